Context: an optimization exercise on an open-source flow, tuned for small area. The choices shown serve that exercise and are no tape-out recipe. Where RTL was checked, it was by simulation tests only, not by an equivalence proof against the original. The runs stand in the order in which they began. Some may have run side by side, so a run need not build on the results above it, and the first need not be the original design. Not every run is shown, and edits may drop behaviour that the tests do not exercise. No functional check of the RTL was part of run 3. Power figures rest on the tool's default switching activity, not on a simulated workload.

### flow/run.sh
#!/bin/bash
# synth_recipe.tcl (not shown) runs the flow's synth.tcl, then flattens the netlist and writes it again
# the make line also repeats each setting of config.mk as NAME=value (left out here)
make -C /OpenROAD-flow-scripts/flow DESIGN_CONFIG=/design/flow/config.mk WORK_HOME=/design/flow/orfs CLKGATE_MAP_FILE= SYNTH_SCRIPT=/design/flow/synth_recipe.tcl finish
### flow/config.mk
export PLATFORM = sky130hd
export DESIGN_NAME = fifo_sync
export DESIGN_NICKNAME = fifo_sync
export VERILOG_FILES = /design/flow/design.v
export SDC_FILE = /design/flow/constraint.sdc
export NUM_CORES = 4
export LEC_CHECK = 0
export CAP_MARGIN = 20
export CORE_MARGIN = 2
export CORE_UTILIZATION = 40
export SLEW_MARGIN = 20
### flow/constraint.sdc
create_clock -name core_clock -period 4.0 [get_ports {clk}]
set_input_delay 0.8000 -clock core_clock [delete_from_list [all_inputs] [get_ports {clk}]]
set_output_delay 0.8000 -clock core_clock [all_outputs]
set_load 0.01 [all_outputs]
### flow/design.v
module fifo_sync(
  clk,
  aresetn,
  data_wr,
  wr_en,
  data_rd,
  rd_en,
  data_count,
  full,
  overflow,
  empty,
  underflow
);
  parameter DATA_W = 8;
  parameter SIZE = 32;
  localparam SIZE_W = $clog2(SIZE) + 1;
  localparam POINTER_W = $clog2(SIZE);
  input clk;
  input aresetn;
  input [DATA_W - 1:0] data_wr;
  input wr_en;
  output reg [DATA_W - 1:0] data_rd;
  input rd_en;
  output reg [SIZE_W - 1:0] data_count;
  output full;
  output reg overflow;
  output empty;
  output reg underflow;
  reg [DATA_W - 1:0] data [0:SIZE - 1];
  reg [POINTER_W - 1:0] head;
  reg [POINTER_W - 1:0] tail;
  assign full = data_count == SIZE;
  assign empty = data_count == 0;
  integer i;
  always@(posedge clk, negedge aresetn) begin
    if(aresetn == 0) begin
      for(i = 0 ; i < SIZE; i = i + 1) begin
        data[i] <= 0;
      end
      data_rd <= 0;
      data_count <= 0;
      overflow <= 0;
      underflow <= 0;
      head <= 0;
      tail <= 0;
    end else begin
      overflow <= 0;
      underflow <= 0;
      if(rd_en == 1) begin
        if(empty == 1) begin
          underflow <= 1;
        end else begin
          data_rd <= data[tail];
          data_count <= data_count - 1;
          tail <= tail + 1;
        end
      end
      if(wr_en == 1) begin
        if(full == 1) begin
          overflow <= 1;
          tail <= tail + 1;
        end else begin
          data_count <= data_count + 1;
        end
        data[head] <= data_wr;
        head <= head + 1;
      end
      if(rd_en == 1 && wr_en == 1 && empty == 0) begin
        data_count <= data_count;
      end
    end
  end
endmodule
==> run summary, run 1 <==
DR WL/cell 25.62 um; final period utilization 0.8307; Area contributors post-synth dfrtp_1 (53%), mux2_2 (22%), mux2i_1 (3.3%); GR Util met1 0.3335; PostCTS Resize Cnt 0; actual slew at the worst max-slew pin between 0.9 and 1 ns; Post-Synthesis Cells 1083; met3 GRT Util 0.04165; Synth top area share 0.5258; DP Cell Count between 1500 and 2000; Post-synth ARST share 1.000; Pleak 6.917 nW; TritonCTS Buffers 31; Seq pwr share 0.391; Ant. Diodes 0; CP delay by family, top buffers and inverters; post-route design area 15310 um^2; Worst Path Max Fanout 7; CTS tree built; minimum clock period 3.323 ns; # fillers 3015; Crit-path slowest cell clkdlybuf4s50_1; Area growth, synth to finish 14.07%; GPL Wtd Cong 0.8947; CTS Buffer Depth 3; 1st-pass router iterations 5; Cell Area, Placed 14250 um^2; Cell variety after synth between 60 and 70; internal power around 8 mW; sw power 4.482 mW; yosys warns 2; antenna viol nets, final 0; via count 9349; worst setup path category reg -> out; Clock Sinks 282; dpl hpwl 26320 um; RSZ-0062 raised after global routing no; Gate power share 0.367; fin util 0.4600; Final Skew 0.01370 ns; Post-synth EDFFs 0; Post-synth top flop dfrtp_1; Hold Path Class in -> async; commonest cells after routing, fill and taps aside dfrtp_1 (279), mux2_2 (266), nand2_1 (65); vias in the first global route 9497; Syn Area/Cell around 12 um^2; total chip power about 12 mW; Final WS setup 0.6774 ns; GRT Overall Usage 0.2318; Worst Path Arrival 2.52 ns; max frequency 301.0 MHz; share of cells above drive strength 1 0.3283; commonest non-fill, non-tap cell in the layout dfrtp_1; CTS root buf clkbuf_16; CP endpoint kind primary output; total gr overflow 0; clock group share of total power 0.241; via/cell ratio just under 6; Worst VDD drop 0.4479 mV; htree depth 1; GR Util met2 0.3453; Remaining DRCs 0; leading area contributor after synthesis dfrtp_1; largest net degree at the start of global routing approximately 110; final count of negative-setup-slack endpoints 0; Die Span Y 187.2 um; FP Rows between 60 and 70; core area about 33000 um^2; sw frac 0.3628; status no timing/DRC/antenna violations; antenna violations before repair 0; data required time at the worst endpoint between 3 and 4 ns; Iter 0 DRT Violations 905; CP bufs+invs 3; slowest stage delay, CP 0.53 ns; Slew HR 0.3998; DIE WIDTH 187.2 um; Setup TNS Final 0 ns; pwr/cell area 807.1 nW/um^2; register area share after synthesis 0.5258; die area ~35000 um^2; pre-CTS setup slack 0.9986 ns; Reg clk slew, reported paths 0.06 ns; Starting Density 0.4032; first-pass GRT wire length 61910 um; crit-path cells inv_1 -> ha_1 -> nor4b_1 -> nand2_1 -> inv_1 -> clkdlybuf4s50_1; grt peak-use layer met2; clock latency (worst-skew pair) 0.57 ns; Routed Wire Length 40440 um; Buffers on Ports 29; Fin Hold WS 0.3041 ns; Fin. Hold Viols 0; Setup Buffers After CTS 0; num ports 30; Synth Cell Area around 13000 um^2; Seq cells post-synth 282; startpoint types register; hold buffers post-CTS 0; Finished Layout Cells 1578; Crit path top cell by count inv_1; max-slew violation count 0; maxcap violations 0; fin nets 1133
==> metal layers <==
metal,vias to the layer above,wire [um]
met3,97,3039
met4,0,1749
met5,-,0
li1,4041,-
met2,401,17510
met1,4810,18130
==> cell families (layout without fill, tap and decap cells) <==
group | Yosys count | after routing | synth area share
and+or+nand+nor | 215 | 215 | 0.08344
xor gates and xnor gates | 7 | 7 | 0.004568
DFF | 282 | 282 | 0.5258
buffers and inverters | 92 | 139 | 0.03030
muxes | 313 | 313 | 0.2585
AOI/OAI and AO/OA | 159 | 159 | 0.08335
adders and majority gates | 15 | 15 | 0.01398
==> worst reg2reg max path, stage by stage (launching register included) <==
cell and delay (ns):
dfrtp_2 0.37, buf_4 0.59, nor2_1 0.31, a21oi_1 0.34, o221ai_1 0.16, a2111o_1 0.37
nor4_1 0.60, o21ai_0 0.20
==> power by group through the flow <==
| stage | Clock, mW | Combinational, mW | Sequential (mW) |
|---|---|---|---|
| finish | 2.98 | 4.54 | 4.84 |
| CTS | 3.03 | 4.49 | 4.81 |
| detailed placement | 0 | 4.48 | 4.85 |
| global placement | 0 | 4.39 | 4.83 |
| floorplan | 0 | 3.11 | 4.58 |
| global route | 3.15 | 4.85 | 4.98 |
==> synthesized netlist by cell type (9+ instances only) <==
| cell | count |
|---|---|
| dfrtp_1 | 282 |
| mux2_2 | 266 |
| nand2_1 | 65 |
| clkbuf_1 | 45 |
| mux2i_1 | 44 |
| o21ai_0 | 39 |
| nand3_1 | 35 |
| nor2_1 | 29 |
| buf_2 | 22 |
| a21oi_1 | 21 |
| a22oi_1 | 17 |
| ha_1 | 15 |
| inv_1 | 14 |
| nand4_1 | 12 |
| nor3_1 | 12 |
| and3_1 | 10 |
| a22o_1 | 9 |
| a32oi_1 | 9 |
==> sequential cells by signal, summed over array words and instances (netlist names) <==
name	cells
data	256
tail	5
data_rd	8
data_count	6
head	5
overflow	1
underflow	1
==> worst paths after layout <==
check / start / end / slack [ns] / cells after the start
max in group asynchronous: aresetn / data[9][0] / 2.80 / 2
hold / removal: aresetn / data[3][1] / 0.30 / 1
min in group core_clock: data_rd[5] / data_rd[5] / 0.48 / 2
hold reg to reg: data_rd[5] / data_rd[5] / 0.48 / 2
setup / recovery: data_count[0] / full / 0.68 / 6
setup reg to reg: tail[4] / data_rd[7] / 0.90 / 7
==> final cells by class <==
cell class | instances | area (um^2) | area share
Sequential cell | 282 | 7061 | 0.4612
Multi-Input combinational cell | 709 | 5957 | 0.3891
Clock buffer | 42 | 877.1 | 0.05729
Timing Repair Buffer | 67 | 613.1 | 0.04005
Tap cell | 448 | 560.5 | 0.03662
Clock inverter | 15 | 183.9 | 0.01201
Inverter | 15 | 56.30 | 0.003678
==> run 2: changes to the inputs <==
==> flow/design.v (replaced) <==
module fifo_sync(
  clk,
  aresetn,
  data_wr,
  wr_en,
  data_rd,
  rd_en,
  data_count,
  full,
  overflow,
  empty,
  underflow
);
  input clk;
  input aresetn;
  input [7:0] data_wr;
  input wr_en;
  output reg [7:0] data_rd;
  input rd_en;
  output reg [5:0] data_count;
  output full;
  output reg overflow;
  output empty;
  output reg underflow;
  reg [7:0] sr [0:31];
  assign full = data_count[5];
  assign empty = data_count == 6'd0;
  wire rd_ok = rd_en & ~empty;
  integer i;
  always @(posedge clk) begin
    if (wr_en) begin
      sr[0] <= data_wr;
      for (i = 1; i < 32; i = i + 1)
        sr[i] <= sr[i - 1];
    end
  end
  reg [7:0] rd_next;
  always @(*) begin
    rd_next = rd_ok ? 8'd0 : data_rd;
    for (i = 0; i < 32; i = i + 1)
      if (rd_en && data_count == i + 1)
        rd_next = rd_next | sr[i];
  end
  always @(posedge clk, negedge aresetn) begin
    if (!aresetn) begin
      data_rd <= 8'd0;
      data_count <= 6'd0;
      overflow <= 1'b0;
      underflow <= 1'b0;
    end else begin
      overflow <= wr_en & full;
      underflow <= rd_en & empty;
      data_rd <= rd_next;
      if (wr_en & ~full & ~rd_ok)
        data_count <= data_count + 6'd1;
      else if (rd_ok & ~wr_en)
        data_count <= data_count - 6'd1;
    end
  end
endmodule
==> run summary, run 2 <==
Largest regs sr (256), data_rd (8), data_count (6); vias in the first global route between 6000 and 7000; GRT Overall Usage 0.1972; Buffers on Ports 29; via count 6662; core area between 20000 and 30000 um^2; first-pass GRT wire length 42210 um; Seq pwr share 0.467; Hold Path Class reg -> reg; CTS Buffer Depth 3; Synth top area share 0.7246; minimum clock period 3.834 ns; Area contributors post-synth edfxtp_1 (72%), nand3_1 (4.4%), dfrtp_1 (3.8%); Worst VDD drop 0.3946 mV; largest net degree at the start of global routing 131; Reg clk slew, reported paths around 0.06 ns; status no timing/DRC/antenna violations; max-slew violation count 0; Die Span Y 166.9 um; pre-CTS setup slack 0.5438 ns; num ports 30; fin nets 719; Final Skew 0.02054 ns; hold buffers post-CTS 0; Worst Path Max Fanout 8; Largest Register sr; total gr overflow 0; actual slew at the worst max-slew pin 1.034 ns; CTS tree built; Area growth, synth to finish 15.25%; clock latency (worst-skew pair) roughly 0.55 ns; most common cell in the netlist edfxtp_1; RSZ-0062 raised after global routing no; FP Rows 59; total chip power between 7 and 8 mW; via/cell ratio 6.297; DIE WIDTH approximately 170 um; Worst Path Arrival 3.03 ns; Post-Synthesis Cells 664; max reg flops 256; yosys warns 2; top cells by count, synth edfxtp_1 (256), nand3_1 (93), nand4_1 (33), a32oi_1 (31), clkbuf_1 (25); antenna viol nets, final 0; maxcap violations 0; pwr/cell area 631.0 nW/um^2; Routed Wire Length ~28000 um; Synth Cell Area approximately 11000 um^2; fin util 0.4692; data required time at the worst endpoint 3.20 ns; die area ~28000 um^2; max frequency between 200 and 300 MHz; Post-synth ARST share 0.05882; CTS root buf clkbuf_16; internal power approximately 5.3 mW; CP endpoint kind primary output; final period utilization 0.9586; commonest cells after routing, fill and taps aside edfxtp_1 (256), nand3_1 (93), nand4_1 (33); Setup TNS Final 0 ns; Post-synth EDFFs 256; sw power 2.381 mW; Starting Density 0.4071; Remaining DRCs 0; Ant. Diodes 0; final count of negative-setup-slack endpoints 0; Post-synth top flop edfxtp_1; 1st-pass router iterations 6; Seq cells post-synth 272; register area share after synthesis 0.7624; Syn Area/Cell 15.98 um^2; commonest non-fill, non-tap cell in the layout edfxtp_1; htree depth 1; TritonCTS Buffers 28; Fin Hold WS 0.4392 ns; Setup Buffers After CTS 0; dpl hpwl 17550 um; Pleak 4.206 nW; share of cells above drive strength 1 0.1093; Slew HR 0.3082; GPL Wtd Cong 0.9809; Iter 0 DRT Violations 895; antenna violations before repair 0; sw frac 0.3086; Gate power share 0.220; startpoint types register; Cell variety after synth 58; Clock Sinks 272; Fin. Hold Viols 0; Final WS setup roughly 0.17 ns; worst setup path category reg -> out; DR WL/cell 26.62 um; leading area contributor after synthesis edfxtp_1; clock group share of total power 0.313
-- run 2: what timing repair did --
item	4_1_cts	5_1_grt
gates resized for setup	0	1
setup endpoints to repair	0	1
endpoints found under the hold margin	0	0
-- run 2: path summary, 6_finish.rpt --
check / startpoint / end / slack, ns / depth (start not counted)
setup / recovery: data_count[0] / empty / 0.17 / 5
min in group asynchronous: aresetn / data_rd[3] / 0.82 / 1
setup reg to reg: data_count[1] / data_rd[3] / 0.91 / 7
max in group asynchronous: aresetn / data_rd[6] / 2.54 / 1
hold reg to reg: sr[21][5] / sr[22][5] / 0.44 / 0
hold / removal: sr[21][5] / sr[22][5] / 0.44 / 0
-- run 2: power groups by stage --
stage | combinational, mW | clock (mW) | sequential (mW)
4_1_cts | 1.67 | 2.45 | 3.60
2_1_floorplan | 0.899 | 0 | 3.57
6_report | 1.70 | 2.41 | 3.60
5_1_grt | 1.79 | 2.57 | 3.63
3_5_place_dp | 1.66 | 0 | 3.66
3_3_place_gp | 1.66 | 0 | 3.65
-- run 2: logic make-up (layout without fill, tap and decap cells) --
group	Yosys count	in the layout	synth area share
DFF	272	272	0.7624
buffers and inverters	50	109	0.02076
AOI/OAI and AO/OA	94	94	0.07088
adders and majority gates	5	5	0.005897
xor gates and xnor gates	4	4	0.003303
muxes	17	17	0.01687
and+or+nand+nor	222	222	0.1199
-- run 2: worst max-delay path: stages (launching register included) --
cell and delay (ns):
dfrtp_1 0.47, inv_1 0.17, ha_2 0.34, or4b_2 0.71, nor2_1 0.23, clkdlybuf4s50_1 0.58
-- run 2: per-stage QoR --
step	area, um^2	std cells
3_5_place_dp	11390	1007
6_report	12230	1058
4_1_cts	12220	1058
3_3_place_gp	11390	1007
2_1_floorplan	10610	664
5_1_grt	12230	1058
-- run 2: final cells by class --
| class | instances | area (um^2) |
|---|---|---|
| clock inverter | 11 | 88.84 |
| fill | 2247 | 13830 |
| timing repair buffer | 54 | 508.0 |
| multi-input combinational | 342 | 2362 |
| inverter | 4 | 15.01 |
| clock buffer | 40 | 745.7 |
| sequential | 272 | 8088 |
| tap | 335 | 419.2 |
-- run 2: layer usage --
layer | GRT usage | routed length [um]
met4 | 0.06409 | 909
met1 | 0.2837 | 11840
met5 | 0 | 0
met2 | 0.3027 | 12870
met3 | 0.03945 | 2553
==> run 3: changes to the inputs <==
--- a/flow/design.v
+++ b/flow/design.v
@@ -35,11 +35,43 @@
     end
   end
-  reg [7:0] rd_next;
-  always @(*) begin
-    rd_next = rd_ok ? 8'd0 : data_rd;
-    for (i = 0; i < 32; i = i + 1)
-      if (rd_en && data_count == i + 1)
-        rd_next = rd_next | sr[i];
-  end
+  wire [3:0] lo_n;
+  wire [7:0] hi_n;
+  wire [32:0] sel;
+  genvar g, j;
+  generate
+    for (j = 0; j < 4; j = j + 1) begin : g_lo
+      fifo_nand3 u_lo(.a(rd_en), .b(data_count[1] == j[1]), .c(data_count[0] == j[0]), .y(lo_n[j]));
+    end
+    for (g = 0; g < 8; g = g + 1) begin : g_hi
+      fifo_nand4 u_hi(.a(~data_count[5]), .b(data_count[4] == g[2]), .c(data_count[3] == g[1]),
+                      .d(data_count[2] == g[0]), .y(hi_n[g]));
+    end
+    for (g = 0; g < 31; g = g + 1) begin : g_sel
+      fifo_nor2 u_sel(.a(hi_n[(g + 1) >> 2]), .b(lo_n[(g + 1) & 3]), .y(sel[g]));
+    end
+  endgenerate
+  assign sel[31] = rd_en & data_count[5];
+  assign sel[32] = ~rd_ok;
+  wire [7:0] rd_next;
+  genvar b, k;
+  generate
+    for (b = 0; b < 8; b = b + 1) begin : g_bit
+      wire [32:0] d;
+      wire [10:0] t;
+      wire [2:0] u;
+      for (k = 0; k < 32; k = k + 1) begin : g_d
+        assign d[k] = sr[k][b];
+      end
+      assign d[32] = data_rd[b];
+      for (k = 0; k < 11; k = k + 1) begin : g_aoi
+        fifo_aoi222 u_aoi(.a1(sel[3 * k]), .a2(d[3 * k]), .b1(sel[3 * k + 1]), .b2(d[3 * k + 1]),
+                          .c1(sel[3 * k + 2]), .c2(d[3 * k + 2]), .y(t[k]));
+      end
+      fifo_nand4 u_n0(.a(t[0]), .b(t[1]), .c(t[2]), .d(t[3]), .y(u[0]));
+      fifo_nand4 u_n1(.a(t[4]), .b(t[5]), .c(t[6]), .d(t[7]), .y(u[1]));
+      fifo_nand3 u_n2(.a(t[8]), .b(t[9]), .c(t[10]), .y(u[2]));
+      fifo_or3 u_or(.a(u[0]), .b(u[1]), .c(u[2]), .y(rd_next[b]));
+    end
+  endgenerate
   always @(posedge clk, negedge aresetn) begin
     if (!aresetn) begin
@@ -59,2 +91,27 @@
   end
 endmodule
+module fifo_aoi222(a1, a2, b1, b2, c1, c2, y);
+  input a1, a2, b1, b2, c1, c2;
+  output y;
+  assign y = ~((a1 & a2) | (b1 & b2) | (c1 & c2));
+endmodule
+module fifo_nand4(a, b, c, d, y);
+  input a, b, c, d;
+  output y;
+  assign y = ~(a & b & c & d);
+endmodule
+module fifo_nand3(a, b, c, y);
+  input a, b, c;
+  output y;
+  assign y = ~(a & b & c);
+endmodule
+module fifo_nor2(a, b, y);
+  input a, b;
+  output y;
+  assign y = ~(a | b);
+endmodule
+module fifo_or3(a, b, c, y);
+  input a, b, c;
+  output y;
+  assign y = a | b | c;
+endmodule
--- a/flow/config.mk
+++ b/flow/config.mk
@@ -10,2 +10,3 @@
 export CORE_UTILIZATION = 40
 export SLEW_MARGIN = 20
+export SYNTH_HIERARCHICAL = 1
==> run summary, run 3 <==
clock latency (worst-skew pair) approximately 0.53 ns; Remaining DRCs 0; register area share after synthesis 0.8301; CTS tree built; max-slew violation count 0; R2R setup slack 0.54 ns; Worst VDD drop 0.4452 mV; max frequency 289.0 MHz; Area growth, synth to finish 15.13%; via count between 5000 and 6000; CTS Buffer Depth 3; maxcap violations 0; Synth Cell Area 9743 um^2; final count of negative-setup-slack endpoints 0; Routed Wire Length 18940 um; Die Span Y 160.1 um; most common cell in the netlist edfxtp_1; Post-synth ARST share 0.05882; Iter 0 DRT Violations 903; Setup TNS Final 0 ns; Starting Density 0.4042; Final Skew 0.01095 ns; Slew HR 0.3260; actual slew at the worst max-slew pin 1.011 ns; Largest regs sr (256), data_rd (8), data_count (6); Setup crit start data_count[1]; total gr overflow 0; PostCTS Resize Cnt 0; Post-Synthesis Cells just under 500; Final WS setup approximately 0.54 ns; core area 24110 um^2; Fin. Hold Viols 0; startpoint types register; fin nets 555; minimum clock period 3.460 ns; Ant. Diodes 0; dpl hpwl 12400 um; yosys warns 8; leading area contributor after synthesis edfxtp_1; Buffers on Ports 29; Hold Path Class reg -> reg; CTS root buf clkbuf_16; Clock Sinks about 270; data required time at the worst endpoint 4.39 ns; status no timing/DRC/antenna violations; GRT Overall Usage 0.1457; commonest non-fill, non-tap cell in the layout edfxtp_1; Post-synth EDFFs 256; Pleak 3.692 nW; Worst Path Arrival 3.85 ns; commonest cells after routing, fill and taps aside edfxtp_1 (256), a222oi_1 (88), nor2_1 (33); share of cells above drive strength 1 0.08408; htree depth 1; RSZ-0062 raised after global routing no; via/cell ratio 5.870; hold buffers post-CTS 0; fin util 0.4653; Largest Register sr; CP endpoint kind register; DR WL/cell approximately 21 um; Crit path top cell by count a211oi_1; DIE WIDTH 160.1 um; slowest stage delay, CP approximately 0.6 ns; hold wc startpoint sr[13][7]; 1st-pass router iterations 6; num ports 30; Setup Buffers After CTS 0; antenna viol nets, final 0; final period utilization 0.8651; worst setup path category reg -> reg; largest net degree at the start of global routing a little over 80; TritonCTS Buffers 27; top cells by count, synth edfxtp_1 (256), a222oi_1 (88), nor2_1 (33), nand4_1 (24), dfrtp_1 (16); max reg flops 256; DP Cell Count around 830; Worst Path Max Fanout 13; FP Rows 57; Syn Area/Cell 20.05 um^2; crit-path cells or4_4 -> o31ai_4 -> nand3_1 -> ha_1 -> a211oi_1 -> o21ai_0 -> a2111oi_0 -> a211oi_1; Synth top area share 0.7890; Seq cells post-synth between 200 and 300; Reg clk slew, reported paths about 0.060 ns; die area 25620 um^2; pre-CTS setup slack 0.5614 ns; antenna violations before repair 1; worst r2r path cells 8; Crit-path slowest cell or4_4; vias in the first global route 5196; Post-synth top flop edfxtp_1; Area contributors post-synth edfxtp_1 (79%), a222oi_1 (9.0%), dfrtp_1 (4.1%); GPL Wtd Cong 0.8022; Cell variety after synth 27; pwr/cell area 592.0 nW/um^2; Hold Crit Depth 0; worst r2r src data_count[1]; first-pass GRT wire length about 30000 um; Finished Layout Cells 883
## run 3: path summary, 6_finish.rpt
check                           endpoint
max                        data_count[5]
max reg2reg                data_count[5]
min reg2reg                    sr[14][7]
max in group asynchronous     data_rd[4]
min in group asynchronous  data_count[1]
min                            sr[14][7]
## run 3: cell type report
cell class | count | area (um^2)
clock buffer | 30 | 686.9
clock inverter | 20 | 131.4
fill | 2072 | 12890
inverter | 6 | 22.52
multi-input combinational | 199 | 1565
sequential | 272 | 8088
tap | 324 | 405.4
timing repair buffer | 32 | 317.8
## run 3: per-module statistics from Yosys (local to each module, per instance)
module	area, um^2	copies in the design
fifo_or3	6.256	8
fifo_aoi222	10.01	88
fifo_nor2	3.754	31
fifo_sync	8486	1
fifo_nand4	6.256	24
fifo_nand3	5.005	12
## run 3: power by group
group / total [mW] / switching (mW) / internal, mW
sequential: 3.57 / 0.198 / 3.37
combinational: 0.746 / 0.419 / 0.327
clock: 2.33 / 1.03 / 1.30
## run 3: cells by family after synthesis
kind of cell	share of synthesized area
AO/OA/AOI/OAI	0.1000
buffers and inverters	0.009246
flip-flops	0.8301
adder cells (fa/ha/maj)	0.007192
AND/OR/NAND/NOR	0.04456
XOR/XNOR	0.003596
multiplexers	0.005265
## run 3: metal layers
layer,track usage,wire (um)
met4,0.03604,373
met2,0.2277,8851
met3,0.02779,1139
met5,0,0
met1,0.2128,8570
## run 3: per-stage QoR
step	area [um^2]	hold slack, ns	power, mW
after CTS	11220	0.4473	6.699
after global placement	10400	0.4278	4.315
after detailed placement	10400	0.4312	4.356
after global routing	11220	0.4500	6.906
after floorplan	9743	0.4252	3.989
final	11220	0.4467	6.640
## run 3: critical path, delay by kind of cell (launching register included)
family                   cells  cell delay, ns
AND/OR/NAND/NOR              2            0.94
adder cells (fa/ha/maj)      1            0.39
flip-flops                   1            0.48
AO/OA/AOI/OAI                5            1.51
==> run 4: changes to the inputs <==
--- a/flow/design.v
+++ b/flow/design.v
@@ -25,13 +25,36 @@
   reg [7:0] sr [0:31];
   assign full = data_count[5];
-  assign empty = data_count == 6'd0;
+  wire [5:0] cnt_ones;
+  wire [6:0] cnt_zero;
+  assign cnt_ones[0] = 1'b1;
+  assign cnt_zero[0] = 1'b1;
+  genvar c;
+  generate
+    for (c = 1; c < 6; c = c + 1) begin : g_chain
+      assign cnt_ones[c] = cnt_ones[c - 1] & data_count[c - 1];
+      assign cnt_zero[c] = cnt_zero[c - 1] & ~data_count[c - 1];
+    end
+  endgenerate
+  assign cnt_zero[6] = cnt_zero[5] & ~data_count[5];
+  assign empty = cnt_zero[6];
   wire rd_ok = rd_en & ~empty;
+  wire cnt_up = wr_en & ~full & ~rd_ok;
+  wire cnt_dn = rd_ok & ~wr_en;
+  wire [5:0] cnt_toggle = ({6{cnt_up}} & cnt_ones) | ({6{cnt_dn}} & cnt_zero[5:0]);
+  wire wr_hold = ~wr_en;
+  wire [7:0] sr_d [0:31];
+  genvar e, f;
+  generate
+    for (e = 0; e < 32; e = e + 1) begin : g_ent
+      for (f = 0; f < 8; f = f + 1) begin : g_fb
+        fifo_ao22 u_d(.a1(wr_en), .a2(e == 0 ? data_wr[f] : sr[e == 0 ? 0 : e - 1][f]),
+                      .b1(wr_hold), .b2(sr[e][f]), .y(sr_d[e][f]));
+      end
+    end
+  endgenerate
   integer i;
   always @(posedge clk) begin
-    if (wr_en) begin
-      sr[0] <= data_wr;
-      for (i = 1; i < 32; i = i + 1)
-        sr[i] <= sr[i - 1];
-    end
+    for (i = 0; i < 32; i = i + 1)
+      sr[i] <= sr_d[i];
   end
   wire [3:0] lo_n;
@@ -84,8 +107,5 @@
       underflow <= rd_en & empty;
       data_rd <= rd_next;
-      if (wr_en & ~full & ~rd_ok)
-        data_count <= data_count + 6'd1;
-      else if (rd_ok & ~wr_en)
-        data_count <= data_count - 6'd1;
+      data_count <= data_count ^ cnt_toggle;
     end
   end
@@ -116,2 +136,7 @@
   assign y = a | b | c;
 endmodule
+module fifo_ao22(a1, a2, b1, b2, y);
+  input a1, a2, b1, b2;
+  output y;
+  assign y = (a1 & a2) | (b1 & b2);
+endmodule
==> flow/flow/run.sh (new file) <==
#!/bin/bash
# Standard ORFS layout (standard.sh, synthesis unchanged) with two changes:
#  - ports are buffered with buf_1 instead of the default buffer cell;
#  - CTS uses clkbuf_8 with sink clusters of 16 and no dummy loads.
set -euo pipefail
bash standard.sh \
  "BUFFER_PORTS_ARGS=-buffer_cell sky130_fd_sc_hd__buf_1" \
  "CTS_ARGS=-sink_clustering_enable -repair_clock_nets -dont_use_dummy_load -buf_list sky130_fd_sc_hd__clkbuf_8 -sink_clustering_size 16 -sink_clustering_max_diameter 60" \
  finish > standard_make.log 2>&1
==> flow/standard.sh (new file) <==
#!/bin/bash
# synth_recipe.tcl (not shown) runs the flow's synth.tcl, then flattens the netlist and writes it again
# the make line also repeats each setting of config.mk as NAME=value (left out here)
make -C /OpenROAD-flow-scripts/flow DESIGN_CONFIG=/design/flow/config.mk WORK_HOME=/design/flow/orfs CLKGATE_MAP_FILE= SYNTH_SCRIPT=/design/flow/synth_recipe.tcl "${@:-finish}"
removed: flow/run.sh
==> run summary, run 4 <==
final count of negative-setup-slack endpoints 0; crit-path cells inv_1 -> nand3_1 -> nor2_1 -> a222oi_1 -> nand4_1 -> or3_1; GRT Overall Usage 0.1819; total chip power 5.415 mW; post-route design area 10180 um^2; TritonCTS Buffers 20; DR WL/cell 21.05 um; core area 23260 um^2; CTS tree built; Post-synth EDFFs 0; via count between 7000 and 8000; Post-synth ARST share 0.05882; Seq cells post-synth 272; pre-CTS setup slack 0.9357 ns; Post-Synthesis Cells 744; status no timing/DRC/antenna violations; share of cells above drive strength 1 0.04701; Clock Sinks 272; Hold Path Class in -> async; Post-synth top flop dfxtp_1; Die Span Y 157.3 um; via/cell ratio 6.431; Cell Area, Placed 9907 um^2; total gr overflow 0; largest net degree at the start of global routing around 200; max-slew violation count 0; DIE WIDTH 157.3 um; Synth top area share 0.5450; pwr/cell area roughly 530 nW/um^2; Pleak 3.828 nW; Largest Register sr; die area 24750 um^2; Largest regs sr (256), data_rd (8), data_count (6); antenna viol nets, final 0; worst setup path category reg -> reg; clock latency (worst-skew pair) 0.53 ns; FP Rows 56; Remaining DRCs 0; htree depth 1; actual slew at the worst max-slew pin between 0.9 and 1 ns; Setup TNS Final 0 ns; Area growth, synth to finish 8.303%; Cell variety after synth 31; Slew HR 0.3478; commonest cells after routing, fill and taps aside a22o_1 (256), dfxtp_1 (256), a222oi_1 (88); Routed Wire Length 23280 um; GPL Wtd Cong about 0.83; Ant. Diodes 0; Starting Density 0.4042; Reg clk slew, reported paths approximately 0.10 ns; Iter 0 DRT Violations 1218; leading area contributor after synthesis dfxtp_1; PostCTS Resize Cnt 0; antenna violations before repair 0; Area contributors post-synth dfxtp_1 (55%), a22o_1 (24%), a222oi_1 (9.4%); # fillers 2242; fin nets about 800; slowest stage delay, CP 0.61 ns; 1st-pass router iterations 6; num ports 30; minimum clock period 2.708 ns; Worst Path Arrival 3.11 ns; dpl hpwl approximately 15000 um; Worst VDD drop around 0.28 mV; Fin. Hold Viols 0; first-pass GRT wire length 36510 um; Buffers on Ports 29; Final Skew 0.02557 ns; Crit-path slowest cell dfrtp_1; Worst Path Max Fanout 10; max reg flops 256; final period utilization 0.6771; max frequency about 370 MHz; Final WS setup 1.292 ns; register area share after synthesis 0.5876; Synth Cell Area between 9000 and 10000 um^2; Setup Buffers After CTS 0; hold buffers post-CTS 0; startpoint types register; Syn Area/Cell 12.64 um^2; vias in the first global route 6645; data required time at the worst endpoint 4.40 ns; maxcap violations 0; CTS root buf clkbuf_8; CP endpoint kind register; top cells by count, synth a22o_1 (256), dfxtp_1 (256), a222oi_1 (88), nor2_1 (33), nand4_1 (25); yosys warns 9; CTS Buffer Depth 3; RSZ-0062 raised after global routing no
==> run 4: cell types whose count changed in the layout (fill, tap and decap cells not counted), moves of 27 or more <==
cell / before / now
edfxtp_1: 256 / 0
dfxtp_1: 0 / 256
clkbuf_16: 27 / 0
a22o_1: 0 / 256
buf_1: 0 / 27
clkdlybuf4s50_1: 28 / 0
==> run 4: through the flow <==
stage / instances / hold slack, ns / utilization
3_3_place_gp: 1086 / 0.4614 / 0.4259
3_5_place_dp: 1086 / 0.4569 / 0.4259
6_report: 1106 / 0.1965 / 0.4378
5_1_grt: 1106 / 0.2195 / 0.4378
4_1_cts: 1106 / 0.4142 / 0.4377
2_1_floorplan: 744 / 0.4394 / -
==> run 4: metal layers <==
layer  part of all wire  vias up  GRT usage
li1                   -     3301          -
met1               0.48     3549     0.2656
met2               0.45      232     0.2849
met3              0.056       31    0.02671
met4              0.017        0    0.03983
met5                  0        -          0
==> run 4: worst max-delay path, delay by kind of cell, from the launching register on <==
family                 cells  cell delay (ns)
AND/OR/NAND/NOR            4             1.31
AO/OA/AOI/OAI              1             0.52
flip-flops                 1             0.61
buffers and inverters      1             0.14
==> run 4: kinds of logic after synthesis <==
logic type | after synthesis | synth area share
DFF | 272 | 0.5876
AOI/OAI and AO/OA | 357 | 0.3418
xor gates and xnor gates | 4 | 0.003725
buffers and inverters | 19 | 0.01238
and+or+nand+nor | 92 | 0.05443
==> run 4: worst paths after layout <==
path / end / slack, ns / depth (start not counted) / startpoint
worst max-delay path: data_rd[6] / 1.29 / 6 / data_count[1]
worst min-delay path: overflow / 0.20 / 1 / aresetn
worst max register to register: data_rd[6] / 1.29 / 6 / data_count[1]
worst min register to register: sr[31][6] / 0.49 / 1 / sr[31][6]
max in group asynchronous: data_rd[1] / 3.47 / 1 / aresetn
min in group core_clock: sr[0][0] / 0.48 / 2 / data_wr[0]
==> run 4: area by class of cell <==
class / count / area, um^2 / area share
clock buffer: 20 / 275.3 / 0.02703
inverter: 8 / 33.78 / 0.003317
multi-input combinational: 453 / 3761 / 0.3693
sequential: 272 / 5525 / 0.5426
tap: 319 / 399.1 / 0.03919
timing repair buffer: 34 / 188.9 / 0.01855
==> run 4: report_power, final <==
part           internal, mW  switching [mW]
registers              3.13           0.404
logic                 0.348           0.279
clock network         0.452           0.801
==> run 4: Yosys stat by module, one instance, submodules excluded <==
module	times used	cell area (um^2)
fifo_ao22	256	8.758
fifo_aoi222	88	10.01
fifo_nand3	12	5.005
fifo_nand4	24	6.256
fifo_nor2	31	3.754
fifo_or3	8	6.256
fifo_sync	1	5903
==> run 5: changes to the inputs <==
==> flow/design.v (replaced) <==
module fifo_sync(
  clk,
  aresetn,
  data_wr,
  wr_en,
  data_rd,
  rd_en,
  data_count,
  full,
  overflow,
  empty,
  underflow
);
  input clk;
  input aresetn;
  input [7:0] data_wr;
  input wr_en;
  output reg [7:0] data_rd;
  input rd_en;
  output reg [5:0] data_count;
  output full;
  output reg overflow;
  output empty;
  output reg underflow;
  genvar e, f, g, j, k;
  reg [7:0] sr [0:31];
  wire [7:0] sr_d [0:31];
  wire wr_hold;
  fifo_inv u_wr_hold(.a(wr_en), .y(wr_hold));
  generate
    for (e = 0; e < 32; e = e + 1) begin : g_ent
      for (f = 0; f < 8; f = f + 1) begin : g_fb
        fifo_ao22 u_d(.a1(wr_en), .a2(e == 0 ? data_wr[f] : sr[e == 0 ? 0 : e - 1][f]),
                      .b1(wr_hold), .b2(sr[e][f]), .y(sr_d[e][f]));
      end
    end
  endgenerate
  integer i;
  always @(posedge clk) begin
    for (i = 0; i < 32; i = i + 1)
      sr[i] <= sr_d[i];
  end
  wire [5:0] c = data_count;
  wire [5:0] cn;
  generate
    for (j = 0; j < 6; j = j + 1) begin : g_cn
      fifo_inv u_cn(.a(c[j]), .y(cn[j]));
    end
  endgenerate
  assign full = c[5];
  wire o4, z2, z3, z4, z5, a2, a3, a4, a5, nonempty;
  fifo_or4   u_o4(.a(c[0]), .b(c[1]), .c(c[2]), .d(c[3]), .y(o4));
  fifo_nor2  u_z2(.a(c[0]), .b(c[1]), .y(z2));
  fifo_nor3  u_z3(.a(c[0]), .b(c[1]), .c(c[2]), .y(z3));
  fifo_inv   u_z4(.a(o4), .y(z4));
  fifo_nor2  u_z5(.a(o4), .b(c[4]), .y(z5));
  fifo_nor3  u_em(.a(o4), .b(c[4]), .c(c[5]), .y(empty));
  fifo_inv   u_ne(.a(empty), .y(nonempty));
  fifo_and2  u_a2(.a(c[0]), .b(c[1]), .y(a2));
  fifo_and3  u_a3(.a(c[0]), .b(c[1]), .c(c[2]), .y(a3));
  fifo_and4  u_a4(.a(c[0]), .b(c[1]), .c(c[2]), .d(c[3]), .y(a4));
  fifo_and2  u_a5(.a(a4), .b(c[4]), .y(a5));
  wire rd_hold, rd_ok, cnt_up, cnt_dn, t0n;
  fifo_nand2 u_rh(.a(rd_en), .b(nonempty), .y(rd_hold));
  fifo_inv   u_ro(.a(rd_hold), .y(rd_ok));
  fifo_nor3  u_up(.a(wr_hold), .b(c[5]), .c(rd_ok), .y(cnt_up));
  fifo_nor2  u_dn(.a(rd_hold), .b(wr_en), .y(cnt_dn));
  wire [5:0] tn;
  wire [5:1] ones = {a5, a4, a3, a2, c[0]};
  wire [5:1] zeros = {z5, z4, z3, z2, cn[0]};
  fifo_nor2 u_t0(.a(cnt_up), .b(cnt_dn), .y(tn[0]));
  generate
    for (j = 1; j < 6; j = j + 1) begin : g_t
      fifo_aoi22 u_t(.a1(cnt_up), .a2(ones[j]), .b1(cnt_dn), .b2(zeros[j]), .y(tn[j]));
    end
  endgenerate
  wire [5:0] c_next;
  generate
    for (j = 0; j < 6; j = j + 1) begin : g_cx
      fifo_xnor2 u_x(.a(c[j]), .b(tn[j]), .y(c_next[j]));
    end
  endgenerate
  wire ovf_next, unf_next;
  fifo_and2 u_ovf(.a(wr_en), .b(c[5]), .y(ovf_next));
  fifo_and2 u_unf(.a(rd_en), .b(empty), .y(unf_next));
  wire [3:0] lo_n;
  wire [7:0] hi_n;
  wire [32:0] sel;
  generate
    for (j = 0; j < 4; j = j + 1) begin : g_lo
      fifo_nand3 u_lo(.a(rd_en), .b(j[1] ? c[1] : cn[1]), .c(j[0] ? c[0] : cn[0]), .y(lo_n[j]));
    end
    for (g = 0; g < 8; g = g + 1) begin : g_hi
      fifo_nand4 u_hi(.a(cn[5]), .b(g[2] ? c[4] : cn[4]), .c(g[1] ? c[3] : cn[3]),
                      .d(g[0] ? c[2] : cn[2]), .y(hi_n[g]));
    end
    for (g = 0; g < 31; g = g + 1) begin : g_sel
      fifo_nor2 u_sel(.a(hi_n[(g + 1) >> 2]), .b(lo_n[(g + 1) & 3]), .y(sel[g]));
    end
  endgenerate
  fifo_and2 u_s31(.a(rd_en), .b(c[5]), .y(sel[31]));
  assign sel[32] = rd_hold;
  wire [7:0] rd_next;
  genvar b;
  generate
    for (b = 0; b < 8; b = b + 1) begin : g_bit
      wire [32:0] d;
      wire [10:0] t;
      wire [2:0] u;
      for (k = 0; k < 32; k = k + 1) begin : g_d
        assign d[k] = sr[k][b];
      end
      assign d[32] = data_rd[b];
      for (k = 0; k < 11; k = k + 1) begin : g_aoi
        fifo_aoi222 u_aoi(.a1(sel[3 * k]), .a2(d[3 * k]), .b1(sel[3 * k + 1]), .b2(d[3 * k + 1]),
                          .c1(sel[3 * k + 2]), .c2(d[3 * k + 2]), .y(t[k]));
      end
      fifo_nand4 u_n0(.a(t[0]), .b(t[1]), .c(t[2]), .d(t[3]), .y(u[0]));
      fifo_nand4 u_n1(.a(t[4]), .b(t[5]), .c(t[6]), .d(t[7]), .y(u[1]));
      fifo_nand3 u_n2(.a(t[8]), .b(t[9]), .c(t[10]), .y(u[2]));
      fifo_or3 u_or(.a(u[0]), .b(u[1]), .c(u[2]), .y(rd_next[b]));
    end
  endgenerate
  always @(posedge clk, negedge aresetn) begin
    if (!aresetn) begin
      data_rd <= 8'd0;
      data_count <= 6'd0;
      overflow <= 1'b0;
      underflow <= 1'b0;
    end else begin
      data_rd <= rd_next;
      data_count <= c_next;
      overflow <= ovf_next;
      underflow <= unf_next;
    end
  end
endmodule
module fifo_inv(a, y);
  input a;
  output y;
  assign y = ~a;
endmodule
module fifo_and2(a, b, y);
  input a, b;
  output y;
  assign y = a & b;
endmodule
module fifo_and3(a, b, c, y);
  input a, b, c;
  output y;
  assign y = a & b & c;
endmodule
module fifo_and4(a, b, c, d, y);
  input a, b, c, d;
  output y;
  assign y = a & b & c & d;
endmodule
module fifo_or3(a, b, c, y);
  input a, b, c;
  output y;
  assign y = a | b | c;
endmodule
module fifo_or4(a, b, c, d, y);
  input a, b, c, d;
  output y;
  assign y = a | b | c | d;
endmodule
module fifo_nand2(a, b, y);
  input a, b;
  output y;
  assign y = ~(a & b);
endmodule
module fifo_nand3(a, b, c, y);
  input a, b, c;
  output y;
  assign y = ~(a & b & c);
endmodule
module fifo_nand4(a, b, c, d, y);
  input a, b, c, d;
  output y;
  assign y = ~(a & b & c & d);
endmodule
module fifo_nor2(a, b, y);
  input a, b;
  output y;
  assign y = ~(a | b);
endmodule
module fifo_nor3(a, b, c, y);
  input a, b, c;
  output y;
  assign y = ~(a | b | c);
endmodule
module fifo_xnor2(a, b, y);
  input a, b;
  output y;
  assign y = ~(a ^ b);
endmodule
module fifo_ao22(a1, a2, b1, b2, y);
  input a1, a2, b1, b2;
  output y;
  assign y = (a1 & a2) | (b1 & b2);
endmodule
module fifo_aoi22(a1, a2, b1, b2, y);
  input a1, a2, b1, b2;
  output y;
  assign y = ~((a1 & a2) | (b1 & b2));
endmodule
module fifo_aoi222(a1, a2, b1, b2, c1, c2, y);
  input a1, a2, b1, b2, c1, c2;
  output y;
  assign y = ~((a1 & a2) | (b1 & b2) | (c1 & c2));
endmodule
==> flow/flow/run.sh (replaced) <==
#!/bin/bash
# Standard ORFS layout (standard.sh, synthesis unchanged) with two changes:
#  - ports are buffered with buf_1 instead of the default buffer cell;
#  - CTS uses clkbuf_8 with sink clusters of 18 and no dummy loads.
set -euo pipefail
bash standard.sh \
  "BUFFER_PORTS_ARGS=-buffer_cell sky130_fd_sc_hd__buf_1" \
  "CTS_ARGS=-sink_clustering_enable -repair_clock_nets -dont_use_dummy_load -buf_list sky130_fd_sc_hd__clkbuf_8 -sink_clustering_size 18 -sink_clustering_max_diameter 60" \
  finish > standard_make.log 2>&1
--- a/flow/config.mk
+++ b/flow/config.mk
@@ -8,5 +8,5 @@
 export CAP_MARGIN = 20
 export CORE_MARGIN = 2
-export CORE_UTILIZATION = 40
+export CORE_UTILIZATION = 65
 export SLEW_MARGIN = 20
 export SYNTH_HIERARCHICAL = 1
==> run summary, run 5 <==
status no timing/DRC/antenna violations; final count of negative-setup-slack endpoints 0; FP Rows 43; Ant. Diodes 0; first-pass GRT wire length roughly 36000 um; Crit-path slowest cell or4_1; Slew HR 0.2552; Post-synth ARST share 0.05882; CP endpoint kind primary output; CTS tree built; Area growth, synth to finish 6.197%; Setup TNS Final 0 ns; Cell Area, Placed approximately 9700 um^2; fin nets 794; data required time at the worst endpoint 3.20 ns; maxcap violations 0; Worst Path Max Fanout 12; core area 13990 um^2; total gr overflow 0; worst r2r src data_count[0]; share of cells above drive strength 1 0.04359; crit-path cells or4_1 -> nor3_2 -> buf_1; htree depth 1; Remaining DRCs 0; Worst VDD drop roughly 0.37 mV; CTS Buffer Depth 3; 1st-pass router iterations 7; num ports 30; Area contributors post-synth dfxtp_1 (55%), a22o_1 (24%), a222oi_1 (9.4%); # fillers 1037; via count between 7000 and 8000; Synth top area share 0.5483; RSZ-0062 raised after global routing no; DIE WIDTH 123.9 um; Multi-input gate area 3717 um^2; Syn Area/Cell between 10 and 15 um^2; PostCTS Resize Cnt 0; Post-synth top flop dfxtp_1; Pleak 3.793 nW; Worst Path Arrival 2.15 ns; fin util 0.7097; slowest stage delay, CP 0.64 ns; max-slew violation count 0; Post-synth EDFFs 0; pwr/cell area a little under 600 nW/um^2; minimum clock period 2.948 ns; Largest Register sr; GRT Overall Usage 0.2971; worst r2r path cells 8; leading area contributor after synthesis dfxtp_1; commonest cells after routing, fill and taps aside a22o_1 (256), dfxtp_1 (256), a222oi_1 (88); Buffers on Ports 29; CTS root buf clkbuf_8; vias in the first global route 6600; R2R setup slack ~1.1 ns; antenna violations before repair 0; Cell variety after synth 18; Post-Synthesis Cells 737; top cells by count, synth a22o_1 (256), dfxtp_1 (256), a222oi_1 (88), nor2_1 (35), nand4_1 (24); total chip power 5.735 mW; Starting Density 0.6682; post-route design area 9927 um^2; largest net degree at the start of global routing 257; clock latency (worst-skew pair) between 0.5 and 0.6 ns; Synth Cell Area between 9000 and 10000 um^2; CP delay by family, top simple AND/OR/NAND/NOR gates; register area share after synthesis 0.5911; Final Skew 0.05497 ns; max reg flops 256; via/cell ratio 7.684; Iter 0 DRT Violations approximately 1200; actual slew at the worst max-slew pin between 1 and 1.5 ns; final period utilization 0.7371; hold buffers post-CTS 0; antenna viol nets, final 0; startpoint types register; Fin. Hold Viols 0; TritonCTS Buffers 19; GPL Wtd Cong just under 0.9; Largest regs sr (256), data_rd (8), data_count (6); Setup Buffers After CTS 0; Reg clk slew, reported paths 0.10 ns; yosys warns 9; Seq cells post-synth 272; DR WL/cell 24.06 um; register area between 5000 and 6000 um^2; Hold Path Class in -> async; Die Span Y 123.9 um; worst setup path category reg -> out; die area 15360 um^2; max frequency 339.2 MHz; Worst R2R End data_count[5]; CP bufs+invs 1; Routed Wire Length 23100 um; Clock Sinks 272; dpl hpwl ~14000 um
==> run 5: stage by stage <==
step,instances,worst slack (ns),hold WS (ns)
after floorplan,737,-0.3023,0.4394
after global placement,941,1.266,0.4530
after detailed placement,941,1.147,0.4578
after CTS,960,1.025,0.2144
after global routing,960,0.9294,0.2245
final,960,1.052,0.2344
==> run 5: area by class of cell <==
type,instances,area share
sequential,272,0.5566
multi-input combinational,446,0.3745
clock buffer,19,0.02634
tap,180,0.02269
timing repair buffer,33,0.01575
inverter,10,0.004159
==> run 5: metal layers <==
layer | up-vias | track usage | wire, um
met1 | 3690 | 0.4420 | 10150
li1 | 3258 | - | -
met5 | - | 0 | 0
met4 | 0 | 0.09691 | 598
met3 | 49 | 0.03800 | 1969
met2 | 380 | 0.4516 | 10380
==> run 5: modules after synthesis, one instance, submodules excluded, excerpt <==
module | copies in the design | cells inside | flops+latches | cell area (um^2)
fifo_aoi22 | 5 | 1 | 0 | 12.51
fifo_aoi222 | 88 | 1 | 0 | 10.01
fifo_xnor2 | 6 | 1 | 0 | 8.758
fifo_and4 | 1 | 1 | 0 | 8.758
fifo_ao22 | 256 | 1 | 0 | 8.758
fifo_or3 | 8 | 1 | 0 | 6.256
fifo_nor2 | 35 | 1 | 0 | 3.754
==> run 5: cells by family (layout without fill, tap and decap cells) <==
family	after synthesis	in the layout	synth area share
simple gates	91	91	0.05127
compound gates	349	349	0.3408
xor+xnor	6	6	0.005622
buf+inv	19	62	0.01124
flops	272	272	0.5911
==> run 5: worst max-delay path by stage <==
stage                  start             to  slack [ns]  cells past startpoint
4_1_cts        data_count[0]          empty        1.03                      3
3_3_place_gp           rd_en     data_rd[6]        1.27                      6
6_report       data_count[0]          empty        1.05                      3
5_1_grt        data_count[0]  data_count[3]        0.93                      8
3_5_place_dp   data_count[0]  data_count[5]        1.15                      8
2_1_floorplan          wr_en  data_count[2]       -0.30                      4
==> run 5: power by group <==
part	internal, mW	total [mW]	switching (mW)
sequential	3.15	3.62	0.468
combinational	0.425	0.891	0.465
clock	0.430	1.22	0.792
==> run 6: changes to the inputs <==
--- a/flow/design.v
+++ b/flow/design.v
@@ -26,11 +26,14 @@
   reg [7:0] sr [0:31];
   wire [7:0] sr_d [0:31];
-  wire wr_hold;
-  fifo_inv u_wr_hold(.a(wr_en), .y(wr_hold));
-  generate
+  wire [7:0] wr_grp_n, wr_grp;
+  generate
+    for (g = 0; g < 8; g = g + 1) begin : g_wr
+      fifo_inv u_wn(.a(wr_en), .y(wr_grp_n[g]));
+      fifo_inv u_wp(.a(wr_grp_n[g]), .y(wr_grp[g]));
+    end
     for (e = 0; e < 32; e = e + 1) begin : g_ent
       for (f = 0; f < 8; f = f + 1) begin : g_fb
-        fifo_ao22 u_d(.a1(wr_en), .a2(e == 0 ? data_wr[f] : sr[e == 0 ? 0 : e - 1][f]),
-                      .b1(wr_hold), .b2(sr[e][f]), .y(sr_d[e][f]));
+        fifo_ao22 u_d(.a1(wr_grp[e / 4]), .a2(e == 0 ? data_wr[f] : sr[e == 0 ? 0 : e - 1][f]),
+                      .b1(wr_grp_n[e / 4]), .b2(sr[e][f]), .y(sr_d[e][f]));
       end
     end
@@ -52,8 +55,8 @@
   fifo_or4   u_o4(.a(c[0]), .b(c[1]), .c(c[2]), .d(c[3]), .y(o4));
   fifo_nor2  u_z2(.a(c[0]), .b(c[1]), .y(z2));
-  fifo_nor3  u_z3(.a(c[0]), .b(c[1]), .c(c[2]), .y(z3));
+  fifo_and2  u_z3(.a(z2), .b(cn[2]), .y(z3));
   fifo_inv   u_z4(.a(o4), .y(z4));
   fifo_nor2  u_z5(.a(o4), .b(c[4]), .y(z5));
-  fifo_nor3  u_em(.a(o4), .b(c[4]), .c(c[5]), .y(empty));
+  fifo_and3  u_em(.a(z4), .b(cn[4]), .c(cn[5]), .y(empty));
   fifo_inv   u_ne(.a(empty), .y(nonempty));
   fifo_and2  u_a2(.a(c[0]), .b(c[1]), .y(a2));
@@ -61,16 +64,15 @@
   fifo_and4  u_a4(.a(c[0]), .b(c[1]), .c(c[2]), .d(c[3]), .y(a4));
   fifo_and2  u_a5(.a(a4), .b(c[4]), .y(a5));
-  wire rd_hold, rd_ok, cnt_up, cnt_dn, t0n;
+  wire rd_hold, cnt_up, cnt_dn;
   fifo_nand2 u_rh(.a(rd_en), .b(nonempty), .y(rd_hold));
-  fifo_inv   u_ro(.a(rd_hold), .y(rd_ok));
-  fifo_nor3  u_up(.a(wr_hold), .b(c[5]), .c(rd_ok), .y(cnt_up));
+  fifo_and3  u_up(.a(wr_en), .b(cn[5]), .c(rd_hold), .y(cnt_up));
   fifo_nor2  u_dn(.a(rd_hold), .b(wr_en), .y(cnt_dn));
-  wire [5:0] tn;
+  wire [5:0] t;
   wire [5:1] ones = {a5, a4, a3, a2, c[0]};
   wire [5:1] zeros = {z5, z4, z3, z2, cn[0]};
-  fifo_nor2 u_t0(.a(cnt_up), .b(cnt_dn), .y(tn[0]));
+  fifo_or2 u_t0(.a(cnt_up), .b(cnt_dn), .y(t[0]));
   generate
     for (j = 1; j < 6; j = j + 1) begin : g_t
-      fifo_aoi22 u_t(.a1(cnt_up), .a2(ones[j]), .b1(cnt_dn), .b2(zeros[j]), .y(tn[j]));
+      fifo_ao22 u_t(.a1(cnt_up), .a2(ones[j]), .b1(cnt_dn), .b2(zeros[j]), .y(t[j]));
     end
   endgenerate
@@ -78,5 +80,5 @@
   generate
     for (j = 0; j < 6; j = j + 1) begin : g_cx
-      fifo_xnor2 u_x(.a(c[j]), .b(tn[j]), .y(c_next[j]));
+      fifo_xor2 u_x(.a(c[j]), .b(t[j]), .y(c_next[j]));
     end
   endgenerate
@@ -186,13 +188,13 @@
   assign y = ~(a | b);
 endmodule
-module fifo_nor3(a, b, c, y);
-  input a, b, c;
-  output y;
-  assign y = ~(a | b | c);
-endmodule
-module fifo_xnor2(a, b, y);
-  input a, b;
-  output y;
-  assign y = ~(a ^ b);
+module fifo_xor2(a, b, y);
+  input a, b;
+  output y;
+  assign y = a ^ b;
+endmodule
+module fifo_or2(a, b, y);
+  input a, b;
+  output y;
+  assign y = a | b;
 endmodule
 module fifo_ao22(a1, a2, b1, b2, y);
@@ -201,9 +203,4 @@
   assign y = (a1 & a2) | (b1 & b2);
 endmodule
-module fifo_aoi22(a1, a2, b1, b2, y);
-  input a1, a2, b1, b2;
-  output y;
-  assign y = ~((a1 & a2) | (b1 & b2));
-endmodule
 module fifo_aoi222(a1, a2, b1, b2, c1, c2, y);
   input a1, a2, b1, b2, c1, c2;
==> flow/flow/run.sh (replaced) <==
#!/bin/bash
# Standard ORFS layout (standard.sh, synthesis unchanged) with these changes:
#  - ports are buffered with buf_1 instead of the default buffer cell;
#  - CTS uses clkbuf_8 with sink clusters of 18 and no dummy loads.
set -euo pipefail
bash standard.sh \
  REMOVE_ABC_BUFFERS=1 \
  "BUFFER_PORTS_ARGS=-buffer_cell sky130_fd_sc_hd__buf_1" \
  "CTS_ARGS=-sink_clustering_enable -repair_clock_nets -dont_use_dummy_load -buf_list sky130_fd_sc_hd__clkbuf_8 -sink_clustering_size 18 -sink_clustering_max_diameter 60" \
  finish > standard_make.log 2>&1
--- a/flow/config.mk
+++ b/flow/config.mk
@@ -9,4 +9,5 @@
 export CORE_MARGIN = 2
 export CORE_UTILIZATION = 65
+export GPL_TIMING_DRIVEN = 0
 export SLEW_MARGIN = 20
 export SYNTH_HIERARCHICAL = 1
==> run summary, run 6 <==
data required time at the worst endpoint around 4.4 ns; Post-Synthesis Cells 751; CP bufs+invs 1; Largest Register sr; Worst VDD drop 0.3685 mV; CP endpoint kind register; clock group share of total power 0.210; Ant. Diodes 0; Fin. Hold Viols 0; final period utilization 0.7395; max-slew violation count 0; Post-synth top flop dfxtp_1; clock latency (worst-skew pair) 0.52 ns; GPL Wtd Cong 0.8466; max reg flops 256; DR WL/cell 23.31 um; Multi-input gate area 3690 um^2; Cell variety after synth 17; via count 7246; Hold Path Class in -> async; crit-path cells inv_1 -> nand3_1 -> nor2_1 -> a222oi_1 -> nand4_1 -> or3_1; commonest non-fill, non-tap cell in the layout a22o_1; Area contributors post-synth dfxtp_1 (55%), a22o_1 (24%), a222oi_1 (9.4%); CTS tree built; Die Span Y 124.1 um; fin nets around 800; post-route design area between 9000 and 10000 um^2; yosys warns 9; Remaining DRCs 0; Syn Area/Cell 12.48 um^2; hold buffers post-CTS 0; Worst Path Arrival 3.36 ns; Cell Area, Placed 9639 um^2; most common cell in the netlist a22o_1; register area 5525 um^2; leading area contributor after synthesis dfxtp_1; Synth Cell Area between 9000 and 10000 um^2; Area growth, synth to finish 5.633%; PostCTS Resize Cnt 0; CTS root buf clkbuf_8; Gate power share 0.165; max frequency about 340 MHz; Iter 0 DRT Violations approximately 1100; Slew HR 0.3385; total chip power 5.772 mW; sw frac 0.2999; largest net degree at the start of global routing 34; internal power just over 4 mW; core area 13990 um^2; Setup Buffers After CTS 0; status no timing/DRC/antenna violations; DIE WIDTH 124.1 um; maxcap violations 0; startpoint types register; fin util 0.7078; final count of negative-setup-slack endpoints 0; Setup TNS Final 0 ns; antenna violations before repair 0; R2R setup slack around 1.0 ns; commonest cells after routing, fill and taps aside a22o_1 (261), dfxtp_1 (256), a222oi_1 (88); CP delay by family, top simple AND/OR/NAND/NOR gates; worst setup path category reg -> reg; Seq cells post-synth 272; Synth top area share 0.5468; RSZ-0062 raised after global routing no; Seq pwr share 0.625; Routed Wire Length 22610 um; die area 15400 um^2; CTS Buffer Depth 3; num ports 30; Crit-path slowest cell a222oi_1; FP Rows between 40 and 50; Pleak slightly below 4 nW; Final Skew 0.03004 ns; Reg clk slew, reported paths 0.11 ns; pwr/cell area 582.9 nW/um^2; Buffers on Ports 29; top cells by count, synth a22o_1 (261), dfxtp_1 (256), a222oi_1 (88), nor2_1 (34); TritonCTS Buffers 19; vias in the first global route roughly 6800; htree depth 1; register area share after synthesis 0.5895; total gr overflow 0; Starting Density 0.6700; share of cells above drive strength 1 0.02405; Worst Path Max Fanout 10; Clock Sinks 272; actual slew at the worst max-slew pin 0.9911 ns; via/cell ratio 7.470; Post-synth ARST share 0.05882; dpl hpwl 14590 um; 1st-pass router iterations 9; sw power 1.731 mW; minimum clock period 2.958 ns; antenna viol nets, final 0; Largest regs sr (256), data_rd (8), data_count (6); slowest stage delay, CP around 0.72 ns; Post-synth EDFFs 0; first-pass GRT wire length 35330 um; GRT Overall Usage 0.2905; # fillers ~1100
[run 6: final cells by class]
class | count | area share
tap | 180 | 0.02275
sequential | 272 | 0.5581
multi-input combinational | 446 | 0.3727
inverter | 24 | 0.009099
clock buffer | 19 | 0.02641
timing repair buffer | 29 | 0.01099
[run 6: final timing paths]
kind,startpoint,cells after the start,to
hold reg to reg,sr[31][0],1,sr[31][0]
min in group core_clock,sr[31][0],1,sr[31][0]
max in group asynchronous,aresetn,1,data_rd[0]
setup reg to reg,data_count[1],6,data_rd[7]
setup / recovery,data_count[1],6,data_rd[7]
hold / removal,aresetn,1,data_rd[3]
[run 6: metal layers]
| layer | up-vias | routed length, um | GRT usage |
|---|---|---|---|
| li1 | 3275 | - | - |
| met1 | 3601 | 9777 | 0.4043 |
| met2 | 309 | 10520 | 0.4597 |
| met3 | 61 | 1468 | 0.04167 |
| met4 | 0 | 841 | 0.1124 |
| met5 | - | 0 | 0 |
[run 6: cell families (layout without fill, tap and decap cells)]
family	after synthesis	in the layout	share of synthesized area
AO/OA/AOI/OAI	349	349	0.3379
flip-flops	272	272	0.5895
AND/OR/NAND/NOR	91	91	0.05019
buffers and inverters	33	72	0.01682
XOR/XNOR	6	6	0.005607
[run 6: modules after synthesis, one instance, submodules excluded, excerpt]
module	flops+latches	copies in the design	area (um^2)	cells inside
fifo_or3	0	8	6.256	1
fifo_nand2	0	1	3.754	1
fifo_or2	0	1	6.256	1
fifo_inv	0	24	3.754	1
fifo_aoi222	0	88	10.01	1
fifo_nand3	0	12	5.005	1
fifo_sync	272	1	5593	281
fifo_and2	0	6	6.256	1
fifo_ao22	0	261	8.758	1
fifo_and4	0	1	8.758	1
fifo_nand4	0	24	6.256	1
fifo_and3	0	3	6.256	1
fifo_xor2	0	6	8.758	1
[run 6: power groups by stage]
stage | Clock [mW] | Sequential, mW | Combinational (mW)
after global routing | 1.34 | 3.67 | 1.03
after detailed placement | 0 | 3.65 | 0.933
final | 1.21 | 3.61 | 0.949
after CTS | 1.24 | 3.60 | 0.938
after floorplan | 0 | 3.56 | 0.645
after global placement | 0 | 3.62 | 0.899
[run 6: metrics by stage]
stage               hold WS, ns  cells  worst slack [ns]
floorplan                0.4396    742             1.758
global placement         0.4577    951            0.8113
detailed placement       0.4580    951            0.7944
CTS                      0.4097    970             1.113
global route             0.4193    970             1.033
finish                   0.3713    970             1.042
[run 6: worst register-to-register path: stages (launching register included)]
cell	delay, ns
dfrtp_1	0.54
inv_1	0.12
nand3_1	0.39
nor2_1	0.30
a222oi_1	0.73
nand4_1	0.32
or3_1	0.44
==> run 7: changes to the inputs <==
==> flow/flow/run.sh (replaced) <==
#!/bin/bash
# Standard ORFS layout (standard.sh, synthesis unchanged) with these changes:
#  - ports are buffered with buf_1 instead of the default buffer cell;
#  - CTS uses clkbuf_8 leaves with sink clusters of 18, clkbuf_2 above
#    them, and no dummy loads.
set -euo pipefail
bash standard.sh \
  REMOVE_ABC_BUFFERS=1 \
  "BUFFER_PORTS_ARGS=-buffer_cell sky130_fd_sc_hd__buf_1" \
  "CTS_ARGS=-sink_clustering_enable -repair_clock_nets -dont_use_dummy_load -buf_list sky130_fd_sc_hd__clkbuf_8 -root_buf sky130_fd_sc_hd__clkbuf_2 -sink_clustering_size 18 -sink_clustering_max_diameter 60" \
  finish > standard_make.log 2>&1
==> run summary, run 7 <==
status no timing/DRC/antenna violations; TritonCTS Buffers 19; max frequency 320.9 MHz; share of cells above drive strength 1 0.02405; 1st-pass router iterations 8; startpoint types register; pwr/cell area just under 600 nW/um^2; Iter 0 DRT Violations about 1000; DP Cell Count 951; first-pass GRT wire length 35290 um; Area growth, synth to finish 5.353%; minimum clock period 3.116 ns; register area 5525 um^2; Multi-input gate area about 3700 um^2; Hold Path Class in -> async; GRT Overall Usage 0.2896; Die Span Y 124.1 um; data required time at the worst endpoint 3.20 ns; Synth top area share 0.5468; core area between 10000 and 15000 um^2; pre-CTS setup slack 0.7944 ns; Worst VDD drop around 0.36 mV; max-slew violation count 0; Fin. Hold Viols 0; Routed Wire Length 22500 um; commonest cells after routing, fill and taps aside a22o_1 (261), dfxtp_1 (256), a222oi_1 (88); antenna violations before repair 0; final period utilization 0.7790; Starting Density 0.6700; largest net degree at the start of global routing 34; Synth Cell Area 9373 um^2; DR WL/cell roughly 23 um; antenna viol nets, final 0; Largest regs sr (256), data_rd (8), data_count (6); R2R setup slack 1.05 ns; Finished Layout Cells 970; htree depth 1; Syn Area/Cell 12.48 um^2; num ports 30; max reg flops 256; CTS root buf clkbuf_2; Post-Synthesis Cells 751; via count 7233; Area contributors post-synth dfxtp_1 (55%), a22o_1 (24%), a222oi_1 (9.4%); vias in the first global route 6766; via/cell ratio 7.457; top cells by count, synth a22o_1 (261), dfxtp_1 (256), a222oi_1 (88), nor2_1 (34); # fillers 1060; PostCTS Resize Cnt 0; Post-synth ARST share 0.05882; CTS Buffer Depth 3; RSZ-0062 raised after global routing no; Worst R2R End data_rd[3]; Slew HR 0.3334; Worst Path Max Fanout 10; Final WS setup 0.8841 ns; commonest non-fill, non-tap cell in the layout a22o_1; maxcap violations 0; DIE WIDTH ~120 um; Cell variety after synth 17; Post-synth top flop dfxtp_1; Buffers on Ports 29; sw power between 1.5 and 2 mW; Seq pwr share 0.632; leading area contributor after synthesis dfxtp_1; worst r2r src data_count[1]; Reg clk slew, reported paths 0.11 ns; internal power 3.983 mW; FP Rows 43; die area ~15000 um^2; Setup Buffers After CTS 0; final count of negative-setup-slack endpoints 0; Gate power share 0.166; CP endpoint kind primary output; Setup TNS Final 0 ns; sw frac 0.3021; clock latency (worst-skew pair) 0.75 ns; Largest Register sr; Ant. Diodes 0; yosys warns 9; clock group share of total power 0.202; worst r2r path cells 6; Pleak 3.879 nW; Seq cells post-synth 272; dpl hpwl approximately 15000 um; Post-synth EDFFs 0; hold buffers post-CTS 0; worst setup path category reg -> out; Remaining DRCs 0; Worst Path Arrival between 2 and 2.5 ns; register area share after synthesis 0.5895; total chip power 5.707 mW; actual slew at the worst max-slew pin approximately 1 ns; Final Skew around 0.037 ns; fin nets 804; most common cell in the netlist a22o_1; total gr overflow 0; GPL Wtd Cong between 0.8 and 0.9; CTS tree built; Clock Sinks 272
## run 7: cell types whose count changed in the layout (fill, tap and decap cells not counted)
cell      previous run  this run
clkbuf_8            19        16
clkbuf_2             0         3
## run 7: modules after synthesis, one instance, submodules excluded, a selection
module       area (um^2)  flip-flops and latches  copies in the design
fifo_or4           7.507                       0                     1
fifo_nand4         6.256                       0                    24
fifo_aoi222        10.01                       0                    88
fifo_or3           6.256                       0                     8
fifo_nand2         3.754                       0                     1
fifo_nand3         5.005                       0                    12
fifo_ao22          8.758                       0                   261
fifo_nor2          3.754                       0                    34
fifo_and4          8.758                       0                     1
fifo_and2          6.256                       0                     6
fifo_inv           3.754                       0                    24
## run 7: routing by layer
layer / part of all wire / vias up / track usage
li1: - / 3270 / -
met1: 0.43 / 3581 / 0.4046
met2: 0.46 / 328 / 0.4546
met3: 0.074 / 54 / 0.04121
met4: 0.036 / 0 / 0.1166
met5: 0 / - / 0
## run 7: critical path: stages (launching register included)
cell     delay, ns
dfrtp_1       0.50
or4_1         0.58
inv_1         0.11
and3_1        0.21
buf_1         0.16
## run 7: final cells by class
| type | count | share of cell area |
|---|---|---|
| sequential | 272 | 0.5596 |
| multi-input combinational | 446 | 0.3737 |
| clock buffer | 19 | 0.02382 |
| tap | 180 | 0.02281 |
| timing repair buffer | 29 | 0.01102 |
| inverter | 24 | 0.009123 |
## run 7: cell families after synthesis
logic type	after synthesis	share of synthesized area
compound gates	349	0.3379
xor+xnor	6	0.005607
buf+inv	33	0.01682
flops	272	0.5895
simple gates	91	0.05019
## run 7: power groups by stage
stage                     registers (mW)  logic [mW]  clock network [mW]
final                               3.61       0.947                1.15
after floorplan                     3.56       0.645                   0
after global placement              3.62       0.899                   0
after detailed placement            3.65       0.933                   0
after CTS                           3.60       0.937                1.17
after global routing                3.67        1.03                1.28
## run 7: metrics by stage
step / cell area, um^2 / hold slack (ns) / util
floorplan: 9305 / 0.4396 / -
global placement: 9639 / 0.4577 / 0.6891
CTS: 9874 / 0.1592 / 0.7059
global route: 9874 / 0.1677 / 0.7059
finish: 9874 / 0.1417 / 0.7059
detailed placement: 9639 / 0.4580 / 0.6891
## run 7: worst max path at each step
stage,from,depth (start not counted),to,slack [ns]
3_3_place_gp,rd_en,6,data_rd[7],0.81
2_1_floorplan,wr_en,3,sr[0][0],1.76
5_1_grt,data_count[1],4,empty,0.78
3_5_place_dp,rd_en,6,data_rd[7],0.79
4_1_cts,data_count[1],4,empty,0.86
6_report,data_count[1],4,empty,0.88
==> run 8: changes to the inputs <==
--- a/flow/design.v
+++ b/flow/design.v
@@ -52,35 +52,36 @@
   endgenerate
   assign full = c[5];
-  wire o4, z2, z3, z4, z5, a2, a3, a4, a5, nonempty;
+  wire o4, nonempty;
   fifo_or4   u_o4(.a(c[0]), .b(c[1]), .c(c[2]), .d(c[3]), .y(o4));
-  fifo_nor2  u_z2(.a(c[0]), .b(c[1]), .y(z2));
-  fifo_and2  u_z3(.a(z2), .b(cn[2]), .y(z3));
-  fifo_inv   u_z4(.a(o4), .y(z4));
-  fifo_nor2  u_z5(.a(o4), .b(c[4]), .y(z5));
-  fifo_and3  u_em(.a(z4), .b(cn[4]), .c(cn[5]), .y(empty));
-  fifo_inv   u_ne(.a(empty), .y(nonempty));
-  fifo_and2  u_a2(.a(c[0]), .b(c[1]), .y(a2));
-  fifo_and3  u_a3(.a(c[0]), .b(c[1]), .c(c[2]), .y(a3));
-  fifo_and4  u_a4(.a(c[0]), .b(c[1]), .c(c[2]), .d(c[3]), .y(a4));
-  fifo_and2  u_a5(.a(a4), .b(c[4]), .y(a5));
+  fifo_or3   u_ne(.a(o4), .b(c[4]), .c(c[5]), .y(nonempty));
+  fifo_inv   u_em(.a(nonempty), .y(empty));
   wire rd_hold, cnt_up, cnt_dn;
   fifo_nand2 u_rh(.a(rd_en), .b(nonempty), .y(rd_hold));
   fifo_and3  u_up(.a(wr_en), .b(cn[5]), .c(rd_hold), .y(cnt_up));
   fifo_nor2  u_dn(.a(rd_hold), .b(wr_en), .y(cnt_dn));
-  wire [5:0] t;
-  wire [5:1] ones = {a5, a4, a3, a2, c[0]};
-  wire [5:1] zeros = {z5, z4, z3, z2, cn[0]};
-  fifo_or2 u_t0(.a(cnt_up), .b(cnt_dn), .y(t[0]));
-  generate
-    for (j = 1; j < 6; j = j + 1) begin : g_t
-      fifo_ao22 u_t(.a1(cnt_up), .a2(ones[j]), .b1(cnt_dn), .b2(zeros[j]), .y(t[j]));
-    end
-  endgenerate
-  wire [5:0] c_next;
-  generate
-    for (j = 0; j < 6; j = j + 1) begin : g_cx
-      fifo_xor2 u_x(.a(c[j]), .b(t[j]), .y(c_next[j]));
-    end
-  endgenerate
+  wire [5:1] uc, dc;
+  fifo_nand2 u_u1(.a(cnt_up), .b(c[0]),  .y(uc[1]));
+  fifo_nor2  u_u2(.a(uc[1]),  .b(cn[1]), .y(uc[2]));
+  fifo_nand2 u_u3(.a(uc[2]),  .b(c[2]),  .y(uc[3]));
+  fifo_nor2  u_u4(.a(uc[3]),  .b(cn[3]), .y(uc[4]));
+  fifo_nand2 u_u5(.a(uc[4]),  .b(c[4]),  .y(uc[5]));
+  fifo_nand2 u_d1(.a(cnt_dn), .b(cn[0]), .y(dc[1]));
+  fifo_nor2  u_d2(.a(dc[1]),  .b(c[1]),  .y(dc[2]));
+  fifo_nand2 u_d3(.a(dc[2]),  .b(cn[2]), .y(dc[3]));
+  fifo_nor2  u_d4(.a(dc[3]),  .b(c[3]),  .y(dc[4]));
+  fifo_nand2 u_d5(.a(dc[4]),  .b(cn[4]), .y(dc[5]));
+  wire [5:0] tgl, c_next;
+  fifo_nor2  u_t0(.a(cnt_up), .b(cnt_dn), .y(tgl[0]));
+  fifo_nand2 u_t1(.a(uc[1]), .b(dc[1]), .y(tgl[1]));
+  fifo_nor2  u_t2(.a(uc[2]), .b(dc[2]), .y(tgl[2]));
+  fifo_nand2 u_t3(.a(uc[3]), .b(dc[3]), .y(tgl[3]));
+  fifo_nor2  u_t4(.a(uc[4]), .b(dc[4]), .y(tgl[4]));
+  fifo_nand2 u_t5(.a(uc[5]), .b(dc[5]), .y(tgl[5]));
+  fifo_xnor2 u_x0(.a(c[0]), .b(tgl[0]), .y(c_next[0]));
+  fifo_xor2  u_x1(.a(c[1]), .b(tgl[1]), .y(c_next[1]));
+  fifo_xnor2 u_x2(.a(c[2]), .b(tgl[2]), .y(c_next[2]));
+  fifo_xor2  u_x3(.a(c[3]), .b(tgl[3]), .y(c_next[3]));
+  fifo_xnor2 u_x4(.a(c[4]), .b(tgl[4]), .y(c_next[4]));
+  fifo_xor2  u_x5(.a(c[5]), .b(tgl[5]), .y(c_next[5]));
   wire ovf_next, unf_next;
   fifo_and2 u_ovf(.a(wr_en), .b(c[5]), .y(ovf_next));
@@ -153,9 +154,4 @@
   assign y = a & b & c;
 endmodule
-module fifo_and4(a, b, c, d, y);
-  input a, b, c, d;
-  output y;
-  assign y = a & b & c & d;
-endmodule
 module fifo_or3(a, b, c, y);
   input a, b, c;
@@ -193,8 +189,8 @@
   assign y = a ^ b;
 endmodule
-module fifo_or2(a, b, y);
-  input a, b;
-  output y;
-  assign y = a | b;
+module fifo_xnor2(a, b, y);
+  input a, b;
+  output y;
+  assign y = ~(a ^ b);
 endmodule
 module fifo_ao22(a1, a2, b1, b2, y);
==> run summary, run 8 <==
status no timing/DRC/antenna violations; Gate power share 0.163; share of cells above drive strength 1 0.02399; register area share after synthesis 0.5917; Post-Synthesis Cells 753; GPL Wtd Cong 0.8294; sw frac 0.3002; # fillers 1028; Worst VDD drop 0.2886 mV; Post-synth top flop dfxtp_1; largest net degree at the start of global routing 34; max-slew violation count 0; total gr overflow 0; Largest Register sr; Worst Path Arrival 2.42 ns; Reg clk slew, reported paths 0.11 ns; R2R setup slack 1.21 ns; TritonCTS Buffers 19; num ports 30; Seq cells post-synth 272; post-route design area about 10000 um^2; commonest cells after routing, fill and taps aside a22o_1 (256), dfxtp_1 (256), a222oi_1 (88); clock group share of total power 0.202; 1st-pass router iterations 8; slowest stage delay, CP 0.53 ns; crit-path cells or4_1 -> or3_1 -> inv_1 -> buf_1; Crit-path slowest cell or4_1; data required time at the worst endpoint around 3.2 ns; Final Skew 0.07307 ns; antenna violations before repair 2; final count of negative-setup-slack endpoints 0; fin nets 806; CTS tree built; Routed Wire Length 21980 um; dpl hpwl 14490 um; via count 7263; max reg flops 256; RSZ-0062 raised after global routing no; FP Rows 43; Syn Area/Cell 12.40 um^2; Worst Path Max Fanout 7; Pleak 3.857 nW; Cell variety after synth 16; yosys warns 9; Hold Path Class in -> async; Slew HR 0.3375; core area approximately 14000 um^2; CTS Buffer Depth 3; leading area contributor after synthesis dfxtp_1; max frequency 310.5 MHz; GRT Overall Usage 0.2858; Area contributors post-synth dfxtp_1 (55%), a22o_1 (24%), a222oi_1 (9.4%); first-pass GRT wire length 34330 um; Largest regs sr (256), data_rd (8), data_count (6); top cells by count, synth a22o_1 (256), dfxtp_1 (256), a222oi_1 (88), nor2_1 (39), nand4_1 (24); hold buffers post-CTS 0; vias in the first global route around 6500; worst r2r path cells 6; final period utilization 0.8052; clock latency (worst-skew pair) 0.78 ns; Post-synth ARST share 0.05882; Worst R2R End data_rd[0]; Starting Density 0.6701; Area growth, synth to finish 5.400%; Buffers on Ports 29; DR WL/cell 22.59 um; worst r2r src data_count[1]; Cell Area, Placed 9604 um^2; CTS root buf clkbuf_2; Setup Buffers After CTS 0; internal power 3.971 mW; minimum clock period around 3.2 ns; worst setup path category reg -> out; Clock Sinks 272; Synth Cell Area approximately 9300 um^2; Fin. Hold Viols 0; Seq pwr share 0.634; Remaining DRCs 0; Post-synth EDFFs 0; Setup TNS Final 0 ns; via/cell ratio 7.465; Synth top area share 0.5488; antenna viol nets, final 0; startpoint types register; pwr/cell area 576.5 nW/um^2; DIE WIDTH 123.9 um; sw power 1.704 mW; Die Span Y 123.9 um; CP endpoint kind primary output; htree depth 1; actual slew at the worst max-slew pin 0.9927 ns; Iter 0 DRT Violations 1067; die area 15340 um^2; PostCTS Resize Cnt 0; maxcap violations 0
[run 8: cells by family after synthesis]
group | synth area share
AO/OA/AOI/OAI | 0.3344
XOR/XNOR | 0.005629
buffers and inverters | 0.01648
flip-flops | 0.5917
AND/OR/NAND/NOR | 0.05172
[run 8: worst max-delay path by stage]
stage,start,endpoint,slack (ns),cells after the start
after detailed placement,wr_en,sr[19][4],0.83,4
final,data_count[1],empty,0.78,4
after global placement,rd_en,data_rd[0],0.87,6
after CTS,data_count[1],empty,0.73,4
after global routing,data_count[1],empty,0.64,4
after floorplan,data_count[1],data_count[5],1.56,11
[run 8: layout make-up]
type / instances / area (um^2) / share of cell area
well taps: 180 / 225.2 / 0.02288
flip-flops and latches: 272 / 5525 / 0.5614
inverters: 23 / 86.33 / 0.008772
multi-input cells: 449 / 3659 / 0.3717
diodes: 1 / 2.502 / 0.0002543
clock buffers: 19 / 235.2 / 0.02390
repair buffers: 29 / 108.9 / 0.01106
[run 8: power groups by stage]
stage                     Clock (mW)  Combinational, mW  Sequential (mW)
after floorplan                    0              0.632             3.56
after global placement             0              0.879             3.62
after detailed placement           0              0.912             3.65
after CTS                       1.18              0.917             3.59
after global routing            1.27               1.01             3.66
final                           1.15              0.926             3.60
[run 8: layer usage]
metal,vias up,wire length (um),global-route usage
met3,37,1656,0.03480
met2,320,10110,0.4406
met5,-,0,0
met1,3638,9550,0.4223
met4,0,659,0.08807
li1,3268,-,-
[run 8: through the flow]
step | hold WS [ns] | worst slack, ns | util | std cells | power (mW)
detailed placement | 0.4552 | 0.8327 | 0.6892 | 953 | 4.559
finish | 0.1358 | 0.7794 | 0.7063 | 973 | 5.674
CTS | 0.1141 | 0.7301 | 0.7061 | 972 | 5.681
floorplan | 0.4396 | 1.559 | - | 744 | 4.188
global placement | 0.4546 | 0.8725 | 0.6892 | 953 | 4.501
global route | 0.1591 | 0.6448 | 0.7063 | 973 | 5.945
[run 8: modules after synthesis, one instance, submodules excluded, excerpt]
module	flip-flops and latches	cells inside	cell area (um^2)
fifo_xor2	0	1	8.758
fifo_nand3	0	1	5.005
fifo_or4	0	1	7.507
fifo_and2	0	1	6.256
fifo_or3	0	1	6.256
fifo_sync	272	281	5593
fifo_nand4	0	1	6.256
fifo_inv	0	1	3.754
[run 8: worst max-delay path: cells and delay by family (launching register included)]
| kind | cells | cell delay [ns] |
|---|---|---|
| and+or+nand+nor | 2 | 0.90 |
| buffers and inverters | 2 | 0.27 |
| DFF | 1 | 0.48 |

port drivers added, routing unchanged:
No port has a modelled driver above. Below, the same layouts with a new extraction and two added sets of constraints. Step 1 sets driving cells, clkbuf_16 on the clock port and buf_2 on the other inputs (assumed; they add their load-dependent delay and slew). Step 2 times the ports against the registers' clock, not the clock port: input delays grow and output delays shrink by t, the midpoint of the rising clock arrivals with the driver on. Slacks: ideal / step 1 / step 2; pairs: ideal / step 1.
run | shift t [ns] | slack for setup (ns) | hold WS [ns] | latest minus earliest clock arrival (ns)
run 1 | 0.608 | 0.677 / 0.633 / 0.827 | 0.304 / 0.309 / 0.479 | 0.016 / 0.016
run 2 | 0.585 | 0.166 / 0.120 / 0.447 | 0.439 / 0.439 / 0.439 | 0.022 / 0.022
run 3 | 0.564 | 0.540 / 0.540 / 0.528 | 0.447 / 0.447 / 0.447 | 0.014 / 0.013
run 4 | 0.555 | 1.292 / 1.292 / 0.862 | 0.196 / 0.181 / 0.486 | 0.027 / 0.027
run 5 | 0.539 | 1.052 / 1.013 / 1.122 | 0.234 / 0.218 / 0.457 | 0.058 / 0.058
run 6 | 0.548 | 1.042 / 1.042 / 0.701 | 0.371 / 0.362 / 0.479 | 0.030 / 0.030
run 7 | 0.770 | 0.884 / 0.846 / 0.704 | 0.142 / 0.135 / 0.489 | 0.039 / 0.039
run 8 | 0.775 | 0.779 / 0.744 / 0.789 | 0.136 / 0.136 / 0.461 | 0.075 / 0.075
After both steps every run listed still meets setup and hold. For run 4, which loses most, drivers alone change the setup slack by 0.000 ns; drivers and shift together by -0.430 ns.
